What follows belongs to an exercise in optimizing a design on an open flow for small area and a short achievable clock period; a production flow would make more cautious choices.
Where RTL was checked, it was by simulation tests only, not by an equivalence proof against the original.
The runs stand in the order in which they began. Some may have run side by side, so a run need not build on the results above it, and the first need not be the original design.
The series may have gaps, and a smaller design here may also do less where the tests do not look.
The RTL of runs 1, 2 and 10 was laid out without a check of its function.
Power is estimated from default activity; no workload was simulated.

===== flow/design.v =====
module MEMCTRL_CORE(
   BIST_PASS,
   MEM_ADDR, MEM_CE, MEM_WEB, MEM_OEB, MEM_CSB, MEM_IDATA, MEM_ODATA_SELECT,
   SPARE_MEM_ADDR, SPARE_MEM_CE, SPARE_MEM_WEB, SPARE_MEM_OEB, SPARE_MEM_CSB,
   SPARE_MEM_IDATA, SPARE_MEM_ODATA_SELECT,
   ADDR, CE, CLK, CSB, IDATA, OEB, RSTN, WEB, BIST_EN, BIST_MODE, MEM_ODATA
   );
   input  [15:0]        ADDR;
   input                CE;
   input                CLK;
   input                CSB;
   input [7:0]          IDATA;
   input                OEB;
   input                RSTN;
   input                WEB;
   input                BIST_EN;
   input [2:0]          BIST_MODE;
   input [7:0]          MEM_ODATA;
   output               BIST_PASS;
   output [9:0]         MEM_ADDR;
   output               MEM_CE;
   output               MEM_WEB;
   output [63:0]        MEM_OEB;
   output [63:0]        MEM_CSB;
   output [7:0]         MEM_IDATA;
   output [5:0]         MEM_ODATA_SELECT;
   output [6:0]         SPARE_MEM_ADDR;
   output               SPARE_MEM_CE;
   output               SPARE_MEM_WEB;
   output [24:0]        SPARE_MEM_OEB;
   output [24:0]        SPARE_MEM_CSB;
   output [7:0]         SPARE_MEM_IDATA;
   output [4:0]         SPARE_MEM_ODATA_SELECT;
   localparam NF = 25;           
   wire en0 = BIST_EN & BIST_MODE[0];    
   wire en1 = BIST_EN & BIST_MODE[1];    
   wire en2 = BIST_EN & BIST_MODE[2];    
   wire ent = en1 | en2;                 
   reg       s0, s1, s2, st;
   reg [1:0] k0, k1, k2, kt;
   wire step0 = en0 & s0 & (&k0);
   wire step1 = en1 & s1 & (&k1);
   wire step2 = en2 & s2 & (&k2);
   wire stept = ent & st & (&kt);
   always @(posedge CLK or negedge RSTN) begin
      if (!RSTN) begin
         s0 <= 1'b0; s1 <= 1'b0; s2 <= 1'b0; st <= 1'b0;
         k0 <= 2'd0; k1 <= 2'd0; k2 <= 2'd0; kt <= 2'd0;
      end
      else begin
         s0 <= en0; k0 <= en0 ? k0 + {1'b0, s0} : 2'd0;
         s1 <= en1; k1 <= en1 ? k1 + {1'b0, s1} : 2'd0;
         s2 <= en2; k2 <= en2 ? k2 + {1'b0, s2} : 2'd0;
         st <= ent; kt <= ent ? kt + {1'b0, st} : 2'd0;
      end
   end
   reg [15:0] lf16;    
   reg [7:0]  lf8;     
   reg [15:0] gcnt;    
   reg [15:0] bcnt;    
   reg        tog;     
   always @(posedge CLK or negedge RSTN) begin
      if (!RSTN) begin
         lf16 <= 16'h8000;
         lf8  <= 8'h80;
         gcnt <= 16'h0000;
         bcnt <= 16'h0000;
         tog  <= 1'b0;
      end
      else begin
         if (step0) begin
            lf16 <= {lf16[14:0], lf16[15] ^ lf16[13] ^ lf16[12] ^ lf16[10]};
            lf8  <= {lf8[6:0], lf8[7] ^ lf8[5] ^ lf8[4] ^ lf8[3]};
         end
         gcnt <= gcnt + {15'd0, step1};
         bcnt <= bcnt + {15'd0, step2};
         if (stept) tog <= ~tog;
      end
   end
   wire m001 = (BIST_MODE == 3'b001);
   wire m010 = (BIST_MODE == 3'b010);
   wire m100 = (BIST_MODE == 3'b100);
   wire [15:0] ga = ({16{m001}} & lf16)
                  | ({16{m010}} & (gcnt ^ {1'b0, gcnt[15:1]}))
                  | ({16{m100}} & bcnt);
   wire [7:0]  gd = ({8{m001}} & lf8) | {8{(m010 | m100) & tog}};
   reg [1:0] ph;
   reg       pb;
   wire sI  = (ph == 2'd0);
   wire sW1 = (ph == 2'd1);
   wire sW2 = (ph == 2'd2);
   wire sR1 = (ph == 2'd3) & ~pb;
   wire sR2 = (ph == 2'd3) & pb;
   always @(posedge CLK or negedge RSTN) begin
      if (!RSTN) begin
         ph <= 2'd0;
         pb <= 1'b0;
      end
      else begin
         case (ph)
           2'd0: begin ph <= BIST_EN ? 2'd1 : 2'd0; pb <= 1'b0; end
           2'd1: ph <= 2'd2;
           2'd2: begin ph <= 2'd3; pb <= 1'b0; end
           default: begin
              if (pb) ph <= BIST_EN ? 2'd1 : 2'd0;
              pb <= 1'b1;
           end
         endcase
      end
   end
   wire bce  = sR1 | ((ph[1] == 1'b0) & pb);    
   wire bweb = ~sR1;
   wire boon = pb & ~(ph == 2'd3);              
   reg [7:0] bidata;
   reg [9:0] baddr;
   reg [5:0] bsel;
   reg [5:0] bpidx;       
   reg [8:0] dra;         
   reg       bpass;
   always @(posedge CLK or negedge RSTN) begin
      if (!RSTN) begin
         bidata <= 8'd0;
         baddr  <= 10'd0;
         bsel   <= 6'd0;
         bpass  <= 1'b0;
      end
      else begin
         if (sI) begin
            bidata <= 8'd0;
            baddr  <= 10'd0;
            bsel   <= 6'd0;
         end
         if (sW1) baddr <= ga[9:0];
         if (sW2) begin
            bidata <= gd;
            bsel   <= ga[15:10];
         end
         bpass <= sW2 & (MEM_ODATA != bidata);
      end
   end
   always @(posedge CLK) begin
      if (sW2 | sR2) bpidx <= ga[15:10];
      if (sW1) dra <= {bsel, baddr[9:7]};
   end
   assign BIST_PASS = bpass;
   reg [9*NF-1:0] fe;
   reg [4:0]      n;        
   reg [4:0]      fbc;      
   reg [4:0]      screg;    
   reg            pend;     
   reg [5:0] ridx;
   reg [9:0] ra;
   wire [8:0] cblk = BIST_EN ? dra : ADDR[15:7];
   wire [8:0] rblk = {ridx, ra[9:7]};
   reg [NF-1:0] hit, below;
   integer i;
   always @(*) begin
      for (i = 0; i < NF; i = i + 1) begin
         hit[i]   = (n > i) && (fe[9*i +: 9] == cblk);
         below[i] = (n > i) && (fe[9*i +: 9] < rblk);
      end
   end
   wire flt = |hit;
   reg [4:0] cnt;
   always @(*) begin
      cnt = 5'd0;
      for (i = 0; i < NF; i = i + 1) cnt = cnt + {4'd0, below[i]};
   end
   wire [4:0] sceff = pend ? cnt : screg;
   wire ins  = BIST_EN & bpass & (fbc != 5'd25);
   wire insn = ins & ~flt;
   always @(posedge CLK or negedge RSTN) begin
      if (!RSTN) begin
         n     <= 5'd0;
         fbc   <= 5'd0;
         screg <= 5'd0;
         pend  <= 1'b0;
      end
      else begin
         fbc   <= fbc + {4'd0, ins};
         n     <= n + {4'd0, insn};
         screg <= sceff;
         pend  <= ~BIST_EN & flt;
      end
   end
   always @(posedge CLK) begin
      for (i = 0; i < NF; i = i + 1)
        if (insn && (n == i)) fe[9*i +: 9] <= dra;
   end
   reg       fm, fs;       
   reg [7:0] rd;
   reg       rce, rweb, rcon, roon;
   reg [5:0] rsel;
   always @(posedge CLK or negedge RSTN) begin
      if (!RSTN) begin
         fm <= 1'b0;
         fs <= 1'b0;
      end
      else begin
         fm <= BIST_EN | ~flt;
         fs <= ~BIST_EN & flt;
      end
   end
   always @(posedge CLK) begin
      ra   <= BIST_EN ? baddr  : ADDR[9:0];
      rd   <= BIST_EN ? bidata : IDATA;
      rce  <= BIST_EN ? bce    : CE;
      rweb <= BIST_EN ? bweb   : WEB;
      rcon <= BIST_EN ? bce    : ~CSB;
      roon <= BIST_EN ? boon   : ~OEB;
      rsel <= BIST_EN ? bsel   : (flt ? {1'b0, sceff} : ADDR[15:10]);
      ridx <= BIST_EN ? bpidx  : ADDR[15:10];
   end
   wire [63:0] dec64 = 64'd1 << ridx;
   wire [24:0] dec25 = 25'd1 << rsel[4:0];
   assign MEM_ADDR         = {10{fm}} & ra;
   assign MEM_CE           = fm & rce;
   assign MEM_WEB          = ~fm | rweb;
   assign MEM_IDATA        = {8{fm}} & rd;
   assign MEM_ODATA_SELECT = {6{fm}} & rsel;
   assign MEM_CSB          = ~({64{fm & rcon}} & dec64);
   assign MEM_OEB          = ~({64{fm & roon}} & dec64);
   assign SPARE_MEM_ADDR         = {7{fs}} & ra[6:0];
   assign SPARE_MEM_CE           = fs & rce;
   assign SPARE_MEM_WEB          = ~fs | rweb;
   assign SPARE_MEM_IDATA        = {8{fs}} & rd;
   assign SPARE_MEM_ODATA_SELECT = {5{fs}} & rsel[4:0];
   assign SPARE_MEM_CSB          = ~({25{fs & rcon}} & dec25);
   assign SPARE_MEM_OEB          = ~({25{fs & roon}} & dec25);
endmodule

===== flow/run.sh =====
#!/bin/bash
# synth_recipe.tcl (not shown) runs the flow's synth.tcl, then flattens the netlist and writes it again
# the make line also repeats each setting of config.mk as NAME=value (left out here)
make -C /OpenROAD-flow-scripts/flow DESIGN_CONFIG=/design/flow/config.mk WORK_HOME=/design/flow/orfs CLKGATE_MAP_FILE= SYNTH_SCRIPT=/design/flow/synth_recipe.tcl finish

===== flow/config.mk =====
export PLATFORM = sky130hd
export DESIGN_NAME = MEMCTRL_CORE
export DESIGN_NICKNAME = MEMCTRL_CORE
export VERILOG_FILES = /design/flow/design.v
export SDC_FILE = /design/flow/constraint.sdc
export NUM_CORES = 4
export LEC_CHECK = 0
export CAP_MARGIN = 20
export CORE_MARGIN = 2
export CORE_UTILIZATION = 40
export SLEW_MARGIN = 20

===== flow/constraint.sdc =====
create_clock -name core_clock -period 350.0 [get_ports {CLK}]
set_input_delay 70.0000 -clock core_clock [delete_from_list [all_inputs] [get_ports {CLK}]]
set_output_delay 70.0000 -clock core_clock [all_outputs]
set_load 0.01 [all_outputs]

==> results of run 1 <==
[metal layers]
metal | share of wire | vias to the layer above | GRT usage
li1 | - | 7895 | -
met1 | 0.44 | 8405 | 0.3072
met2 | 0.49 | 448 | 0.3999
met3 | 0.047 | 121 | 0.03259
met4 | 0.024 | 4 | 0.06492
met5 | 0.00031 | - | 0
[cells by family (layout without fill, tap and decap cells)]
logic type      count (synthesis)  count (layout)
buf+inv                       119             423
simple gates                  664             664
compound gates                282             282
fa+ha+maj                     252             252
mux                            73              73
flops                         388             388
xor+xnor                      283             283
[final cells by class]
| class | instances | area [um2] |
|---|---|---|
| Clock buffer | 54 | 1147 |
| Clock inverter | 26 | 267.8 |
| Fill cell | 5236 | 29370 |
| Inverter | 38 | 142.6 |
| Multi-Input combinational cell | 1554 | 11880 |
| Sequential cell | 388 | 10740 |
| Tap cell | 765 | 957.2 |
| Timing Repair Buffer | 305 | 2959 |
[sequential cells by signal, summed over array words and instances (netlist names), 8 cells and up]
signal  count
rd          8
baddr      10
fe        225
lf8         8
bcnt       16
ra         10
gcnt       16
bidata      8
lf16       16
dra         9
[worst paths after layout]
check	to	slack (ns)
max	fe[105]	275.57
min	dra[0]	0.47
max reg2reg	rsel[4]	342.50
min reg2reg	dra[0]	0.47
max in group asynchronous	lf16[2]	279.43
min in group asynchronous	bidata[0]	69.39
[worst max-delay path, stage by stage]
cell	delay [ns]
buf_4	0.67
mux2i_4	0.34
buf_4	0.52
xor2_1	0.15
nand4_1	0.13
nor4_1	0.06
nor4_1	0.54
and3_1	0.26
nand4_2	0.50
nor4b_2	0.86
and2_1	0.51
[metrics by stage]
step / util / setup WS [ns] / hold slack, ns / cells
after floorplan: - / 277.07 / 0.4192 / 2061
after global placement: 0.4639 / 275.12 / 0.4516 / 3050
after detailed placement: 0.4640 / 275.01 / 0.4593 / 3050
after CTS: 0.4886 / 275.61 / 0.4742 / 3130
after global routing: 0.4889 / 275.41 / 0.4924 / 3130
final: 0.4889 / 275.57 / 0.4711 / 3130
[placed cells by master (no fill, tap or decap), drive strengths merged, types with 39 or more instances in the layout]
| cell | count |
|---|---|
| a21o | 128 |
| a21oi | 53 |
| and2 | 63 |
| buf | 39 |
| clkbuf | 54 |
| clkdlybuf4s50 | 266 |
| dfrtp | 112 |
| edfxtp | 240 |
| ha | 234 |
| inv | 45 |
| mux2 | 50 |
| nand2 | 236 |
| nand2b | 56 |
| nand4 | 52 |
| nor2 | 58 |
| nor3 | 63 |
| o21ai | 63 |
| xnor2 | 88 |
| xor2 | 195 |
[power by group]
part	internal, mW	switching (mW)	total, mW
Sequential	0.0531	0.00419	0.0573
Clock	0.0265	0.0194	0.0459
Combinational	0.0252	0.0395	0.0647
==> metrics.csv, run 1 <==
stage,metric,value,unit
outcome,status,finished clean,
floorplan,die-area,0.05975,mm2
place,place.gp.congestion,0.9204,
power_and_ir_drop,p_leak,11.49,nW
yosys,avgSynthCellArea,11.22,um2
global_route,antenna_found_initial,2,
yosys,synth_compound_area_frac,0.07964,
layout,nets,2624,
timing,min_period_over_period,0.2127,
yosys,synth_top_cell_area_share,0.3116,
cts,clock-sinks,388,
yosys,synth_edf_count,240,
yosys,yosys.cell_count.top_type,edfxtp_1,
place,place_area,0.02667,mm2
critical_path,reg2reg_depth,24,
critical_path,cp_max_fo,61,
global_route,grt_pass1_vias,17540,
yosys,synthCells,2061,
floorplan,io-pin-count,269,
cts,clock_path_buffers,3,
job,cap_violations,0,
route,drc_errors,0,
hold_path,hp-class,reg2reg,
floorplan,die_h,244.4,um
yosys,synth_xor_area_frac,0.1072,
timing,clock_skew,0.02097,ns
cts,cts_tree,done,
yosys,synthSimpleGateAreaFrac,0.1448,
critical_path,end_kind,flop,
hold_path,worstHoldStart,baddr[7],
cts,root_buffer,clkbuf_16,
timing,worst_pin_slew,1.108,ns
cts,clk_latency,0.58,ns
critical_path,required,350.22,ns
yosys,ys_warn_count,1,
floorplan,fp.coreArea,0.05748,mm2
critical_path,crit_start,BIST_EN,
yosys,ys_types,56,
cts,htree_levels,2,
power_and_ir_drop,power,0.1679,mW
yosys,syn-num-nets,2355,
floorplan,std_cell_rows,88,
yosys,ys_ff_latch,388,
critical_path,critPathLaunchType,input pin,
layout,area_growth,21.51,%
route,drt-total-wl,69890,um
route,drt_iter0_markers,1208,
cts,cts_setup_buffers,0,
yosys,syn_area,0.02313,mm2
yosys,synth_top_family_by_area,simple AND/OR/NAND/NOR gates,
timing,tns,0,ns
yosys,synth.area.top_cells,"edfxtp_1, ha_1, dfrtp_1",
place,numPortBuffers,268,
timing,rsz0062_at_grt,false,
timing,slew_violations,0,
timing,relSlewSlack,0.2583,
cts,cts_buffers,43,
floorplan,die_w,244.4,um
yosys,yosys.area.top_type,edfxtp_1,
timing,fmax,0.01344,GHz
yosys,yosys-top-cells-count,"edfxtp_1, nand2_1, ha_1",
timing,period_minus_slack,74.43,ns
floorplan,start_util,0.4024,
yosys,yosysSeqAreaShare,0.4645,
global_route,grt_start_max_net_pins,79,
power_and_ir_drop,powerDensity,5.976,mW/mm2
critical_path,r2r_start,ra[8],
timing,hold_viol_final,0,
route,ant_nets,0,
layout,final_design_area_no_fill,0.02810,mm2
route,via_count,16870,
critical_path,crit_type,in2reg,
yosys,synthFlopType,edfxtp_1,
yosys,synthAdderAreaFrac,0.1422,
hold_path,hold_depth,0,
cts,clk_pin_slew,0.06,ns
route,viasPerCell,5.391,
timing,final-setup-viol-count,0,
global_route,overflow,0,
cts,postCtsHoldBufs,0,
critical_path,crit_arrival,74.65,ns
layout,drive_gt1_frac,0.07738,
route,routed_wire_length_per_instance,22.33,um
layout,diodes,0,
cts,postCtsResizedCells,0,
global_route,grt_pass1_wl,107000,um
power_and_ir_drop,vdd_ir_drop_max,0.00001073,V
place,hpwlAfterDp,46860,um
yosys,synth_mux_area_frac,0.03917,
route,drt-pass1-iter-count,6,
yosys,async_reset_ff_frac,0.2938,
global_route,track_usage,0.2331,
==> run 2: changes to the inputs <==
--- a/flow/design.v
+++ b/flow/design.v
@@ -154,2 +154,12 @@
    wire [8:0] rblk = {ridx, ra[9:7]};
+   function lt9(input [8:0] a, input [8:0] b);
+      integer k;
+      reg c;
+      begin
+         c = 1'b0;
+         for (k = 0; k < 9; k = k + 1)
+           c = (b[k] & ~a[k]) | (b[k] & c) | (~a[k] & c);
+         lt9 = c;
+      end
+   endfunction
    reg [NF-1:0] hit, below;
@@ -159,3 +169,3 @@
          hit[i]   = (n > i) && (fe[9*i +: 9] == cblk);
-         below[i] = (n > i) && (fe[9*i +: 9] < rblk);
+         below[i] = (n > i) && lt9(fe[9*i +: 9], rblk);
       end
@@ -169,3 +179,4 @@
    wire [4:0] sceff = pend ? cnt : screg;
-   wire ins  = BIST_EN & bpass & (fbc != 5'd25);
+   wire wr   = bpass & (fbc != 5'd25);
+   wire ins  = BIST_EN & wr;
    wire insn = ins & ~flt;
@@ -187,3 +198,3 @@
       for (i = 0; i < NF; i = i + 1)
-        if (insn && (n == i)) fe[9*i +: 9] <= dra;
+        if (wr && (n == i)) fe[9*i +: 9] <= dra;
    end
--- a/flow/config.mk
+++ b/flow/config.mk
@@ -10,2 +10,3 @@
 export CORE_UTILIZATION = 40
+export CTS_BUF_LIST = sky130_fd_sc_hd__clkbuf_4
 export SLEW_MARGIN = 20
==> metrics.csv, run 2 <==
stage,metric,value,unit,change
route,drt_iter0_markers,1564,,+29%
yosys,yosys.cell_count.top_type,nand2_1,,
cts,cts_buffers,107,,+150%
cts,clock_path_buffers,3,,unchanged
layout,largest-register,fe,,
timing,min_period_over_period,0.2111,,-0.001609
timing,final-setup-viol-count,0,,unchanged
layout,drive_gt1_frac,0.1292,,+0.05186
layout,largest_reg_flops,225,,unchanged
global_route,grt_start_max_net_pins,61,,-23%
power_and_ir_drop,p_leak,9.978,nW,-13%
yosys,synthCells,2068,,+0.34%
yosys,ys_warn_count,1,,unchanged
cts,cts_setup_buffers,0,,unchanged
floorplan,die-area,0.05688,mm2,-4.8%
place,place.gp.congestion,0.9381,,+1.9%
yosys,yosysSeqAreaShare,0.4884,,+0.02389
timing,fin_ws,276.13,ns,+0.5630 ns
layout,nets,2479,,-5.5%
cts,cts_tree,done,,
cts,clk_pin_slew,0.07,ns,about the same
critical_path,critPathLaunchType,flop,,
timing,hold_viol_final,0,,unchanged
place,dp_slack,276.01,ns,+1.002 ns
cts,postCtsHoldBufs,0,,unchanged
route,ant_nets,0,,unchanged
place,numPortBuffers,268,,unchanged
yosys,synthFlopType,edfxtp_1,,
cts,postCtsResizedCells,0,,unchanged
cts,clock-sinks,388,,unchanged
floorplan,std_cell_rows,85,,-3.4%
layout,layout_common_cells,"nand2_1, clkdlybuf4s50_1, edfxtp_1, xnor2_1, clkbuf_4",,
timing,rsz0062_at_grt,false,,
timing,relSlewSlack,0.2507,,-0.007647
yosys,synth_edf_count,240,,unchanged
place,place_inst,2970,,-2.6%
timing,clock_skew,0.04077,ns,+0.01979 ns
route,routed_wire_length_per_instance,22.22,um,-0.49%
power_and_ir_drop,vdd_ir_drop_max,0.000006863,V,-36%
timing,fmax,0.01354,GHz,+0.76%
global_route,track_usage,0.2461,,+0.01303
hold_path,hp-class,reg2reg,,
yosys,syn-num-nets,2162,,-8.2%
timing,slew_violations,0,,unchanged
outcome,status,finished clean,,
layout,area_growth,22.45,%,
floorplan,start_util,0.4063,,+0.003946
route,drc_errors,0,,unchanged
global_route,grt_pass1_wl,106800,um,-0.19%
yosys,synth_top_cell_area_share,0.3277,,+0.01603
timing,period_minus_slack,73.87,ns,-0.5630 ns
layout,final_cell_count_no_fill,3175,,+1.4%
route,viasPerCell,5.486,,+1.8%
yosys,ys_ff_latch,388,,unchanged
critical_path,crit_arrival,3.87,ns,-70.78 ns
floorplan,io-pin-count,269,,unchanged
critical_path,required,280.00,ns,-70.22 ns
floorplan,fp.coreArea,0.05413,mm2,-5.8%
yosys,yosys-top-cells-count,"nand2_1, edfxtp_1, xnor2_1",,
critical_path,end_kind,output port,,
floorplan,die_h,238.5,um,-2.4%
yosys,avgSynthCellArea,10.64,um2,-5.2%
critical_path,cp_max_fo,31,,-49%
yosys,yosys.area.top_type,edfxtp_1,,
yosys,synth.area.top_cells,"edfxtp_1, dfrtp_1, xnor2_1",,
yosys,ys_types,62,,+11%
timing,tns,0,ns,unchanged
yosys,syn_area,0.02199,mm2,-4.9%
global_route,grt_pass1_vias,17710,,+0.98%
route,via_count,17420,,+3.2%
timing,worst_pin_slew,1.118,ns,+0.009475 ns
job,cap_violations,0,,unchanged
critical_path,crit_type,reg2out,,
global_route,antenna_found_initial,3,,+1
yosys,async_reset_ff_frac,0.2938,,unchanged
route,drt-pass1-iter-count,5,,-1
cts,htree_levels,3,,+1
route,drt-total-wl,70550,um,+0.94%
cts,root_buffer,clkbuf_4,,
layout,final_util,0.4975,,+0.008596
power_and_ir_drop,powerDensity,6.023,mW/mm2,+0.78%
place,hpwlAfterDp,48340,um,+3.1%
cts,clk_latency,0.88,ns,+0.30 ns
floorplan,die_w,238.5,um,-2.4%
global_route,overflow,0,,unchanged
[run 2: cell types whose count changed in the layout (fill, tap and decap cells not counted), moves of 32 or more]
cell,change
nor3_1,-32
inv_1,+72
xnor2_1,+141
maj3_1,+72
a21o_1,-120
o221ai_1,+32
clkbuf_16,-43
clkbuf_4,+162
xor2_1,-141
ha_1,-201
[run 2: cells by family after synthesis]
kind of cell / synth area share
XOR/XNOR: 0.1127
multiplexers: 0.03891
AND/OR/NAND/NOR: 0.1604
AO/OA/AOI/OAI: 0.08715
buffers and inverters: 0.04397
adder cells (fa/ha/maj): 0.06849
flip-flops: 0.4884
[run 2: area by class of cell]
class / instances / area [um2]
timing repair buffer: 319 / 3060
inverter: 116 / 435.4
clock inverter: 38 / 224.0
tap: 696 / 870.8
antenna: 3 / 7.507
clock buffer: 162 / 1216
multi-input combinational: 1453 / 10370
sequential: 388 / 10750
fill: 4940 / 27200
[run 2: power by group]
part	leakage (nW)	total, mW	internal [mW]	switching, mW
Combinational	5.10	0.0608	0.0234	0.0374
Sequential	4.01	0.0587	0.0543	0.00445
Clock	0.860	0.0427	0.0227	0.0200
Total	9.98	0.162	0.100	0.0618
[run 2: through the flow]
stage | instance area [um2] | hold slack (ns) | power, mW
final | 26930 | 0.4603 | 0.1622
after global placement | 25400 | 0.4486 | 0.1179
after floorplan | 21990 | 0.4191 | 0.09740
after detailed placement | 25450 | 0.4437 | 0.1196
after global routing | 26930 | 0.4783 | 0.1721
after CTS | 26890 | 0.4567 | 0.1627
[run 2: worst max-delay path, cell delays in order, from the launching register on]
cell,delay [ns]
dfxtp_1,0.31
buf_4,0.41
clkinv_1,0.68
nor3_4,0.84
nand2_1,0.15
clkdlybuf4s50_1,0.58
[run 2: final timing paths]
path,depth (start not counted),slack (ns),to,from
min reg2reg,2,0.46,ridx[5],bpidx[5]
max reg2reg,19,342.82,rsel[1],ridx[1]
min,2,0.46,ridx[5],bpidx[5]
max in group asynchronous,2,279.58,kt[0],RSTN
max,5,276.13,MEM_CSB[19],ridx[4]
min in group asynchronous,1,69.17,bidata[0],RSTN
[run 2: per-layer routing]
layer,global-route usage,up-vias,wire (um)
met5,0,-,19
met4,0.07576,2,1683
met3,0.04688,129,3862
met2,0.4182,570,35180
met1,0.3180,8708,29810
li1,-,8008,-
==> run 3: changes to the inputs <==
--- a/flow/design.v
+++ b/flow/design.v
@@ -154,10 +154,10 @@
    wire [8:0] rblk = {ridx, ra[9:7]};
-   function lt9(input [8:0] a, input [8:0] b);
+   function lt9(input [8:0] a, input [8:0] nb);
       integer k;
-      reg c;
+      reg d;
       begin
-         c = 1'b0;
+         d = 1'b1;
          for (k = 0; k < 9; k = k + 1)
-           c = (b[k] & ~a[k]) | (b[k] & c) | (~a[k] & c);
-         lt9 = c;
+           d = (nb[k] & a[k]) | (nb[k] & d) | (a[k] & d);
+         lt9 = ~d;
       end
@@ -169,3 +169,3 @@
          hit[i]   = (n > i) && (fe[9*i +: 9] == cblk);
-         below[i] = (n > i) && lt9(fe[9*i +: 9], rblk);
+         below[i] = (n > i) && lt9(fe[9*i +: 9], ~rblk);
       end
@@ -191,3 +191,3 @@
          fbc   <= fbc + {4'd0, ins};
-         n     <= n + {4'd0, insn};
+         n     <= insn ? n + 5'd1 : n;
          screg <= sceff;
@@ -201,4 +201,6 @@
    reg       fm, fs;       
+   reg       mc, mo;       
+   reg       sc, so;       
    reg [7:0] rd;
-   reg       rce, rweb, rcon, roon;
+   reg       rce, rweb;
    reg [5:0] rsel;
@@ -208,2 +210,6 @@
          fs <= 1'b0;
+         mc <= 1'b0;
+         mo <= 1'b0;
+         sc <= 1'b0;
+         so <= 1'b0;
       end
@@ -212,2 +218,6 @@
          fs <= ~BIST_EN & flt;
+         mc <= BIST_EN ? bce  : (~flt & ~CSB);
+         mo <= BIST_EN ? boon : (~flt & ~OEB);
+         sc <= ~BIST_EN & flt & ~CSB;
+         so <= ~BIST_EN & flt & ~OEB;
       end
@@ -219,4 +229,2 @@
       rweb <= BIST_EN ? bweb   : WEB;
-      rcon <= BIST_EN ? bce    : ~CSB;
-      roon <= BIST_EN ? boon   : ~OEB;
       rsel <= BIST_EN ? bsel   : (flt ? {1'b0, sceff} : ADDR[15:10]);
@@ -231,4 +239,4 @@
    assign MEM_ODATA_SELECT = {6{fm}} & rsel;
-   assign MEM_CSB          = ~({64{fm & rcon}} & dec64);
-   assign MEM_OEB          = ~({64{fm & roon}} & dec64);
+   assign MEM_CSB          = ~({64{mc}} & dec64);
+   assign MEM_OEB          = ~({64{mo}} & dec64);
    assign SPARE_MEM_ADDR         = {7{fs}} & ra[6:0];
@@ -238,4 +246,4 @@
    assign SPARE_MEM_ODATA_SELECT = {5{fs}} & rsel[4:0];
-   assign SPARE_MEM_CSB          = ~({25{fs & rcon}} & dec25);
-   assign SPARE_MEM_OEB          = ~({25{fs & roon}} & dec25);
+   assign SPARE_MEM_CSB          = ~({25{sc}} & dec25);
+   assign SPARE_MEM_OEB          = ~({25{so}} & dec25);
 endmodule
==> flow/flow/run.sh (new file) <==
#!/bin/bash
# The standard layout (standard.sh: standard synthesis, floorplan, place,
# CTS, route, finish), except that the buffers put on the input and output
# ports are the smallest buffer cell instead of the resizer's default choice.
# make's full output goes to flow_make.log; each ORFS step keeps its own log
# under orfs/logs/.
set -euo pipefail
bash standard.sh "BUFFER_PORTS_ARGS=-buffer_cell sky130_fd_sc_hd__buf_1" finish > flow_make.log 2>&1
==> flow/standard.sh (new file) <==
#!/bin/bash
# synth_recipe.tcl (not shown) runs the flow's synth.tcl, then flattens the netlist and writes it again
# the make line also repeats each setting of config.mk as NAME=value (left out here)
make -C /OpenROAD-flow-scripts/flow DESIGN_CONFIG=/design/flow/config.mk WORK_HOME=/design/flow/orfs CLKGATE_MAP_FILE= SYNTH_SCRIPT=/design/flow/synth_recipe.tcl "${@:-finish}"
--- a/flow/config.mk
+++ b/flow/config.mk
@@ -10,3 +10,3 @@
 export CORE_UTILIZATION = 40
-export CTS_BUF_LIST = sky130_fd_sc_hd__clkbuf_4
+export CTS_BUF_LIST = sky130_fd_sc_hd__clkbuf_8
 export SLEW_MARGIN = 20
removed: flow/run.sh
==> metrics.csv, run 3 <==
stage,metric,value,unit,change
power_and_ir_drop,combinationalPowerShare,0.447,,+0.072
layout,layout_common_cells,"buf_1, nand2_1, edfxtp_1, xnor2_1, inv_1",,
floorplan,std_cell_rows,86,,+1.2%
hold_path,hp-class,reg2reg,,
layout,nFillCells,5175,,+4.8%
floorplan,start_util,0.4044,,-0.001927
timing,relSlewSlack,0.2787,,+0.02800
cts,clock-sinks,390,,+0.52%
timing,final-setup-viol-count,0,,unchanged
route,ant_nets,0,,unchanged
timing,fmax,0.01367,GHz,+1.0%
global_route,antenna_found_initial,2,,-1
cts,clock_path_buffers,3,,unchanged
layout,nets,2463,,-0.65%
global_route,track_usage,0.2299,,-0.01622
layout,area_growth,13.82,%,
power_and_ir_drop,vdd_ir_drop_max,0.000008813,V,+28%
floorplan,io-pin-count,269,,unchanged
floorplan,die-area,0.05749,mm2,+1.1%
place,hpwlAfterDp,44750,um,-7.4%
cts,cts_setup_buffers,0,,unchanged
timing,min_period_over_period,0.2090,,-0.002100
critical_path,end_kind,output port,,
route,drt-pass1-iter-count,6,,+1
power_and_ir_drop,switching_power,0.07211,mW,+17%
route,drt_iter0_markers,1553,,-0.70%
yosys,syn_area,0.02224,mm2,+1.1%
global_route,grt.busiest_layer,met2,,
layout,largest-register,fe,,
timing,fin_ws,276.87,ns,+0.7350 ns
cts,postCtsResizedCells,0,,unchanged
critical_path,required,280.00,ns,about the same
timing,clock_skew,0.05103,ns,+0.01027 ns
yosys,synth_top_cell_area_share,0.3241,,-0.003540
yosys,yosys.area.top_type,edfxtp_1,,
yosys,ys_types,69,,+11%
timing,period_minus_slack,73.13,ns,-0.7350 ns
critical_path,crit_arrival,3.13,ns,-0.74 ns
layout,largest_reg_flops,225,,unchanged
global_route,use_met1,0.3121,,-0.005920
timing,worst_pin_slew,1.068,ns,-0.04998 ns
place,numPortBuffers,268,,unchanged
route,via_count,17230,,-1.1%
yosys,yosysSeqAreaShare,0.4858,,-0.002576
floorplan,die_h,239.8,um,+0.53%
critical_path,crit_type,reg2out,,
power_and_ir_drop,powerDensity,7.093,mW/mm2,+18%
cts,postCtsHoldBufs,0,,unchanged
layout,final_util,0.4603,,-0.03725
yosys,ys_ff_latch,390,,+0.52%
global_route,overflow,0,,unchanged
power_and_ir_drop,p_leak,9.155,nW,-8.3%
cts,htree_levels,3,,unchanged
floorplan,fp.coreArea,0.05499,mm2,+1.6%
yosys,synth_edf_count,240,,unchanged
power_and_ir_drop,seqPwrFrac,0.327,,-0.035
route,drt-total-wl,66790,um,-5.3%
timing,rsz0062_at_grt,false,,
power_and_ir_drop,clockPowerShare,0.226,,-0.037
yosys,synth.area.top_cells,"edfxtp_1, dfrtp_1, xnor2_1",,
yosys,syn-num-nets,2198,,+1.7%
cts,cts_tree,done,,
cts,clk_pin_slew,0.06,ns,about the same
yosys,yosys-top-cells-count,"nand2_1, edfxtp_1, xnor2_1",,
power_and_ir_drop,power,0.1795,mW,+11%
global_route,grtUsageMet3,0.04230,,-0.004586
layout,final_common_cell,buf_1,,
place,place.gp.congestion,0.8633,,-8.0%
route,viasPerCell,5.438,,-0.86%
global_route,grt_pass1_wl,100500,um,-5.9%
layout,drive_gt1_frac,0.09050,,-0.03874
outcome,status,finished clean,,
critical_path,cp_max_fo,49,,+58%
yosys,synthFlopType,edfxtp_1,,
timing,hold_viol_final,0,,unchanged
floorplan,die_w,239.8,um,+0.53%
place,dp_slack,276.25,ns,+0.2390 ns
yosys,synthCells,2101,,+1.6%
yosys,avgSynthCellArea,10.58,um2,-0.50%
power_and_ir_drop,internal_power,0.1074,mW,+6.9%
global_route,grt_start_max_net_pins,70,,+15%
timing,tns,0,ns,unchanged
cts,clk_latency,0.66,ns,-0.22 ns
cts,cts_buffers,70,,-35%
route,routed_wire_length_per_instance,21.08,um,-5.2%
cts,root_buffer,clkbuf_8,,
global_route,use_met2,0.3731,,-0.04511
critical_path,critPathLaunchType,flop,,
job,cap_violations,0,,unchanged
power_and_ir_drop,swShare,0.4017,,+0.02100
yosys,async_reset_ff_frac,0.3026,,+0.008750
global_route,grt_pass1_vias,16830,,-4.9%
route,drc_errors,0,,unchanged
yosys,ys_warn_count,1,,unchanged
yosys,yosys.cell_count.top_type,nand2_1,,
timing,slew_violations,0,,unchanged
==> run 3: changes by cell type after synthesis, moves of 8 or more <==
cell	change
nand2_1	-11
nor2_1	+11
nor3_1	-11
nor2b_1	+9
and3_1	+8
clkbuf_1	+8
inv_1	+8
xnor2_1	+8
xor2_1	-8
==> run 3: final timing paths <==
check	startpoint	to	slack (ns)	depth (start not counted)
min reg2reg	bpidx[5]	ridx[5]	0.47	2
max in group asynchronous	RSTN	gcnt[4]	279.21	2
min	bpidx[5]	ridx[5]	0.47	2
min in group asynchronous	RSTN	baddr[2]	69.42	1
max reg2reg	ra[8]	rsel[4]	342.88	24
max	ridx[0]	MEM_CSB[38]	276.87	6
==> run 3: worst max-delay path: stages (launching register included) <==
cell	delay (ns)
dfxtp_1	0.47
inv_1	0.11
buf_4	0.55
nand2_1	0.27
nor3_1	0.73
nand2_1	0.17
buf_1	0.18
==> run 3: kinds of logic (layout without fill, tap and decap cells) <==
kind of cell	count (synthesis)	in the layout	synth area share
other cells	0	1	0
buf+inv	239	558	0.04440
simple gates	724	724	0.1629
mux	69	69	0.03849
xor+xnor	283	283	0.1115
compound gates	266	266	0.08610
fa+ha+maj	130	130	0.07079
flops	390	390	0.4858
==> run 3: metal layers <==
layer  part of all wire  up-vias
li1                   -     7908
met1               0.43     8580
met2               0.48      635
met3              0.071      111
met4              0.020        0
met5                  0        -
==> run 3: area by class of cell <==
type | instances | area, um2 | area share
Clock inverter | 47 | 219.0 | 0.008652
Sequential cell | 390 | 10810 | 0.4270
Antenna cell | 1 | 2.502 | 0.00009888
Tap cell | 748 | 935.9 | 0.03698
Multi-Input combinational cell | 1472 | 10470 | 0.4137
Inverter | 121 | 454.2 | 0.01795
Timing Repair Buffer | 311 | 1334 | 0.05270
Clock buffer | 79 | 1087 | 0.04296
==> run 3: power groups by stage <==
| stage | registers, mW | clock network [mW] | logic (mW) |
|---|---|---|---|
| global placement | 0.0594 | 0 | 0.0780 |
| CTS | 0.0586 | 0.0416 | 0.0807 |
| detailed placement | 0.0595 | 0 | 0.0793 |
| global route | 0.0592 | 0.0436 | 0.0896 |
| floorplan | 0.0580 | 0 | 0.0560 |
| finish | 0.0588 | 0.0405 | 0.0802 |
==> run 3: through the flow <==
stage,cells,instance area [um2],hold slack [ns]
floorplan,2101,22240,0.4192
global placement,3041,23980,0.4418
detailed placement,3041,23980,0.4538
CTS,3167,25280,0.4720
global route,3169,25310,0.4909
finish,3169,25310,0.4691
==> run 4: changes to the inputs <==
==> flow/run.sh (new file) <==
#!/bin/bash
# synth_recipe.tcl (not shown) runs the flow's synth.tcl, then flattens the netlist and writes it again
# the make line also repeats each setting of config.mk as NAME=value (left out here)
make -C /OpenROAD-flow-scripts/flow DESIGN_CONFIG=/design/flow/config.mk WORK_HOME=/design/flow/orfs CLKGATE_MAP_FILE= SYNTH_SCRIPT=/design/flow/synth_recipe.tcl finish
removed: flow/flow/run.sh
removed: flow/standard.sh
==> metrics.csv, run 4 <==
stage,metric,value,unit,change
outcome,status,finished clean,,
layout,drive_gt1_frac,0.09061,,+0.0001123
place,place.gp.congestion,0.8839,,+2.4%
route,via_count,16930,,-1.7%
power_and_ir_drop,p_leak,9.961,nW,+8.8%
yosys,synthFlopType,edfxtp_1,,
power_and_ir_drop,swShare,0.3937,,-0.008073
cts,cts_buffers,70,,unchanged
timing,fin_ws,276.43,ns,-0.4390 ns
global_route,grt_pass1_wl,102900,um,+2.4%
critical_path,crit_type,reg2out,,
floorplan,std_cell_rows,86,,unchanged
yosys,synth_top_cell_area_share,0.3241,,unchanged
floorplan,start_util,0.4044,,unchanged
yosys,synth.area.top_cells,"edfxtp_1, dfrtp_1, xnor2_1",,
global_route,track_usage,0.2353,,+0.005368
floorplan,fp.coreArea,0.05499,mm2,unchanged
power_and_ir_drop,seqPwrFrac,0.329,,+0.002
route,drt-pass1-iter-count,5,,-1
route,ant_nets,0,,unchanged
critical_path,worstPathCellList,buf_4 -> nand2_1 -> nor3_1 -> nand2_1 -> clkdlybuf4s50_1,,
yosys,async_reset_ff_frac,0.3026,,unchanged
layout,area_growth,21.36,%,
cts,clk_pin_slew,0.07,ns,about the same
yosys,synth_edf_count,240,,unchanged
yosys,yosysSeqAreaShare,0.4858,,unchanged
critical_path,required,280.00,ns,about the same
cts,root_buffer,clkbuf_8,,
place,place_area,0.02563,mm2,+6.9%
route,viasPerCell,5.347,,-1.7%
critical_path,slowest_stage,nor3_1,,
yosys,syn-num-nets,2198,,unchanged
timing,final-setup-viol-count,0,,unchanged
power_and_ir_drop,internal_power,0.1087,mW,+1.2%
global_route,overflow,0,,unchanged
cts,cts_setup_buffers,0,,unchanged
critical_path,crit_top_cell,nand2_1,,
route,drt_iter0_markers,1176,,-24%
layout,layout_common_cells,"clkdlybuf4s50_1, nand2_1, edfxtp_1, xnor2_1, inv_1",,
timing,worst_pin_slew,1.072,ns,+0.003876 ns
global_route,antenna_found_initial,2,,unchanged
timing,period_minus_slack,73.57,ns,+0.4390 ns
hold_path,hp-class,reg2reg,,
power_and_ir_drop,powerDensity,6.642,mW/mm2,-6.4%
yosys,yosys.area.top_type,edfxtp_1,,
yosys,avgSynthCellArea,10.58,um2,unchanged
yosys,ys_ff_latch,390,,unchanged
yosys,ys_warn_count,1,,unchanged
floorplan,die-area,0.05749,mm2,unchanged
critical_path,critPathLaunchType,flop,,
timing,relSlewSlack,0.2800,,+0.001298
cts,postCtsHoldBufs,0,,unchanged
route,drc_errors,0,,unchanged
layout,final_design_area_no_fill,0.02698,mm2,+6.6%
timing,fmax,0.01359,GHz,-0.60%
yosys,ys_types,69,,unchanged
cts,cts_tree,done,,
timing,rsz0062_at_grt,false,,
timing,clock_skew,0.03119,ns,-0.01985 ns
critical_path,crit_arrival,3.57,ns,+0.44 ns
yosys,synthCells,2101,,unchanged
power_and_ir_drop,combinationalPowerShare,0.439,,-0.008
layout,largest_reg_flops,225,,unchanged
cts,htree_levels,3,,unchanged
timing,tns,0,ns,unchanged
timing,slew_violations,0,,unchanged
timing,min_period_over_period,0.2102,,+0.001254
route,routed_wire_length_per_instance,21.46,um,+1.8%
critical_path,cpPeakStageDelay,0.85,ns,+0.12 ns
layout,largest-register,fe,,
power_and_ir_drop,switching_power,0.07055,mW,-2.2%
route,drt-total-wl,67970,um,+1.8%
job,cap_violations,0,,unchanged
critical_path,cp_max_fo,30,,-39%
place,numPortBuffers,268,,unchanged
power_and_ir_drop,vdd_ir_drop_max,0.00001390,V,+58%
cts,clk_latency,0.66,ns,about the same
critical_path,r2r_slack,342.50,ns,-0.38 ns
cts,clock_path_buffers,3,,unchanged
global_route,grt_pass1_vias,17050,,+1.3%
place,dp_slack,276.36,ns,+0.1070 ns
layout,final_common_cell,clkdlybuf4s50_1,,
layout,nets,2461,,-0.081%
global_route,grt_start_max_net_pins,72,,+2.9%
floorplan,io-pin-count,269,,unchanged
place,hpwlAfterDp,47200,um,+5.5%
floorplan,die_h,239.8,um,unchanged
yosys,yosys.cell_count.top_type,nand2_1,,
yosys,syn_area,0.02224,mm2,unchanged
floorplan,die_w,239.8,um,unchanged
timing,hold_viol_final,0,,unchanged
critical_path,end_kind,output port,,
power_and_ir_drop,clockPowerShare,0.232,,+0.006
cts,clock-sinks,390,,unchanged
cts,postCtsResizedCells,0,,unchanged
yosys,yosys-top-cells-count,"nand2_1, edfxtp_1, xnor2_1",,
==> run 4: cell types whose count changed in the layout (fill, tap and decap cells not counted), sizes merged, moves of 2 or more <==
cell / change
clkbuf: -8
buf: -265
clkinv: -2
inv: +2
clkdlybuf4s50: +266
bufinv: +3
==> run 4: worst paths after layout <==
check	startpoint	depth (start not counted)	endpoint
worst max-delay path	ridx[3]	5	MEM_OEB[24]
worst min-delay path	bpidx[5]	2	ridx[5]
worst max register to register	ridx[1]	21	rsel[4]
worst min register to register	bpidx[5]	2	ridx[5]
max in group asynchronous	RSTN	2	screg[1]
min in group asynchronous	RSTN	1	baddr[0]
==> run 4: cell type report <==
class	instances	area [um2]
Multi-Input combinational cell	1472	10460
Clock buffer	74	1018
Inverter	121	454.2
Antenna cell	2	5.005
Timing Repair Buffer	309	2985
Clock inverter	51	316.6
Tap cell	748	935.9
Fill cell	5029	28000
Sequential cell	390	10810
==> run 4: logic make-up (layout without fill, tap and decap cells) <==
kind of cell               count (synthesis)  in the layout  synth area share
and+or+nand+nor                          724            724            0.1629
xor gates and xnor gates                 283            283            0.1115
AOI/OAI and AO/OA                        266            266           0.08610
buffers and inverters                    239            555           0.04440
other                                      0              2                 0
muxes                                     69             69           0.03849
adders and majority gates                130            130           0.07079
DFF                                      390            390            0.4858
==> run 4: power groups by stage <==
stage | sequential (mW) | clock, mW | combinational (mW)
finish | 0.0590 | 0.0416 | 0.0787
global route | 0.0594 | 0.0447 | 0.0899
CTS | 0.0588 | 0.0427 | 0.0793
detailed placement | 0.0597 | 0 | 0.0789
global placement | 0.0595 | 0 | 0.0782
floorplan | 0.0580 | 0 | 0.0560
==> run 4: through the flow <==
stage	utilization	instances	power [mW]	hold slack, ns
detailed placement	0.4662	3040	0.1386	0.4424
global route	0.4907	3166	0.1940	0.4830
finish	0.4907	3167	0.1792	0.4533
CTS	0.4905	3165	0.1809	0.4547
global placement	0.4662	3040	0.1377	0.4438
floorplan	-	2101	0.1140	0.4192
==> run 4: layer usage <==
metal	routed length, um	track usage	vias up
met5	10	0	-
met4	1607	0.07481	2
met1	29400	0.3109	8439
met3	3386	0.04218	106
met2	33570	0.3910	482
li1	-	-	7905
==> run 4: critical path, delay by kind of cell, from the launching register on <==
| kind | cells | cell delay (ns) |
|---|---|---|
| buffers and inverters | 2 | 0.99 |
| flip-flops | 1 | 0.76 |
| AND/OR/NAND/NOR | 3 | 1.16 |
==> run 5: changes to the inputs <==
--- a/flow/design.v
+++ b/flow/design.v
@@ -232,4 +232,21 @@
    end
-   wire [63:0] dec64 = 64'd1 << ridx;
-   wire [24:0] dec25 = 25'd1 << rsel[4:0];
+   wire [7:0] lo8 = 8'd1 << ridx[2:0];
+   wire [7:0] hi8 = 8'd1 << ridx[5:3];
+   wire [7:0] hic = {8{mc}} & hi8;
+   wire [7:0] hio = {8{mo}} & hi8;
+   wire [7:0] slo = 8'd1 << rsel[2:0];
+   wire [3:0] shi = 4'd1 << rsel[4:3];
+   wire [3:0] shc = {4{sc}} & shi;
+   wire [3:0] sho = {4{so}} & shi;
+   genvar gj;
+   generate
+      for (gj = 0; gj < 64; gj = gj + 1) begin : g_mem_sel
+         assign MEM_CSB[gj] = ~(hic[gj / 8] & lo8[gj % 8]);
+         assign MEM_OEB[gj] = ~(hio[gj / 8] & lo8[gj % 8]);
+      end
+      for (gj = 0; gj < 25; gj = gj + 1) begin : g_spare_sel
+         assign SPARE_MEM_CSB[gj] = ~(shc[gj / 8] & slo[gj % 8]);
+         assign SPARE_MEM_OEB[gj] = ~(sho[gj / 8] & slo[gj % 8]);
+      end
+   endgenerate
    assign MEM_ADDR         = {10{fm}} & ra;
@@ -239,4 +256,2 @@
    assign MEM_ODATA_SELECT = {6{fm}} & rsel;
-   assign MEM_CSB          = ~({64{mc}} & dec64);
-   assign MEM_OEB          = ~({64{mo}} & dec64);
    assign SPARE_MEM_ADDR         = {7{fs}} & ra[6:0];
@@ -246,4 +261,2 @@
    assign SPARE_MEM_ODATA_SELECT = {5{fs}} & rsel[4:0];
-   assign SPARE_MEM_CSB          = ~({25{sc}} & dec25);
-   assign SPARE_MEM_OEB          = ~({25{so}} & dec25);
 endmodule
==> flow/flow/run.sh (new file) <==
#!/bin/bash
# The standard layout (standard.sh: standard synthesis, floorplan, place,
# CTS, route, finish), except that the buffers put on the input and output
# ports are the smallest buffer cell instead of the resizer's default choice.
# make's full output goes to flow_make.log; each ORFS step keeps its own log
# under orfs/logs/.
set -euo pipefail
bash standard.sh "BUFFER_PORTS_ARGS=-buffer_cell sky130_fd_sc_hd__buf_1" finish > flow_make.log 2>&1
==> flow/standard.sh (new file) <==
#!/bin/bash
# synth_recipe.tcl (not shown) runs the flow's synth.tcl, then flattens the netlist and writes it again
# the make line also repeats each setting of config.mk as NAME=value (left out here)
make -C /OpenROAD-flow-scripts/flow DESIGN_CONFIG=/design/flow/config.mk WORK_HOME=/design/flow/orfs CLKGATE_MAP_FILE= SYNTH_SCRIPT=/design/flow/synth_recipe.tcl "${@:-finish}"
--- a/flow/config.mk
+++ b/flow/config.mk
@@ -10,3 +10,5 @@
 export CORE_UTILIZATION = 40
-export CTS_BUF_LIST = sky130_fd_sc_hd__clkbuf_8
+export CTS_BUF_LIST = sky130_fd_sc_hd__clkbuf_16
+export CTS_CLUSTER_DIAMETER = 100
+export CTS_CLUSTER_SIZE = 20
 export SLEW_MARGIN = 20
removed: flow/run.sh
==> metrics.csv, run 5 <==
stage,metric,value,unit,change
critical_path,critPathLaunchType,flop,,
timing,rsz0062_at_grt,false,,
layout,largest-register,fe,,
global_route,track_usage,0.2260,,-0.009233
critical_path,r2r_start,ridx[1],,
timing,clock_skew,0.01345,ns,-0.01773 ns
layout,nets,2408,,-2.2%
critical_path,cp_max_fo,34,,+13%
yosys,synthFlopType,edfxtp_1,,
timing,worst_pin_slew,1.211,ns,+0.1389 ns
yosys,synth.area.top_cells,"edfxtp_1, dfrtp_1, xnor2_1",,
yosys,synth_xor_area_frac,0.1118,,+0.0003524
hold_path,hold_depth,2,,unchanged
timing,tns,0,ns,unchanged
critical_path,crit_arrival,3.38,ns,-0.19 ns
global_route,overflow,0,,unchanged
cts,clock-sinks,390,,unchanged
layout,final_common_cell,nand2_1,,
yosys,synth_top_family_by_area,simple AND/OR/NAND/NOR gates,,
floorplan,fp.coreArea,0.05499,mm2,unchanged
floorplan,die_w,239.4,um,-0.15%
critical_path,end_kind,output port,,
route,ant_nets,0,,unchanged
global_route,grt_pass1_wl,99380,um,-3.4%
yosys,synth_top_cell_area_share,0.3251,,+0.001025
timing,hold_viol_final,0,,unchanged
yosys,synthCells,2092,,-0.43%
global_route,grt_pass1_vias,16350,,-4.1%
cts,clk_latency,0.57,ns,-0.09 ns
layout,largest_reg_flops,225,,unchanged
timing,fmax,0.01363,GHz,+0.25%
route,drt-pass1-iter-count,6,,+1
route,viasPerCell,5.517,,+3.2%
place,place.gp.congestion,0.9666,,+9.4%
cts,cts_tree,done,,
cts,clock_path_buffers,3,,unchanged
critical_path,crit_type,reg2out,,
floorplan,start_util,0.4031,,-0.001274
cts,cts_setup_buffers,0,,unchanged
layout,area_growth,11.05,%,
critical_path,r2r-end,rsel[4],,
cts,root_buffer,clkbuf_16,,
yosys,async_reset_ff_frac,0.3026,,unchanged
critical_path,reg2reg_depth,22,,+4.8%
power_and_ir_drop,powerDensity,7.036,mW/mm2,+5.9%
layout,diodes,0,,-2
cts,cts_buffers,23,,-67%
hold_path,hp-class,reg2reg,,
power_and_ir_drop,power,0.1732,mW,-3.4%
timing,slew_violations,0,,unchanged
timing,final-setup-viol-count,0,,unchanged
yosys,yosys-top-cells-count,"nand2_1, edfxtp_1, xnor2_1",,
route,drt_iter0_markers,1553,,+32%
critical_path,r2r_slack,342.47,ns,-0.03 ns
yosys,synth_mux_area_frac,0.03861,,+0.0001217
yosys,yosys.area.top_type,edfxtp_1,,
floorplan,io-pin-count,269,,unchanged
floorplan,die-area,0.05731,mm2,-0.31%
yosys,synthSimpleGateAreaFrac,0.1608,,-0.002082
yosys,syn_area,0.02217,mm2,-0.32%
cts,postCtsHoldBufs,0,,unchanged
timing,min_period_over_period,0.2097,,-0.0005343
cts,htree_levels,1,,-2
global_route,grt_start_max_net_pins,61,,-15%
place,numPortBuffers,268,,unchanged
route,via_count,16970,,+0.22%
timing,relSlewSlack,0.1912,,-0.08884
floorplan,std_cell_rows,86,,unchanged
layout,drive_gt1_frac,0.06830,,-0.02231
route,drt-total-wl,66420,um,-2.3%
place,hpwlAfterDp,45970,um,-2.6%
timing,period_minus_slack,73.38,ns,-0.1870 ns
route,drc_errors,0,,unchanged
yosys,yosysSeqAreaShare,0.4874,,+0.001536
yosys,synth_edf_count,240,,unchanged
power_and_ir_drop,p_leak,8.704,nW,-13%
layout,layout_common_cells,"nand2_1, buf_1, edfxtp_1, xnor2_1, inv_1",,
cts,postCtsResizedCells,0,,unchanged
global_route,antenna_found_initial,0,,-2
yosys,syn-num-nets,2189,,-0.41%
power_and_ir_drop,vdd_ir_drop_max,0.00001073,V,-23%
layout,regArea,0.01081,mm2,about the same
yosys,synth_compound_area_frac,0.08671,,+0.0006109
job,cap_violations,0,,unchanged
yosys,ys_warn_count,1,,unchanged
critical_path,cp-endpoint,MEM_CSB[11],,
yosys,avgSynthCellArea,10.60,um2,+0.11%
yosys,yosys.cell_count.top_type,nand2_1,,
floorplan,die_h,239.4,um,-0.15%
yosys,ys_types,66,,-4.3%
yosys,ys_ff_latch,390,,unchanged
outcome,status,finished clean,,
critical_path,required,280.00,ns,about the same
cts,clk_pin_slew,0.09,ns,+0.02 ns
layout,nFillCells,5189,,+3.2%
yosys,synthAdderAreaFrac,0.07101,,+0.0002238
critical_path,crit_start,ridx[1],,
layout,multi_input_area,0.01047,mm2,about the same
route,routed_wire_length_per_instance,21.59,um,+0.61%
-- run 5: routing by layer --
layer	routed length (um)	GRT usage
met3	4194	0.03457
met4	1569	0.05455
met1	29010	0.3144
met2	31650	0.3704
met5	0	0
-- run 5: power by group --
group / leakage, nW / total, mW / internal [mW] / switching [mW]
Sequential: 4.02 / 0.0592 / 0.0545 / 0.00466
Clock: 0.379 / 0.0276 / 0.0121 / 0.0155
Combinational: 4.30 / 0.0864 / 0.0340 / 0.0524
Total: 8.70 / 0.173 / 0.101 / 0.0726
-- run 5: how the worst min path moves through the flow --
stage                  start      end  slack [ns]
floorplan           bpidx[5]  ridx[5]        0.42
global placement    bpidx[5]  ridx[5]        0.44
detailed placement  bpidx[5]  ridx[5]        0.43
CTS                 bpidx[5]  ridx[5]        0.46
global route        bpidx[5]  ridx[5]        0.47
finish              bpidx[5]  ridx[5]        0.45
-- run 5: final cells by class --
class	count	share of cell area
Inverter	118	0.01799
Multi-Input combinational cell	1471	0.4253
Tap cell	748	0.03802
Timing Repair Buffer	307	0.05297
Clock inverter	19	0.003304
Clock buffer	23	0.02338
Sequential cell	390	0.4391
-- run 5: per-stage QoR --
| step | cell area (um2) | util | cells | hold WS (ns) | setup slack, ns |
|---|---|---|---|---|---|
| 2_1_floorplan | 22170 | - | 2092 | 0.4191 | 277.62 |
| 3_3_place_gp | 23920 | 0.4351 | 3034 | 0.4363 | 276.40 |
| 3_5_place_dp | 23930 | 0.4352 | 3034 | 0.4349 | 276.36 |
| 4_1_cts | 24590 | 0.4472 | 3076 | 0.4553 | 276.81 |
| 5_1_grt | 24610 | 0.4477 | 3076 | 0.4724 | 276.53 |
| 6_report | 24610 | 0.4477 | 3076 | 0.4521 | 276.62 |
-- run 5: logic make-up after synthesis --
family | count (synthesis)
and+or+nand+nor | 722
DFF | 390
muxes | 69
adders and majority gates | 130
AOI/OAI and AO/OA | 267
buffers and inverters | 231
xor gates and xnor gates | 283
-- run 5: worst max-delay path, cell delays in order, from the launching register on --
cell	delay [ns]
dfxtp_1	0.87
inv_2	0.51
nor3_2	1.01
nand2_1	0.16
buf_1	0.24
==> run 6: changes to the inputs <==
--- a/flow/design.v
+++ b/flow/design.v
@@ -164,2 +164,12 @@
    endfunction
+   function lt9n(input [8:0] na, input [8:0] b);
+      integer k;
+      reg c;
+      begin
+         c = 1'b0;
+         for (k = 0; k < 9; k = k + 1)
+           c = (na[k] & b[k]) | (na[k] & c) | (b[k] & c);
+         lt9n = c;
+      end
+   endfunction
    reg [NF-1:0] hit, below;
@@ -168,4 +178,4 @@
       for (i = 0; i < NF; i = i + 1) begin
-         hit[i]   = (n > i) && (fe[9*i +: 9] == cblk);
-         below[i] = (n > i) && lt9(fe[9*i +: 9], ~rblk);
+         hit[i]   = (n > i) && (fe[9*i +: 9] == ~cblk);
+         below[i] = (n > i) && lt9n(fe[9*i +: 9], rblk);
       end
@@ -198,3 +208,3 @@
       for (i = 0; i < NF; i = i + 1)
-        if (wr && (n == i)) fe[9*i +: 9] <= dra;
+        if (wr && (n == i)) fe[9*i +: 9] <= ~dra;
    end
==> metrics.csv, run 6 <==
stage,metric,value,unit,change
yosys,yosys.cell_count.top_type,nand2_1,,
timing,relSlewSlack,0.2396,,+0.04845
critical_path,r2r-end,rsel[1],,
cts,clk_pin_slew,0.09,ns,about the same
timing,final-setup-viol-count,0,,unchanged
yosys,yosys-top-cells-count,"nand2_1, edfxtp_1, xnor2_1",,
critical_path,crit_type,in2reg,,
route,viasPerCell,5.643,,+2.3%
critical_path,worstPathCellList,clkbuf_4 -> buf_4 -> mux2i_4 -> buf_4 -> xnor2_1 -> nand3_1 -> nor4_1 -> nor4_1 -> nand3_1 -> nor3_1 -> a22o_1,,
layout,area_growth,10.62,%,
critical_path,crit_arrival,74.04,ns,+70.66 ns
layout,regArea,0.01081,mm2,about the same
floorplan,die-area,0.05577,mm2,-2.7%
yosys,ys_ff_latch,390,,unchanged
cts,cts_buffers,23,,unchanged
layout,layout_common_cells,"nand2_1, buf_1, edfxtp_1, xnor2_1, dfrtp_1",,
hold_path,hp-class,reg2reg,,
floorplan,die_w,236.2,um,-1.4%
timing,fmax,0.01360,GHz,-0.21%
timing,min_period_over_period,0.2101,,+0.0004371
timing,worst_pin_slew,1.138,ns,-0.07252 ns
critical_path,reg2reg_depth,20,,-9.1%
route,drt_iter0_markers,1497,,-3.6%
cts,clk_latency,0.57,ns,about the same
job,cap_violations,0,,unchanged
route,ant_nets,0,,unchanged
yosys,ys_warn_count,1,,unchanged
cts,postCtsResizedCells,0,,unchanged
yosys,synth_top_cell_area_share,0.3343,,+0.009114
yosys,synth_edf_count,240,,unchanged
cts,clock-sinks,390,,unchanged
critical_path,slowest_stage,nor4_1,,
yosys,async_reset_ff_frac,0.3026,,unchanged
place,place.gp.congestion,0.9544,,-1.3%
global_route,grt_pass1_vias,15840,,-3.1%
critical_path,r2r_start,ridx[0],,
global_route,antenna_found_initial,0,,unchanged
hold_path,hold_depth,1,,-1
cts,postCtsHoldBufs,0,,unchanged
layout,nFillCells,5098,,-1.8%
yosys,ys_types,63,,-4.5%
floorplan,std_cell_rows,85,,-1.2%
cts,htree_levels,1,,unchanged
route,top_layer_used,met4,,
critical_path,r2r_slack,342.81,ns,+0.34 ns
global_route,grt_start_max_net_pins,83,,+36%
hold_path,min_delay_worst_endpoint,ridx[5],,
layout,multi_input_area,0.01007,mm2,-3.8%
route,drc_errors,0,,unchanged
critical_path,cp_max_fo,62,,+82%
route,drt-total-wl,63960,um,-3.7%
timing,fin_ws,276.46,ns,-0.1530 ns
place,hpwlAfterDp,43600,um,-5.2%
yosys,synthCells,2013,,-3.8%
global_route,grt_pass1_wl,96170,um,-3.2%
route,routed_wire_length_per_instance,21.88,um,+1.3%
route,drt-pass1-iter-count,6,,unchanged
route,dr_wl_met3,4401,um,+4.9%
yosys,synthFlopType,edfxtp_1,,
layout,final_common_cell,nand2_1,,
global_route,overflow,0,,unchanged
cts,cts_setup_buffers,0,,unchanged
layout,nets,2307,,-4.2%
timing,rsz0062_at_grt,false,,
cts,root_buffer,clkbuf_16,,
layout,largest_reg_flops,225,,unchanged
cts,cts_tree,done,,
timing,period_minus_slack,73.54,ns,+0.1530 ns
route,wl_met1,27670,um,-4.6%
yosys,yosys.area.top_type,edfxtp_1,,
floorplan,start_util,0.4022,,-0.0008675
critical_path,end_kind,flop,,
layout,largest-register,fe,,
place,dp_slack,275.91,ns,-0.4540 ns
power_and_ir_drop,p_leak,8.317,nW,-4.4%
power_and_ir_drop,powerDensity,7.032,mW/mm2,about the same
cts,clock_path_buffers,3,,unchanged
route,wl_met2,30510,um,-3.6%
layout,drive_gt1_frac,0.07274,,+0.004445
route,via_count,16490,,-2.8%
floorplan,die_h,236.2,um,-1.4%
timing,tns,0,ns,unchanged
global_route,track_usage,0.2228,,-0.003252
hold_path,worstHoldStart,bpidx[5],,
power_and_ir_drop,vdd_ir_drop_max,0.00001182,V,+10%
outcome,status,finished clean,,
layout,diodes,0,,unchanged
critical_path,critPathLaunchType,input pin,,
yosys,synth.area.top_cells,"edfxtp_1, dfrtp_1, xnor2_1",,
critical_path,crit_start,BIST_EN,,
timing,slew_violations,0,,unchanged
yosys,syn-num-nets,2110,,-3.6%
timing,hold_viol_final,0,,unchanged
yosys,avgSynthCellArea,10.71,um2,+1.1%
floorplan,fp.coreArea,0.05360,mm2,-2.5%
yosys,syn_area,0.02156,mm2,-2.7%
timing,clock_skew,0.01729,ns,+0.003832 ns
floorplan,io-pin-count,269,,unchanged
critical_path,cpPeakStageDelay,0.84,ns,-0.17 ns
critical_path,required,350.50,ns,+70.50 ns
yosys,yosysSeqAreaShare,0.5010,,+0.01366
place,numPortBuffers,268,,unchanged
run 6: report_power, final:
group	total (mW)	internal, mW	switching [mW]
sequential	0.0593	0.0545	0.00479
combinational	0.0807	0.0322	0.0485
clock	0.0277	0.0121	0.0156
total	0.168	0.0988	0.0689
run 6: cells by family (layout without fill, tap and decap cells):
| kind of cell | after synthesis | in the layout | share of synthesized area |
|---|---|---|---|
| AOI/OAI and AO/OA | 310 | 310 | 0.09691 |
| xor gates and xnor gates | 283 | 283 | 0.1150 |
| adders and majority gates | 105 | 105 | 0.06140 |
| buffers and inverters | 172 | 386 | 0.03406 |
| DFF | 390 | 390 | 0.5010 |
| muxes | 69 | 69 | 0.04027 |
| and+or+nand+nor | 684 | 684 | 0.1513 |
run 6: critical path, delay by kind of cell:
family                 cells  cell delay, ns
AO/OA/AOI/OAI              1            0.20
multiplexers               1            0.34
AND/OR/NAND/NOR            5            1.96
buffers and inverters      3            1.28
XOR/XNOR                   1            0.15
run 6: worst max-delay path by stage:
stage / cells after the start / slack [ns] / to
floorplan: 11 / 277.52 / n[1]
global route: 11 / 276.24 / rsel[5]
finish: 11 / 276.46 / rsel[5]
global placement: 11 / 275.95 / n[1]
CTS: 11 / 276.47 / rsel[5]
detailed placement: 11 / 275.91 / rsel[5]
run 6: cell type report:
class,instances,share of cell area
clock buffer,23,0.02413
clock inverter,19,0.003462
inverter,44,0.006925
multi-input combinational,1451,0.4223
sequential,390,0.4533
tap,696,0.03651
timing repair buffer,300,0.05340
run 6: layer usage:
| layer | GRT usage | vias up |
|---|---|---|
| li1 | - | 7550 |
| met2 | 0.3694 | 585 |
| met4 | 0.04795 | 0 |
| met5 | 0 | - |
| met3 | 0.03195 | 90 |
| met1 | 0.3107 | 8269 |
run 6: metrics by stage:
| stage | hold slack, ns | instances | instance area [um2] | total power, mW | util |
|---|---|---|---|---|---|
| 2_1_floorplan | 0.4235 | 2013 | 21560 | 0.1142 | - |
| 3_3_place_gp | 0.4385 | 2880 | 23140 | 0.1383 | 0.4317 |
| 3_5_place_dp | 0.4441 | 2881 | 23180 | 0.1400 | 0.4324 |
| 4_1_cts | 0.4604 | 2923 | 23840 | 0.1679 | 0.4447 |
| 5_1_grt | 0.4753 | 2923 | 23850 | 0.1781 | 0.4450 |
| 6_report | 0.4527 | 2923 | 23850 | 0.1677 | 0.4450 |
==> run 7: changes to the inputs <==
--- a/flow/design.v
+++ b/flow/design.v
@@ -239,3 +239,3 @@
       rweb <= BIST_EN ? bweb   : WEB;
-      rsel <= BIST_EN ? bsel   : (flt ? {1'b0, sceff} : ADDR[15:10]);
+      rsel <= BIST_EN ? bsel   : ADDR[15:10];
       ridx <= BIST_EN ? bpidx  : ADDR[15:10];
@@ -246,4 +246,4 @@
    wire [7:0] hio = {8{mo}} & hi8;
-   wire [7:0] slo = 8'd1 << rsel[2:0];
-   wire [3:0] shi = 4'd1 << rsel[4:3];
+   wire [7:0] slo = 8'd1 << screg[2:0];
+   wire [3:0] shi = 4'd1 << screg[4:3];
    wire [3:0] shc = {4{sc}} & shi;
@@ -270,3 +270,3 @@
    assign SPARE_MEM_IDATA        = {8{fs}} & rd;
-   assign SPARE_MEM_ODATA_SELECT = {5{fs}} & rsel[4:0];
+   assign SPARE_MEM_ODATA_SELECT = {5{fs}} & screg;
 endmodule
==> metrics.csv, run 7 <==
stage,metric,value,unit,change
yosys,synthCells,2099,,+4.3%
critical_path,r2r_slack,343.03,ns,+0.22 ns
floorplan,die_w,237.8,um,+0.70%
yosys,syn_area,0.02187,mm2,+1.4%
critical_path,critPathTopFamily,simple AND/OR/NAND/NOR gates,,
cts,cts_buffers,23,,unchanged
hold_path,worstHoldStart,bpidx[2],,
cts,clk_latency,0.58,ns,about the same
timing,slew_violations,0,,unchanged
route,drt_iter0_markers,1791,,+20%
place,numPortBuffers,268,,unchanged
global_route,overflow,0,,unchanged
layout,final_common_cell,nand2_1,,
global_route,track_usage,0.2227,,about the same
layout,layout_common_cells,"nand2_1, buf_1, edfxtp_1, xnor2_1, dfrtp_1",,
route,routed_wire_length_per_instance,21.55,um,-1.5%
timing,relSlewSlack,0.1810,,-0.05858
timing,fmax,0.01368,GHz,+0.59%
route,drt-pass1-iter-count,7,,+1
floorplan,fp.coreArea,0.05392,mm2,+0.60%
critical_path,worstPathCellList,buf_4 -> inv_1 -> nor2_1 -> nand2_1 -> buf_1,,
critical_path,cpPeakStageDelay,0.99,ns,+0.15 ns
layout,largest-register,fe,,
yosys,ys_warn_count,1,,unchanged
global_route,antenna_found_initial,1,,+1
layout,diodes,0,,unchanged
yosys,synth_top_cell_area_share,0.3295,,-0.004724
yosys,synthFlopType,edfxtp_1,,
floorplan,io-pin-count,269,,unchanged
critical_path,crit_buf_inv,3,,unchanged
job,cap_violations,0,,unchanged
route,drt-total-wl,64990,um,+1.6%
layout,largest_reg_flops,225,,unchanged
cts,postCtsHoldBufs,0,,unchanged
layout,final_util,0.4471,,+0.002147
cts,clock_path_buffers,3,,unchanged
power_and_ir_drop,powerDensity,6.625,mW/mm2,-5.8%
timing,final-setup-viol-count,0,,unchanged
yosys,synth.area.top_cells,"edfxtp_1, dfrtp_1, xnor2_1",,
layout,drive_gt1_frac,0.07331,,+0.0005639
yosys,ys_types,77,,+22%
timing,hold_viol_final,0,,unchanged
yosys,yosysSeqAreaShare,0.4940,,-0.007080
route,drc_errors,0,,unchanged
timing,min_period_over_period,0.2089,,-0.001240
power_and_ir_drop,vdd_ir_drop_max,0.00001099,V,-7.0%
global_route,grt_start_max_net_pins,68,,-18%
timing,tns,0,ns,unchanged
timing,rsz0062_at_grt,false,,
cts,postCtsResizedCells,0,,unchanged
timing,clock_skew,0.01963,ns,+0.002341 ns
route,via_count,17140,,+3.9%
critical_path,end_kind,output port,,
critical_path,crit_type,reg2out,,
power_and_ir_drop,power,0.1597,mW,-4.8%
yosys,yosys-top-cells-count,"nand2_1, edfxtp_1, xnor2_1",,
timing,holdWs,0.4433,ns,-0.009482 ns
place,place.gp.congestion,0.9431,,-1.2%
timing,period_minus_slack,73.10,ns,-0.4340 ns
hold_path,hp-class,reg2reg,,
critical_path,r2r-end,screg[2],,
cts,clock-sinks,390,,unchanged
yosys,avgSynthCellArea,10.42,um2,-2.7%
floorplan,start_util,0.4056,,+0.003351
floorplan,die_h,237.8,um,+0.70%
outcome,status,finished clean,,
yosys,ys_ff_latch,390,,unchanged
cts,cts_setup_buffers,0,,unchanged
yosys,synth_edf_count,240,,unchanged
floorplan,die-area,0.05656,mm2,+1.4%
yosys,syn-num-nets,2196,,+4.1%
yosys,yosys.cell_count.top_type,nand2_1,,
cts,cts_tree,done,,
cts,htree_levels,1,,unchanged
layout,nets,2399,,+4.0%
critical_path,cp_max_fo,30,,-52%
layout,area_growth,10.24,%,
cts,clk_pin_slew,0.09,ns,about the same
global_route,grt_pass1_wl,98510,um,+2.4%
yosys,yosys.area.top_type,edfxtp_1,,
cts,root_buffer,clkbuf_16,,
critical_path,required,280.00,ns,-70.50 ns
yosys,async_reset_ff_frac,0.3026,,unchanged
critical_path,slowest_stage,nor2_1,,
route,ant_nets,0,,unchanged
hold_path,min_delay_worst_endpoint,ridx[2],,
critical_path,reg2reg_depth,20,,unchanged
route,viasPerCell,5.685,,+0.74%
hold_path,hold_depth,2,,+1
critical_path,critPathLaunchType,flop,,
place,hpwlAfterDp,44700,um,+2.5%
timing,worst_pin_slew,1.224,ns,+0.08581 ns
power_and_ir_drop,p_leak,8.498,nW,+2.2%
critical_path,crit_arrival,3.10,ns,-70.94 ns
critical_path,r2r_start,ra[7],,
floorplan,std_cell_rows,85,,unchanged
global_route,grt_pass1_vias,16550,,+4.5%
run 7: worst register-to-register path: cells and delay by family, from the launching register on:
family                   cells  cell delay [ns]
adder cells (fa/ha/maj)      7             3.57
multiplexers                 1             0.25
XOR/XNOR                     1             0.14
flip-flops                   1             0.71
buffers and inverters        3             0.68
AO/OA/AOI/OAI                8             1.52
run 7: layer usage:
metal	track usage	part of all wire	vias up
li1	-	-	7823
met1	0.3101	0.44	8603
met2	0.3681	0.48	620
met3	0.03019	0.061	91
met4	0.05470	0.024	2
met5	0	0.00020	-
run 7: where the power goes:
group	total, mW	internal (mW)	switching (mW)	leakage, nW
combinational	0.0720	0.0282	0.0438	4.09
clock	0.0282	0.0122	0.0160	0.390
sequential	0.0595	0.0543	0.00520	4.02
run 7: cell type report:
class | instances | area (um2)
multi-input combinational | 1519 | 10210
fill | 5033 | 29810
sequential | 390 | 10810
clock buffer | 23 | 575.6
timing repair buffer | 307 | 1311
inverter | 61 | 229.0
tap | 696 | 870.8
clock inverter | 19 | 95.09
run 7: through the flow:
step	setup WS [ns]	cell area, um2	cells
finish	276.90	24110	3015
global route	276.94	24110	3015
CTS	277.10	24090	3014
detailed placement	276.68	23420	2972
global placement	276.68	23410	2971
floorplan	277.84	21870	2099
run 7: logic make-up after synthesis:
group                      after synthesis  synth area share
adders and majority gates               71           0.04497
muxes                                   64           0.03713
and+or+nand+nor                        718            0.1551
DFF                                    390            0.4940
xor gates and xnor gates               283            0.1133
buffers and inverters                  190           0.03988
AOI/OAI and AO/OA                      383            0.1156
run 7: worst max-delay path by stage:
stage / endpoint / from / cells after the start
after floorplan: n[1] / BIST_EN / 9
after global placement: n[1] / BIST_EN / 10
after detailed placement: n[1] / BIST_EN / 10
after CTS: MEM_CSB[45] / ridx[2] / 5
after global routing: MEM_OEB[4] / ridx[2] / 5
final: MEM_OEB[4] / ridx[2] / 5
==> run 8: changes to the inputs <==
--- a/flow/design.v
+++ b/flow/design.v
@@ -239,3 +239,3 @@
       rweb <= BIST_EN ? bweb   : WEB;
-      rsel <= BIST_EN ? bsel   : ADDR[15:10];
+      rsel <= BIST_EN ? bsel   : (flt ? {1'b0, sceff} : ADDR[15:10]);
       ridx <= BIST_EN ? bpidx  : ADDR[15:10];
@@ -246,4 +246,4 @@
    wire [7:0] hio = {8{mo}} & hi8;
-   wire [7:0] slo = 8'd1 << screg[2:0];
-   wire [3:0] shi = 4'd1 << screg[4:3];
+   wire [7:0] slo = 8'd1 << rsel[2:0];
+   wire [3:0] shi = 4'd1 << rsel[4:3];
    wire [3:0] shc = {4{sc}} & shi;
@@ -270,3 +270,3 @@
    assign SPARE_MEM_IDATA        = {8{fs}} & rd;
-   assign SPARE_MEM_ODATA_SELECT = {5{fs}} & screg;
+   assign SPARE_MEM_ODATA_SELECT = {5{fs}} & rsel[4:0];
 endmodule
==> flow/flow/run.sh (replaced) <==
#!/bin/bash
# The standard layout (standard.sh: standard synthesis, floorplan, place,
# CTS, route, finish), except that the buffers put on the input and output
# ports are the smallest buffer cell instead of the resizer's default choice,
# and the clock tree is built without dummy balancing loads.
# make's full output goes to flow_make.log; each ORFS step keeps its own log
# under orfs/logs/.
set -euo pipefail
bash standard.sh \
  "BUFFER_PORTS_ARGS=-buffer_cell sky130_fd_sc_hd__buf_1" \
  "CTS_ARGS=-sink_clustering_enable -repair_clock_nets -sink_clustering_size 20 -sink_clustering_max_diameter 100 -buf_list sky130_fd_sc_hd__clkbuf_16 -dont_use_dummy_load" \
  finish > flow_make.log 2>&1
--- a/flow/config.mk
+++ b/flow/config.mk
@@ -9,3 +9,3 @@
 export CORE_MARGIN = 2
-export CORE_UTILIZATION = 40
+export CORE_UTILIZATION = 65
 export CTS_BUF_LIST = sky130_fd_sc_hd__clkbuf_16
==> metrics.csv, run 8 <==
stage,metric,value,unit,change
yosys,syn-num-nets,2110,,-3.9%
layout,nets,2306,,-3.9%
cts,cts_tree,done,,
timing,fmax,0.01363,GHz,-0.37%
layout,final_util,0.7184,,+0.2713
timing,period_minus_slack,73.38,ns,+0.2730 ns
route,drt-pass1-iter-count,6,,-1
cts,htree_levels,1,,unchanged
power_and_ir_drop,switching_power,0.06701,mW,+3.1%
timing,relSlewSlack,0.2186,,+0.03757
cts,clock-sinks,390,,unchanged
place,hpwlAfterDp,40910,um,-8.5%
critical_path,crit_arrival,73.86,ns,+70.76 ns
cts,postCtsResizedCells,0,,unchanged
layout,area_growth,8.687,%,
power_and_ir_drop,combinationalPowerShare,0.483,,+0.032
hold_path,hp-class,reg2reg,,
floorplan,fp.coreArea,0.03262,mm2,-40%
power_and_ir_drop,clockPowerShare,0.158,,-0.018
yosys,async_reset_ff_frac,0.3026,,unchanged
timing,slew_violations,0,,unchanged
layout,drive_gt1_frac,0.07159,,-0.001717
yosys,yosys.area.top_type,edfxtp_1,,
yosys,avgSynthCellArea,10.71,um2,+2.8%
timing,worst_pin_slew,1.168,ns,-0.05615 ns
yosys,yosys.cell_count.top_type,nand2_1,,
global_route,grt_pass1_wl,90890,um,-7.7%
critical_path,critPathLaunchType,input pin,,
global_route,antenna_found_initial,2,,+1
critical_path,end_kind,flop,,
cts,clock_path_buffers,3,,unchanged
floorplan,die-area,0.03464,mm2,-39%
cts,clk_latency,0.55,ns,-0.03 ns
timing,hold_viol_final,0,,unchanged
outcome,status,finished clean,,
yosys,synthFlopType,edfxtp_1,,
power_and_ir_drop,swShare,0.4064,,-0.0005488
global_route,overflow,0,,unchanged
yosys,synthCells,2013,,-4.1%
cts,root_buffer,clkbuf_16,,
layout,largest-register,fe,,
yosys,ys_ff_latch,390,,unchanged
timing,clock_skew,0.02769,ns,+0.008059 ns
global_route,grt_pass1_vias,15750,,-4.8%
route,drt-total-wl,61270,um,-5.7%
yosys,ys_types,63,,-18%
yosys,ys_warn_count,1,,unchanged
floorplan,die_h,186.1,um,-22%
cts,postCtsHoldBufs,0,,unchanged
place,place.gp.congestion,0.9035,,-4.2%
route,via_count,16840,,-1.7%
global_route,grt_start_max_net_pins,78,,+15%
timing,final-setup-viol-count,0,,unchanged
yosys,yosysSeqAreaShare,0.5010,,+0.007080
route,drc_errors,0,,unchanged
timing,fin_ws,276.62,ns,-0.2730 ns
place,dp_slack,276.11,ns,-0.5740 ns
power_and_ir_drop,p_leak,8.210,nW,-3.4%
cts,cts_setup_buffers,0,,unchanged
layout,layout_common_cells,"nand2_1, buf_1, edfxtp_1, xnor2_1, dfrtp_1",,
global_route,track_usage,0.3467,,+0.1240
power_and_ir_drop,seqPwrFrac,0.359,,-0.014
floorplan,std_cell_rows,66,,-22%
yosys,syn_area,0.02156,mm2,-1.4%
critical_path,crit_type,in2reg,,
timing,tns,0,ns,unchanged
power_and_ir_drop,internal_power,0.09786,mW,+3.3%
yosys,synth_top_cell_area_share,0.3343,,+0.004724
critical_path,cp_max_fo,62,,+110%
floorplan,die_w,186.1,um,-22%
layout,diodes,0,,unchanged
cts,cts_buffers,23,,unchanged
yosys,yosys-top-cells-count,"nand2_1, edfxtp_1, xnor2_1",,
yosys,synth_edf_count,240,,unchanged
power_and_ir_drop,vdd_ir_drop_max,0.00001703,V,+55%
route,ant_nets,0,,unchanged
route,drt_iter0_markers,1782,,-0.50%
route,routed_wire_length_per_instance,23.13,um,+7.3%
layout,final_common_cell,nand2_1,,
floorplan,start_util,0.6610,,+0.2554
yosys,synth.area.top_cells,"edfxtp_1, dfrtp_1, xnor2_1",,
layout,largest_reg_flops,225,,unchanged
timing,holdWs,0.4787,ns,+0.03540 ns
timing,rsz0062_at_grt,false,,
power_and_ir_drop,powerDensity,7.036,mW/mm2,+6.2%
critical_path,required,350.49,ns,+70.49 ns
place,numPortBuffers,268,,unchanged
job,cap_violations,0,,unchanged
route,viasPerCell,6.358,,+12%
timing,min_period_over_period,0.2096,,+0.0007800
cts,clk_pin_slew,0.08,ns,about the same
floorplan,io-pin-count,269,,unchanged
-- run 8: cell types whose count changed in the layout (fill, tap and decap cells not counted), moves of 16 or more --
cell      delta
a211oi_1    -18
o21ai_0     -18
inv_1       -33
maj3_1      +34
or2_2       -16
a221oi_1    +22
a22oi_1     -16
nand2_1     -26
a21oi_1     -28
-- run 8: power groups by stage --
stage	clock [mW]	sequential [mW]	combinational, mW
2_1_floorplan	0	0.0575	0.0567
3_3_place_gp	0	0.0598	0.0750
3_5_place_dp	0	0.0600	0.0768
4_1_cts	0.0263	0.0590	0.0778
5_1_grt	0.0276	0.0597	0.0869
6_report	0.0261	0.0593	0.0796
-- run 8: layout make-up --
class / count / area (um2)
repair buffers: 299 / 1274
fillers: 2422 / 9185
clock buffers: 23 / 575.6
multi-input cells: 1451 / 10060
inverters: 44 / 165.2
well taps: 442 / 553.0
flip-flops and latches: 390 / 10810
-- run 8: path summary, 6_finish.rpt --
check                          from  endpoint  slack, ns  cells past startpoint
setup / recovery            BIST_EN   rsel[5]     276.62                     11
hold / removal             bpidx[3]   ridx[3]       0.48                      1
setup reg to reg              ra[7]   rsel[4]     342.71                     22
hold reg to reg            bpidx[3]   ridx[3]       0.48                      1
max in group asynchronous      RSTN    fbc[2]     279.12                      2
min in group asynchronous      RSTN   gcnt[9]      69.47                      1
-- run 8: cells by family (layout without fill, tap and decap cells) --
logic type | after synthesis | after routing | synth area share
adders and majority gates | 105 | 105 | 0.06140
buffers and inverters | 172 | 366 | 0.03406
AOI/OAI and AO/OA | 310 | 310 | 0.09691
muxes | 69 | 69 | 0.04027
and+or+nand+nor | 684 | 684 | 0.1513
xor gates and xnor gates | 283 | 283 | 0.1150
DFF | 390 | 390 | 0.5010
-- run 8: metrics by stage --
stage,instances,total power [mW],cell area (um2)
3_5_place_dp,2626,0.1368,22850
6_report,2649,0.1649,23430
2_1_floorplan,2013,0.1142,21560
5_1_grt,2649,0.1742,23430
4_1_cts,2649,0.1631,23420
3_3_place_gp,2624,0.1348,22800
-- run 8: worst max-delay path, stage by stage --
cell       delay, ns
clkbuf_4        0.10
buf_4           0.67
mux2i_4         0.33
buf_4           0.52
xor2_1          0.20
nor4_1          0.07
and4_1          0.25
a2111oi_2       0.50
nand3_1         0.33
nor3_1          0.59
a22o_1          0.23
-- run 8: layer usage --
metal	up-vias	wire (um)	global-route usage	part of all wire
met1	8286	23630	0.4599	0.39
li1	7520	-	-	-
met2	850	29410	0.5701	0.48
met4	4	2395	0.1294	0.039
met3	182	5806	0.06711	0.095
met5	-	21	0	0.00034
==> run 9: changes to the inputs <==
--- a/flow/design.v
+++ b/flow/design.v
@@ -239,3 +239,3 @@
       rweb <= BIST_EN ? bweb   : WEB;
-      rsel <= BIST_EN ? bsel   : (flt ? {1'b0, sceff} : ADDR[15:10]);
+      rsel <= BIST_EN ? bsel   : ADDR[15:10];
       ridx <= BIST_EN ? bpidx  : ADDR[15:10];
@@ -246,4 +246,4 @@
    wire [7:0] hio = {8{mo}} & hi8;
-   wire [7:0] slo = 8'd1 << rsel[2:0];
-   wire [3:0] shi = 4'd1 << rsel[4:3];
+   wire [7:0] slo = 8'd1 << screg[2:0];
+   wire [3:0] shi = 4'd1 << screg[4:3];
    wire [3:0] shc = {4{sc}} & shi;
@@ -270,3 +270,3 @@
    assign SPARE_MEM_IDATA        = {8{fs}} & rd;
-   assign SPARE_MEM_ODATA_SELECT = {5{fs}} & rsel[4:0];
+   assign SPARE_MEM_ODATA_SELECT = {5{fs}} & screg;
 endmodule
==> metrics.csv, run 9 <==
stage,metric,value,unit,change
timing,final-setup-viol-count,0,,unchanged
timing,period_minus_slack,72.67,ns,-0.7030 ns
cts,cts_tree,done,,
layout,drive_gt1_frac,0.07143,,-0.0001618
route,drt_iter0_markers,1430,,-20%
route,ant_nets,0,,unchanged
yosys,async_reset_ff_frac,0.3026,,unchanged
job,cap_violations,0,,unchanged
layout,largest-register,fe,,
route,via_count,16980,,+0.79%
yosys,syn_area,0.02187,mm2,+1.4%
yosys,synth_top_cell_area_share,0.3295,,-0.004724
critical_path,required,280.00,ns,-70.49 ns
floorplan,die_w,187.4,um,+0.70%
timing,clock_skew,0.02199,ns,-0.005699 ns
yosys,synthFlopType,edfxtp_1,,
yosys,ys_types,77,,+22%
place,dp_slack,276.93,ns,+0.8250 ns
yosys,synthCells,2099,,+4.3%
cts,postCtsResizedCells,0,,unchanged
yosys,syn-num-nets,2196,,+4.1%
layout,nFillCells,2571,,+6.2%
layout,nets,2395,,+3.9%
yosys,synth_edf_count,240,,unchanged
layout,area_growth,8.496,%,
timing,fmax,0.01376,GHz,+0.97%
timing,min_period_over_period,0.2076,,-0.002009
global_route,grt_pass1_wl,91980,um,+1.2%
critical_path,cp_max_fo,50,,-19%
global_route,overflow,0,,unchanged
power_and_ir_drop,p_leak,8.381,nW,+2.1%
route,routed_wire_length_per_instance,21.60,um,-6.6%
global_route,grt_pass1_vias,16690,,+5.9%
global_route,track_usage,0.3340,,-0.01273
floorplan,fp.coreArea,0.03336,mm2,+2.3%
outcome,status,finished clean,,
yosys,yosys-top-cells-count,"nand2_1, edfxtp_1, xnor2_1",,
floorplan,start_util,0.6555,,-0.005511
floorplan,std_cell_rows,67,,+1.5%
timing,fin_ws,277.33,ns,+0.7030 ns
power_and_ir_drop,power,0.1579,mW,-4.2%
cts,postCtsHoldBufs,0,,unchanged
cts,cts_buffers,23,,unchanged
floorplan,io-pin-count,269,,unchanged
route,drt-total-wl,59260,um,-3.3%
global_route,grt_start_max_net_pins,75,,-3.8%
layout,diodes,0,,unchanged
critical_path,slowest_stage,nor3_1,,
place,numPortBuffers,268,,unchanged
layout,layout_common_cells,"nand2_1, buf_1, edfxtp_1, xnor2_1, dfrtp_1",,
critical_path,critPathLaunchType,flop,,
yosys,avgSynthCellArea,10.42,um2,-2.7%
route,drc_errors,0,,unchanged
timing,tns,0,ns,unchanged
timing,relSlewSlack,0.2772,,+0.05862
critical_path,cpPeakStageDelay,0.72,ns,+0.05 ns
hold_path,hp-class,reg2reg,,
place,place.gp.congestion,0.9076,,+0.45%
critical_path,end_kind,output port,,
cts,htree_levels,1,,unchanged
place,hpwlAfterDp,40350,um,-1.4%
timing,worst_pin_slew,1.078,ns,-0.08949 ns
cts,cts_setup_buffers,0,,unchanged
cts,clock_path_buffers,3,,unchanged
cts,root_buffer,clkbuf_16,,
yosys,yosysSeqAreaShare,0.4940,,-0.007080
yosys,yosys.cell_count.top_type,nand2_1,,
global_route,antenna_found_initial,0,,-2
cts,clk_pin_slew,0.08,ns,about the same
yosys,synth.area.top_cells,"edfxtp_1, dfrtp_1, xnor2_1",,
yosys,yosys.area.top_type,edfxtp_1,,
yosys,ys_warn_count,1,,unchanged
layout,final_common_cell,nand2_1,,
critical_path,crit_type,reg2out,,
floorplan,die_h,187.4,um,+0.70%
critical_path,worstPathCellList,buf_4 -> nand2_1 -> nor3_1 -> nand2_1 -> buf_1,,
route,drt-pass1-iter-count,6,,unchanged
cts,clk_latency,0.55,ns,about the same
critical_path,r2r_slack,343.07,ns,+0.36 ns
floorplan,die-area,0.03513,mm2,+1.4%
timing,slew_violations,0,,unchanged
power_and_ir_drop,vdd_ir_drop_max,0.000008977,V,-47%
layout,regArea,0.01081,mm2,about the same
critical_path,crit_top_cell,nand2_1,,
layout,largest_reg_flops,225,,unchanged
power_and_ir_drop,powerDensity,6.654,mW/mm2,-5.4%
layout,multi_input_area,0.01023,mm2,+1.7%
cts,clock-sinks,390,,unchanged
critical_path,crit_arrival,2.67,ns,-71.19 ns
yosys,ys_ff_latch,390,,unchanged
timing,rsz0062_at_grt,false,,
timing,hold_viol_final,0,,unchanged
route,viasPerCell,6.186,,-2.7%
-- run 9: changes by cell type in the layout (fill, tap and decap cells not counted), sizes merged, moves of 12 or more --
cell,change
maj3,-34
a21oi,+28
nand2,+26
a221oi,-22
a211oi,+18
o21ai,+18
or2,+17
a22oi,+16
xnor2,+15
xor2,-15
a22o,+12
inv,+12
-- run 9: per-layer routing --
metal | global-route usage | wire [um] | up-vias
met4 | 0.1305 | 2316 | 0
li1 | - | - | 7802
met2 | 0.5702 | 28950 | 749
met3 | 0.04071 | 4315 | 146
met1 | 0.4393 | 23670 | 8278
met5 | 0 | 0 | -
-- run 9: kinds of logic after synthesis --
logic type | after synthesis | synth area share
AND/OR/NAND/NOR | 718 | 0.1551
flip-flops | 390 | 0.4940
AO/OA/AOI/OAI | 383 | 0.1156
XOR/XNOR | 283 | 0.1133
buffers and inverters | 190 | 0.03988
adder cells (fa/ha/maj) | 71 | 0.04497
multiplexers | 64 | 0.03713
-- run 9: through the flow --
step / util / area (um2) / hold WS, ns / cells
after floorplan: - / 21870 / 0.4155 / 2099
after global placement: 0.6913 / 23060 / 0.4239 / 2718
after detailed placement: 0.6922 / 23090 / 0.4286 / 2719
after CTS: 0.7094 / 23670 / 0.4492 / 2742
after global routing: 0.7112 / 23730 / 0.4794 / 2744
final: 0.7112 / 23730 / 0.4488 / 2744
-- run 9: final cells by class --
cell class,count,share of cell area
Sequential cell,390,0.4557
Multi-Input combinational cell,1519,0.4310
Timing Repair Buffer,303,0.05579
Clock buffer,23,0.02426
Tap cell,448,0.02362
Inverter,61,0.009650
-- run 9: worst max-delay path, delay by kind of cell (launching register included) --
kind,cells,cell delay (ns)
simple gates,3,1.10
flops,1,0.32
buf+inv,2,0.69
-- run 9: worst paths after layout --
| path | from | to | cells after the start |
|---|---|---|---|
| min reg2reg | bpidx[4] | ridx[4] | 2 |
| max | ridx[3] | MEM_OEB[9] | 5 |
| min | bpidx[4] | ridx[4] | 2 |
| max in group asynchronous | RSTN | screg[0] | 2 |
| max reg2reg | ra[8] | screg[2] | 22 |
| min in group asynchronous | RSTN | baddr[3] | 1 |
-- run 9: power breakdown --
part           total [mW]  internal [mW]  switching [mW]
combinational      0.0721         0.0283          0.0438
clock              0.0264         0.0117          0.0147
sequential         0.0594         0.0543         0.00506
==> run 10: changes to the inputs <==
--- a/flow/design.v
+++ b/flow/design.v
@@ -244,4 +244,4 @@
    wire [7:0] hi8 = 8'd1 << ridx[5:3];
-   wire [7:0] hic = {8{mc}} & hi8;
-   wire [7:0] hio = {8{mo}} & hi8;
+   wire [7:0] loc = {8{mc}} & lo8;
+   wire [7:0] loo = {8{mo}} & lo8;
    wire [7:0] slo = 8'd1 << screg[2:0];
@@ -253,4 +253,4 @@
       for (gj = 0; gj < 64; gj = gj + 1) begin : g_mem_sel
-         assign MEM_CSB[gj] = ~(hic[gj / 8] & lo8[gj % 8]);
-         assign MEM_OEB[gj] = ~(hio[gj / 8] & lo8[gj % 8]);
+         assign MEM_CSB[gj] = ~(hi8[gj / 8] & loc[gj % 8]);
+         assign MEM_OEB[gj] = ~(hi8[gj / 8] & loo[gj % 8]);
       end
==> metrics.csv, run 10 <==
stage,metric,value,unit,change
route,routed_wire_length_per_instance,23.09,um,+6.9%
cts,postCtsResizedCells,0,,unchanged
layout,nFillCells,2514,,-2.2%
timing,min_period_over_period,0.2092,,+0.001580
route,drt-total-wl,63160,um,+6.6%
cts,clock_path_buffers,3,,unchanged
floorplan,die_w,187.2,um,-0.11%
yosys,ys_ff_latch,390,,unchanged
yosys,yosys-top-cells-count,"nand2_1, edfxtp_1, xnor2_1",,
cts,root_buffer,clkbuf_16,,
cts,cts_tree,done,,
layout,final_util,0.7120,,+0.0008140
critical_path,required,350.45,ns,+70.45 ns
hold_path,hold_depth,0,,-2
yosys,avgSynthCellArea,10.48,um2,+0.54%
layout,largest-register,fe,,
timing,worst_pin_slew,1.170,ns,+0.09215 ns
yosys,synth_top_family_by_area,simple AND/OR/NAND/NOR gates,,
yosys,synth.area.top_cells,"edfxtp_1, dfrtp_1, xnor2_1",,
yosys,synthCells,2083,,-0.76%
cts,cts_buffers,23,,unchanged
place,place_area,0.02308,mm2,about the same
power_and_ir_drop,p_leak,8.416,nW,+0.43%
cts,postCtsHoldBufs,0,,unchanged
critical_path,crit_type,in2reg,,
yosys,yosys.cell_count.top_type,nand2_1,,
critical_path,crit_start,BIST_EN,,
critical_path,reg2reg_depth,20,,-9.1%
layout,final_common_cell,nand2_1,,
yosys,syn_area,0.02182,mm2,-0.22%
layout,final_design_area_no_fill,0.02370,mm2,-0.14%
critical_path,worstPathCellList,clkbuf_4 -> buf_4 -> mux2i_4 -> buf_4 -> xor2_1 -> nor4_1 -> and3_1 -> nor4_1 -> nand2_1 -> nor3_4 -> a32o_1,,
timing,clock_skew,0.04744,ns,+0.02546 ns
layout,largest_reg_flops,225,,unchanged
yosys,yosys.area.top_type,edfxtp_1,,
critical_path,crit_arrival,73.68,ns,+71.01 ns
yosys,syn-num-nets,2180,,-0.73%
timing,period_minus_slack,73.23,ns,+0.5530 ns
floorplan,fp.coreArea,0.03328,mm2,-0.25%
cts,clk_latency,0.56,ns,about the same
floorplan,std_cell_rows,67,,unchanged
layout,final_cell_count_no_fill,2735,,-0.33%
place,hpwlAfterDp,43140,um,+6.9%
critical_path,cp_max_fo,40,,-20%
yosys,yosysSeqAreaShare,0.4951,,+0.001105
place,place.gp.congestion,0.9408,,+3.7%
critical_path,critPathLaunchType,input pin,,
timing,rsz0062_at_grt,false,,
timing,holdWs,0.4557,ns,+0.006933 ns
global_route,antenna_found_initial,0,,unchanged
job,cap_violations,0,,unchanged
yosys,synth_edf_count,240,,unchanged
route,drt-pass1-iter-count,6,,unchanged
power_and_ir_drop,powerDensity,6.655,mW/mm2,about the same
layout,area_growth,8.589,%,about the same
cts,cts_setup_buffers,0,,unchanged
layout,diodes,0,,unchanged
timing,relSlewSlack,0.2155,,-0.06177
floorplan,die-area,0.03505,mm2,-0.22%
power_and_ir_drop,power,0.1577,mW,-0.13%
hold_path,hp-class,reg2reg,,
critical_path,slowest_stage,nor4_1,,
layout,layout_common_cells,"nand2_1, buf_1, edfxtp_1, xnor2_1, dfrtp_1",,
timing,fin_ws,276.77,ns,-0.5530 ns
timing,fmax,0.01366,GHz,-0.76%
hold_path,worstHoldStart,baddr[8],,
timing,slew_violations,0,,unchanged
yosys,synth_compound_area_frac,0.1130,,-0.002666
floorplan,die_h,187.2,um,-0.11%
route,viasPerCell,6.356,,+2.7%
critical_path,end_kind,flop,,
yosys,synthAdderAreaFrac,0.04736,,+0.002394
route,ant_nets,0,,unchanged
yosys,synth_xor_area_frac,0.1136,,+0.0002534
layout,nets,2386,,-0.38%
floorplan,start_util,0.6557,,about the same
yosys,ys_types,74,,-3.9%
yosys,ys_warn_count,1,,unchanged
route,drc_errors,0,,unchanged
cts,htree_levels,1,,unchanged
outcome,status,finished clean,,
cts,clk_pin_slew,0.08,ns,about the same
timing,tns,0,ns,unchanged
layout,drive_gt1_frac,0.07433,,+0.002905
cts,clock-sinks,390,,unchanged
global_route,overflow,0,,unchanged
place,numPortBuffers,268,,unchanged
route,via_count,17380,,+2.4%
global_route,grt_pass1_wl,96370,um,+4.8%
place,place_inst,2711,,-0.29%
global_route,grt_start_max_net_pins,65,,-13%
power_and_ir_drop,vdd_ir_drop_max,0.00001040,V,+16%
floorplan,io-pin-count,269,,unchanged
critical_path,cpPeakStageDelay,0.63,ns,-0.09 ns
yosys,async_reset_ff_frac,0.3026,,unchanged
timing,hold_viol_final,0,,unchanged
timing,final-setup-viol-count,0,,unchanged
place,dp_slack,276.26,ns,-0.6730 ns
global_route,grt_pass1_vias,16680,,-0.042%
yosys,synth_mux_area_frac,0.03721,,+0.00008303
global_route,track_usage,0.3558,,+0.02174
yosys,synth_top_cell_area_share,0.3303,,+0.0007369
critical_path,r2r_start,ra[7],,
route,drt_iter0_markers,2018,,+41%
yosys,synthFlopType,edfxtp_1,,
yosys,synthSimpleGateAreaFrac,0.1553,,+0.0002322
==> run 10: cell type report <==
cell class	count	area, um2	share of cell area
multi-input cells	1512	10220	0.4312
inverters	56	210.2	0.008871
flip-flops and latches	390	10810	0.4563
repair buffers	306	1319	0.05566
well taps	448	560.5	0.02366
clock buffers	23	575.6	0.02429
==> run 10: cell families (layout without fill, tap and decap cells) <==
group           after synthesis  after routing
simple gates                714            714
mux                          64             64
fa+ha+maj                    76             76
xor+xnor                    283            283
compound gates              375            375
flops                       390            390
buf+inv                     181            385
==> run 10: report_power, final <==
group	total (mW)	leakage [nW]	switching, mW	internal (mW)
Combinational	0.0726	4.11	0.0446	0.0281
Clock	0.0260	0.283	0.0144	0.0117
Sequential	0.0590	4.02	0.00471	0.0543
==> run 10: final timing paths <==
check                           end  slack (ns)
max                              mo      276.77
max in group asynchronous        mo      279.08
min reg2reg                  dra[1]        0.46
max reg2reg                screg[2]      342.96
min                          dra[1]        0.46
min in group asynchronous   bcnt[3]       69.56
==> run 10: critical path: cells and delay by family <==
kind	cells	cell delay [ns]
xor+xnor	1	0.21
compound gates	1	0.20
mux	1	0.32
simple gates	5	1.49
buf+inv	3	1.43
==> run 10: layer usage <==
layer	up-vias	wire, um	global-route usage
met5	-	0	0
met4	0	1828	0.1026
met3	143	6110	0.06417
met2	885	29850	0.5802
met1	8608	25370	0.4927
li1	7747	-	-
==> run 11: changes to the inputs <==
--- a/flow/design.v
+++ b/flow/design.v
@@ -239,3 +239,3 @@
       rweb <= BIST_EN ? bweb   : WEB;
-      rsel <= BIST_EN ? bsel   : ADDR[15:10];
+      rsel <= BIST_EN ? bsel   : (flt ? {1'b0, sceff} : ADDR[15:10]);
       ridx <= BIST_EN ? bpidx  : ADDR[15:10];
@@ -244,6 +244,6 @@
    wire [7:0] hi8 = 8'd1 << ridx[5:3];
-   wire [7:0] loc = {8{mc}} & lo8;
-   wire [7:0] loo = {8{mo}} & lo8;
-   wire [7:0] slo = 8'd1 << screg[2:0];
-   wire [3:0] shi = 4'd1 << screg[4:3];
+   wire [7:0] hic = {8{mc}} & hi8;
+   wire [7:0] hio = {8{mo}} & hi8;
+   wire [7:0] slo = 8'd1 << rsel[2:0];
+   wire [3:0] shi = 4'd1 << rsel[4:3];
    wire [3:0] shc = {4{sc}} & shi;
@@ -253,4 +253,4 @@
       for (gj = 0; gj < 64; gj = gj + 1) begin : g_mem_sel
-         assign MEM_CSB[gj] = ~(hi8[gj / 8] & loc[gj % 8]);
-         assign MEM_OEB[gj] = ~(hi8[gj / 8] & loo[gj % 8]);
+         assign MEM_CSB[gj] = ~(hic[gj / 8] & lo8[gj % 8]);
+         assign MEM_OEB[gj] = ~(hio[gj / 8] & lo8[gj % 8]);
       end
@@ -270,3 +270,3 @@
    assign SPARE_MEM_IDATA        = {8{fs}} & rd;
-   assign SPARE_MEM_ODATA_SELECT = {5{fs}} & screg;
+   assign SPARE_MEM_ODATA_SELECT = {5{fs}} & rsel[4:0];
 endmodule
--- a/flow/config.mk
+++ b/flow/config.mk
@@ -7,3 +7,3 @@
 export LEC_CHECK = 0
-export CAP_MARGIN = 20
+export CAP_MARGIN = 0
 export CORE_MARGIN = 2
@@ -13,2 +13,2 @@
 export CTS_CLUSTER_SIZE = 20
-export SLEW_MARGIN = 20
+export SLEW_MARGIN = 0
==> metrics.csv, run 11 <==
stage,metric,value,unit,change
cts,clk_pin_slew,0.08,ns,about the same
power_and_ir_drop,clockPowerShare,0.158,,-0.007
route,via_count,16770,,-3.5%
power_and_ir_drop,internal_power,0.09740,mW,+3.6%
timing,tns,0,ns,unchanged
power_and_ir_drop,vdd_ir_drop_max,0.00001285,V,+24%
floorplan,std_cell_rows,66,,-1.5%
floorplan,die_w,186.1,um,-0.58%
yosys,async_reset_ff_frac,0.3026,,unchanged
cts,clk_latency,0.57,ns,about the same
outcome,status,finished clean,,
power_and_ir_drop,swShare,0.4077,,+0.004210
place,place_area,0.02280,mm2,-1.2%
global_route,grt_pass1_wl,91040,um,-5.5%
floorplan,io-pin-count,269,,unchanged
cts,cts_buffers,23,,unchanged
yosys,synthCells,2013,,-3.4%
global_route,overflow,0,,unchanged
critical_path,crit_arrival,73.82,ns,+0.14 ns
place,place.gp.congestion,0.9035,,-4.0%
hold_path,hp-class,reg2reg,,
yosys,synth_edf_count,240,,unchanged
job,cap_violations,0,,unchanged
timing,rsz0062_at_grt,false,,
route,drc_errors,0,,unchanged
yosys,synth.area.top_cells,"edfxtp_1, dfrtp_1, xnor2_1",,
critical_path,r2r_slack,342.79,ns,-0.17 ns
route,viasPerCell,6.335,,-0.33%
floorplan,die-area,0.03464,mm2,-1.2%
timing,fmax,0.01363,GHz,-0.20%
layout,layout_common_cells,"nand2_1, buf_1, edfxtp_1, xnor2_1, dfrtp_1",,
timing,relSlewSlack,0.06222,,-0.1532
yosys,ys_warn_count,1,,unchanged
layout,regArea,0.01081,mm2,about the same
power_and_ir_drop,switching_power,0.06704,mW,+5.4%
global_route,grt_start_max_net_pins,78,,+20%
power_and_ir_drop,powerDensity,7.034,mW/mm2,+5.7%
cts,cts_setup_buffers,0,,unchanged
global_route,track_usage,0.3464,,-0.009379
yosys,syn-num-nets,2110,,-3.2%
critical_path,cp_max_fo,62,,+55%
global_route,antenna_found_initial,2,,+2
timing,fin_ws,276.63,ns,-0.1450 ns
floorplan,die_h,186.1,um,-0.58%
cts,root_buffer,clkbuf_16,,
layout,largest_reg_flops,225,,unchanged
cts,postCtsHoldBufs,0,,unchanged
critical_path,critPathLaunchType,input pin,,
yosys,ys_types,63,,-15%
route,drt_iter0_markers,1712,,-15%
layout,drive_gt1_frac,0.06803,,-0.006306
cts,htree_levels,1,,unchanged
power_and_ir_drop,p_leak,8.192,nW,-2.7%
critical_path,end_kind,flop,,
critical_path,crit_type,in2reg,,
yosys,synth_top_cell_area_share,0.3343,,+0.003987
yosys,ys_ff_latch,390,,unchanged
yosys,synthFlopType,edfxtp_1,,
yosys,syn_area,0.02156,mm2,-1.2%
yosys,yosys.area.top_type,edfxtp_1,,
layout,largest-register,fe,,
layout,nets,2304,,-3.4%
cts,clock_path_buffers,3,,unchanged
route,ant_nets,0,,unchanged
layout,final_common_cell,nand2_1,,
place,hpwlAfterDp,40610,um,-5.8%
timing,clock_skew,0.05402,ns,+0.006581 ns
route,drt-pass1-iter-count,7,,+1
cts,clock-sinks,390,,unchanged
timing,slew_violations,0,,unchanged
cts,postCtsResizedCells,0,,unchanged
yosys,yosys-top-cells-count,"nand2_1, edfxtp_1, xnor2_1",,
layout,final_design_area_no_fill,0.02338,mm2,-1.3%
place,dp_slack,276.10,ns,-0.1610 ns
hold_path,hold_depth,1,,+1
power_and_ir_drop,seqPwrFrac,0.360,,-0.014
power_and_ir_drop,power,0.1645,mW,+4.3%
route,routed_wire_length_per_instance,23.03,um,-0.25%
yosys,avgSynthCellArea,10.71,um2,+2.2%
place,numPortBuffers,268,,unchanged
global_route,grt_pass1_vias,15790,,-5.3%
critical_path,required,350.45,ns,about the same
floorplan,fp.coreArea,0.03262,mm2,-2.0%
power_and_ir_drop,combinationalPowerShare,0.482,,+0.021
cts,cts_tree,done,,
timing,worst_pin_slew,1.405,ns,+0.2347 ns
floorplan,start_util,0.6610,,+0.005326
timing,hold_viol_final,0,,unchanged
critical_path,reg2reg_depth,20,,unchanged
layout,nFillCells,2409,,-4.2%
timing,period_minus_slack,73.37,ns,+0.1450 ns
timing,final-setup-viol-count,0,,unchanged
timing,min_period_over_period,0.2096,,+0.0004143
layout,area_growth,8.444,%,
layout,multi_input_area,0.01004,mm2,-1.7%
route,drt-total-wl,61000,um,-3.4%
yosys,yosys.cell_count.top_type,nand2_1,,
yosys,yosysSeqAreaShare,0.5010,,+0.005976
## run 11: cell count changes after synthesis, moves of 18 or more
cell and change:
a21oi_1 -28, a221oi_1 +25, maj3_1 +29, nand2_1 -18, o21ai_0 -22
## run 11: worst max-delay path, stage by stage
cell	delay [ns]
clkbuf_4	0.10
buf_4	0.68
mux2i_4	0.34
buf_4	0.52
xnor2_1	0.19
nand3_1	0.09
nor4_1	0.77
nor4_1	0.23
and3_1	0.30
and4_4	0.24
mux2_4	0.30
## run 11: area by class of cell
| class | instances | share of cell area |
|---|---|---|
| multi-input combinational | 1451 | 0.4296 |
| sequential | 390 | 0.4624 |
| antenna | 1 | 0.0001070 |
| timing repair buffer | 297 | 0.05266 |
| tap | 442 | 0.02365 |
| inverter | 44 | 0.007064 |
| clock buffer | 23 | 0.02462 |
## run 11: final timing paths
| check | startpoint | end |
|---|---|---|
| setup / recovery | BIST_EN | n[1] |
| hold / removal | bpidx[5] | ridx[5] |
| setup reg to reg | ra[7] | rsel[1] |
| hold reg to reg | bpidx[5] | ridx[5] |
| max in group asynchronous | RSTN | fbc[2] |
| min in group asynchronous | RSTN | gcnt[13] |
## run 11: metrics by stage
stage	hold slack, ns	cells	utilization
global route	0.4884	2647	0.7167
finish	0.4742	2648	0.7168
global placement	0.4468	2624	0.6991
floorplan	0.4235	2013	-
CTS	0.4749	2647	0.7167
detailed placement	0.4425	2624	0.6991
## run 11: logic make-up (layout without fill, tap and decap cells)
group / after synthesis / in the layout / share of synthesized area
buf+inv: 172 / 364 / 0.03406
simple gates: 684 / 684 / 0.1513
xor+xnor: 283 / 283 / 0.1150
compound gates: 310 / 310 / 0.09691
flops: 390 / 390 / 0.5010
other cells: 0 / 1 / 0
mux: 69 / 69 / 0.04027
fa+ha+maj: 105 / 105 / 0.06140
## run 11: power groups by stage
| stage | registers, mW | logic (mW) | clock network [mW] |
|---|---|---|---|
| floorplan | 0.0575 | 0.0567 | 0 |
| global placement | 0.0598 | 0.0750 | 0 |
| detailed placement | 0.0600 | 0.0768 | 0 |
| CTS | 0.0590 | 0.0779 | 0.0262 |
| global route | 0.0597 | 0.0868 | 0.0277 |
| finish | 0.0592 | 0.0793 | 0.0259 |
## run 11: per-layer routing
layer	part of all wire	wire, um	GRT usage
met2	0.49	29770	0.5768
met5	0.00044	27	0
met4	0.034	2084	0.1153
met1	0.39	23890	0.4661
met3	0.086	5219	0.05615
==> run 12: changes to the inputs <==
--- a/flow/flow/run.sh
+++ b/flow/flow/run.sh
@@ -10,3 +10,3 @@
   "BUFFER_PORTS_ARGS=-buffer_cell sky130_fd_sc_hd__buf_1" \
-  "CTS_ARGS=-sink_clustering_enable -repair_clock_nets -sink_clustering_size 20 -sink_clustering_max_diameter 100 -buf_list sky130_fd_sc_hd__clkbuf_16 -dont_use_dummy_load" \
+  "CTS_ARGS=-sink_clustering_enable -repair_clock_nets -sink_clustering_size 12 -sink_clustering_max_diameter 80 -buf_list sky130_fd_sc_hd__clkbuf_8 -dont_use_dummy_load" \
   finish > flow_make.log 2>&1
==> metrics.csv, run 12 <==
stage,metric,value,unit,change
cts,postCtsHoldBufs,0,,unchanged
layout,diodes,0,,-1
cts,clock_path_buffers,3,,unchanged
floorplan,fp.coreArea,0.03262,mm2,unchanged
yosys,synth_compound_area_frac,0.09691,,unchanged
yosys,async_reset_ff_frac,0.3026,,unchanged
critical_path,crit_arrival,73.89,ns,+0.07 ns
global_route,overflow,0,,unchanged
yosys,synth_top_family_by_area,simple AND/OR/NAND/NOR gates,,
critical_path,critPathLaunchType,input pin,,
power_and_ir_drop,combinationalPowerShare,0.487,,+0.005
cts,postCtsResizedCells,0,,unchanged
layout,largest_reg_flops,225,,unchanged
power_and_ir_drop,p_leak,8.182,nW,-0.12%
layout,nFillCells,2421,,+0.50%
place,dp_slack,276.10,ns,unchanged
yosys,synthSimpleGateAreaFrac,0.1513,,unchanged
global_route,grt_pass1_vias,15870,,+0.48%
layout,final_util,0.7151,,-0.001688
timing,tns,0,ns,unchanged
floorplan,die-area,0.03464,mm2,unchanged
yosys,avgSynthCellArea,10.71,um2,unchanged
yosys,synth.area.top_cells,"edfxtp_1, dfrtp_1, xnor2_1",,
cts,clock-sinks,390,,unchanged
timing,rsz0062_at_grt,false,,
power_and_ir_drop,powerDensity,6.986,mW/mm2,-0.67%
floorplan,die_h,186.1,um,unchanged
floorplan,die_w,186.1,um,unchanged
critical_path,cpPeakStageDelay,0.82,ns,+0.05 ns
layout,final_common_cell,nand2_1,,
power_and_ir_drop,vdd_ir_drop_max,0.00001360,V,+5.8%
timing,fmax,0.01362,GHz,about the same
route,via_count,16780,,+0.036%
layout,multi_input_area,0.01004,mm2,unchanged
route,routed_wire_length_per_instance,23.04,um,about the same
timing,fin_ws,276.56,ns,-0.07100 ns
route,drt_iter0_markers,1698,,-0.82%
place,place.gp.congestion,0.9035,,unchanged
hold_path,hp-class,reg2reg,,
layout,area_growth,8.188,%,
timing,min_period_over_period,0.2098,,about the same
route,ant_nets,0,,unchanged
global_route,track_usage,0.3487,,+0.002286
yosys,synth_mux_area_frac,0.04027,,unchanged
timing,clock_skew,0.04277,ns,-0.01126 ns
place,hpwlAfterDp,40610,um,unchanged
yosys,ys_ff_latch,390,,unchanged
power_and_ir_drop,seqPwrFrac,0.364,,+0.004
layout,largest-register,fe,,
yosys,synthFlopType,edfxtp_1,,
cts,root_buffer,clkbuf_8,,
timing,slew_violations,0,,unchanged
global_route,antenna_found_initial,1,,-1
critical_path,required,350.44,ns,about the same
layout,layout_common_cells,"nand2_1, buf_1, edfxtp_1, xnor2_1, dfrtp_1",,
cts,clk_pin_slew,0.08,ns,about the same
floorplan,std_cell_rows,66,,unchanged
yosys,ys_types,63,,unchanged
critical_path,crit_type,in2reg,,
timing,hold_viol_final,0,,unchanged
critical_path,end_kind,flop,,
floorplan,start_util,0.6610,,unchanged
floorplan,io-pin-count,269,,unchanged
power_and_ir_drop,switching_power,0.06733,mW,+0.43%
yosys,syn-num-nets,2110,,unchanged
route,drt-pass1-iter-count,6,,-1
critical_path,crit_buf_inv,3,,unchanged
timing,worst_pin_slew,1.374,ns,-0.03117 ns
yosys,synthCells,2013,,unchanged
outcome,status,finished clean,,
power_and_ir_drop,internal_power,0.09562,mW,-1.8%
timing,period_minus_slack,73.44,ns,+0.07100 ns
cts,clk_latency,0.57,ns,about the same
global_route,grt_start_max_net_pins,78,,unchanged
critical_path,critPathTopFamily,simple AND/OR/NAND/NOR gates,,
global_route,grt_pass1_wl,91290,um,+0.28%
power_and_ir_drop,swShare,0.4132,,+0.005510
cts,cts_buffers,38,,+65%
cts,htree_levels,2,,+1
timing,final-setup-viol-count,0,,unchanged
critical_path,cp_max_fo,62,,unchanged
yosys,yosys.cell_count.top_type,nand2_1,,
route,viasPerCell,6.304,,-0.49%
yosys,synthAdderAreaFrac,0.06140,,unchanged
layout,nets,2319,,+0.65%
route,drt-total-wl,61320,um,+0.54%
yosys,yosysSeqAreaShare,0.5010,,unchanged
critical_path,slowest_stage,nor4_1,,
job,cap_violations,0,,unchanged
critical_path,worstPathCellList,clkbuf_4 -> buf_4 -> mux2i_4 -> buf_4 -> xnor2_1 -> nand3_1 -> nor4_1 -> nor4_1 -> and3_1 -> and4_4 -> mux2_4,,
yosys,syn_area,0.02156,mm2,unchanged
yosys,yosys.area.top_type,edfxtp_1,,
timing,relSlewSlack,0.08302,,+0.02080
yosys,synth_top_cell_area_share,0.3343,,unchanged
power_and_ir_drop,clockPowerShare,0.149,,-0.009
critical_path,r2r_slack,342.76,ns,-0.03 ns
route,drc_errors,0,,unchanged
cts,cts_setup_buffers,0,,unchanged
layout,regArea,0.01081,mm2,unchanged
yosys,synth_xor_area_frac,0.1150,,unchanged
place,numPortBuffers,268,,unchanged
yosys,yosys-top-cells-count,"nand2_1, edfxtp_1, xnor2_1",,
layout,drive_gt1_frac,0.07432,,+0.006297
yosys,ys_warn_count,1,,unchanged
yosys,synth_edf_count,240,,unchanged
cts,cts_tree,done,,
[run 12: cell counts after synthesis]
Identical to the previous run, type by type.
[run 12: path summary, 6_finish.rpt]
check,startpoint,endpoint,cells after the start
max in group asynchronous,RSTN,fbc[4],2
max reg2reg,ra[7],rsel[4],22
min in group asynchronous,RSTN,gcnt[15],1
min reg2reg,bpidx[5],ridx[5],1
min,bpidx[5],ridx[5],1
max,BIST_EN,n[1],11
[run 12: final cells by class]
| class | instances | area share |
|---|---|---|
| Multi-Input combinational cell | 1451 | 0.4306 |
| Clock buffer | 38 | 0.02242 |
| Timing Repair Buffer | 297 | 0.05278 |
| Sequential cell | 390 | 0.4634 |
| Inverter | 44 | 0.007080 |
| Tap cell | 442 | 0.02371 |
[run 12: power groups by stage]
stage	clock (mW)	combinational (mW)	sequential [mW]
finish	0.0243	0.0794	0.0593
global route	0.0264	0.0869	0.0596
CTS	0.0246	0.0779	0.0590
detailed placement	0	0.0768	0.0600
global placement	0	0.0750	0.0598
floorplan	0	0.0567	0.0575
[run 12: logic make-up after synthesis]
family,Yosys count
multiplexers,69
flip-flops,390
buffers and inverters,172
adder cells (fa/ha/maj),105
AND/OR/NAND/NOR,684
XOR/XNOR,283
AO/OA/AOI/OAI,310
[run 12: per-stage QoR]
| stage | cells | instance area, um2 | power (mW) | hold WS (ns) |
|---|---|---|---|---|
| finish | 2662 | 23330 | 0.1630 | 0.4688 |
| global route | 2662 | 23330 | 0.1730 | 0.4801 |
| CTS | 2662 | 23330 | 0.1616 | 0.4681 |
| detailed placement | 2624 | 22800 | 0.1368 | 0.4425 |
| global placement | 2624 | 22800 | 0.1348 | 0.4468 |
| floorplan | 2013 | 21560 | 0.1142 | 0.4235 |
[run 12: metal layers]
| layer | vias up | global-route usage | share of wire |
|---|---|---|---|
| met5 | - | 0 | 0.00021 |
| met4 | 2 | 0.1257 | 0.031 |
| met3 | 156 | 0.05909 | 0.089 |
| met2 | 850 | 0.5720 | 0.48 |
| met1 | 8222 | 0.4709 | 0.39 |
| li1 | 7550 | - | - |
[run 12: worst register-to-register path: stages (launching register included)]
cell and delay, ns:
dfxtp_2 0.31, buf_4 0.34, a21oi_1 0.27, nor3_1 0.07, a221oi_1 0.19, o21ai_0 0.14, maj3_1 0.38, maj3_1 0.37
o221a_2 0.13, o21ai_0 0.54, fa_1 0.56, fa_1 0.47, fa_1 0.52, fa_1 0.56, inv_1 0.08, fa_1 0.51
fa_1 0.47, fa_1 0.41, a21o_1 0.19, a21oi_1 0.17, a21oi_1 0.11, o31ai_1 0.15, a31oi_1 0.13

-- afterwards: timing with drivers on the ports --
Ports are ideal in the flow. The routed layouts listed here were re-timed in OpenROAD.
Step 1: set_driving_cell puts a clkbuf_16 on CLK and a buf_2 on each other input, an assumption about the parent block.
Step 2 also shifts input and output timing later by t, the mid clock arrival at the registers, as if the neighbouring blocks saw the same clock.
Three values: no drivers, after step 1, after step 2; two values: the first two.
| run | t (ns) | slack for setup (ns) | hold WS [ns] | latest minus earliest clock arrival (ns) |
|---|---|---|---|---|
| run 1 | 0.625 | 275.569 / 275.603 / 274.978 | 0.471 / 0.471 / 0.471 | 0.021 / 0.021 |
| run 2 | 0.928 | 276.132 / 276.068 / 275.879 | 0.460 / 0.460 / 0.460 | 0.041 / 0.041 |
| run 3 | 0.691 | 276.867 / 276.807 / 276.248 | 0.469 / 0.469 / 0.469 | 0.051 / 0.051 |
| run 4 | 0.702 | 276.428 / 276.368 / 276.327 | 0.453 / 0.453 / 0.453 | 0.033 / 0.033 |
| run 5 | 0.629 | 276.615 / 276.549 / 276.305 | 0.452 / 0.452 / 0.452 | 0.017 / 0.018 |
| run 6 | 0.625 | 276.462 / 276.498 / 275.873 | 0.453 / 0.453 / 0.453 | 0.020 / 0.019 |
| run 7 | 0.629 | 276.896 / 276.839 / 276.690 | 0.443 / 0.443 / 0.443 | 0.024 / 0.025 |
| run 8 | 0.589 | 276.623 / 276.656 / 276.068 | 0.479 / 0.479 / 0.479 | 0.028 / 0.027 |
| run 9 | 0.594 | 277.326 / 277.273 / 276.887 | 0.449 / 0.449 / 0.449 | 0.022 / 0.022 |
| run 10 | 0.599 | 276.773 / 276.784 / 276.184 | 0.456 / 0.456 / 0.456 | 0.047 / 0.047 |
| run 11 | 0.593 | 276.628 / 276.659 / 276.066 | 0.474 / 0.474 / 0.474 | 0.061 / 0.061 |
| run 12 | 0.603 | 276.557 / 276.585 / 275.981 | 0.469 / 0.469 / 0.469 | 0.043 / 0.043 |
After both steps setup and hold are still met in every run listed. For run 3, which loses most, drivers alone change the setup slack by -0.060 ns; drivers and shift together by -0.619 ns.
